This design comes from an exercise in tuning for a short achievable clock period and few clock cycles on the open sky130 flow, not from production work.
Function was checked by simulation only, so behaviour that the tests miss may differ from the original.
The runs stand in the order in which they began. Some may have run side by side, so a run need not build on the results above it, and the first need not be the original design.
Not every run is shown, and edits may drop behaviour that the tests do not exercise.

==> design/flow/design.v <==
`timescale 1ns / 1ps
module CU(
    input [5:0] op,
    input [5:0] funct,
    input [4:0] rt_op,
	 input [1:0] ACmpB,
	 input [1:0] ACmp0,
	 output cal_r,
	 output cal_i,
	 output load,
	 output store,
	 output branch,
	 output j_addr,
	 output j_link,
	 output j_reg,
	 output md,
	 output mf,
	 output mt,
	 output [1:0] NPCOp,
	 output EXTOp,
	 output [1:0] ALUASel,
	 output [1:0] ALUBSel,
	 output [3:0] ALUOp,
	 output [3:0] HILOOp,
	 output [1:0] EYSel,
	 output [2:0] DMOp,
	 output DMWr,
	 output RFWr,
	 output [1:0] GRFA3Sel,
	 output [1:0] GRFWDSel
    );
	parameter special	= 6'b00_0000;
	parameter regimm	= 6'b00_0001;
	parameter ADD		= 6'b10_0000;	 
	parameter ADDU		= 6'b10_0001;	 
	parameter SUB		= 6'b10_0010;	 
	parameter SUBU		= 6'b10_0011;	 
	parameter AND		= 6'b10_0100;	 
	parameter OR		= 6'b10_0101;	 
	parameter XOR		= 6'b10_0110;	 
	parameter NOR		= 6'b10_0111;	 
	parameter SLT		= 6'b10_1010;	 
	parameter SLTU		= 6'b10_1011;	 
	parameter SLL		= 6'b00_0000;	 
	parameter SRL		= 6'b00_0010;	 
	parameter SRA		= 6'b00_0011;	 
	parameter SLLV		= 6'b00_0100;	 
	parameter SRLV		= 6'b00_0110;	 
	parameter SRAV		= 6'b00_0111;	 
	parameter ADDI		= 6'b00_1000;
	parameter ADDIU 	= 6'b00_1001;
	parameter SLTI		= 6'b00_1010;
	parameter SLTIU	= 6'b00_1011;
	parameter ANDI		= 6'b00_1100;
	parameter ORI		= 6'b00_1101;
	parameter XORI		= 6'b00_1110;
	parameter LUI		= 6'b00_1111;
	parameter MULT		= 6'b01_1000;	 
	parameter MULTU	= 6'b01_1001;	 
	parameter DIV		= 6'b01_1010;	 
	parameter DIVU		= 6'b01_1011;	 
	parameter MFHI		= 6'b01_0000;	 
	parameter MTHI		= 6'b01_0001;	 
	parameter MFLO		= 6'b01_0010;	 
	parameter MTLO		= 6'b01_0011;	 
	parameter LB		= 6'b10_0000;
	parameter LH		= 6'b10_0001;
	parameter LW		= 6'b10_0011;
	parameter LBU		= 6'b10_0100;
	parameter LHU		= 6'b10_0101;
	parameter SB		= 6'b10_1000;
	parameter SH		= 6'b10_1001;
	parameter SW		= 6'b10_1011;
	parameter BEQ		= 6'b00_0100;
	parameter BNE		= 6'b00_0101;
	parameter BLEZ 	= 6'b00_0110;
	parameter BGTZ 	= 6'b00_0111;	 
	parameter BGEZ 	= 5'b0_0001;	 
	parameter BLTZ 	= 5'b0_0000;	 
	parameter JAL		= 6'b00_0011;
	parameter J			= 6'b00_0010;
	parameter JR		= 6'b00_1000;	 
	parameter JALR 	= 6'b00_1001;   
	parameter BGEZAL	= 5'b1_0001;    
	assign addu		= (op == special) & (funct == ADDU);
	assign add		= (op == special) & (funct == ADD );
	assign subu		= (op == special) & (funct == SUBU);
	assign sub		= (op == special) & (funct == SUB );
	assign _and		= (op == special) & (funct == AND );
	assign _or		= (op == special) & (funct == OR  );
	assign _xor		= (op == special) & (funct == XOR );
	assign _nor		= (op == special) & (funct == NOR );
	assign slt		= (op == special) & (funct == SLT );
	assign sltu		= (op == special) & (funct == SLTU);
	assign sll		= (op == special) & (funct == SLL );
	assign srl		= (op == special) & (funct == SRL );
	assign sra		= (op == special) & (funct == SRA );
	assign sllv		= (op == special) & (funct == SLLV);
	assign srlv		= (op == special) & (funct == SRLV);
	assign srav		= (op == special) & (funct == SRAV);
	assign addi		= (op == ADDI);
	assign addiu	= (op == ADDIU);
	assign slti		= (op == SLTI);
	assign sltiu	= (op == SLTIU);
	assign andi		= (op == ANDI);
	assign ori		= (op == ORI);
	assign xori		= (op == XORI);
	assign lui		= (op == LUI);
	assign mult		= (op == special) & (funct == MULT );
	assign multu	= (op == special) & (funct == MULTU);
	assign div		= (op == special) & (funct == DIV  );
	assign divu		= (op == special) & (funct == DIVU );
	assign mfhi		= (op == special) & (funct == MFHI );
	assign mthi		= (op == special) & (funct == MTHI );
	assign mflo		= (op == special) & (funct == MFLO );
	assign mtlo		= (op == special) & (funct == MTLO );
	assign lw		= (op == LW	);
	assign lh		= (op == LH	);
	assign lhu		= (op == LHU);
	assign lb		= (op == LB	);
	assign lbu		= (op == LBU);
	assign sw		= (op == SW	);
	assign sh		= (op == SH	);
	assign sb		= (op == SB	);
	assign beq		= (op == BEQ);
	assign bne		= (op == BNE);
	assign bgtz 	= (op == BGTZ);
	assign blez		= (op == BLEZ);
	assign bgez		= (op == regimm)	& (rt_op == BGEZ);
	assign bltz		= (op == regimm)	& (rt_op == BLTZ);
	assign jal		= (op == JAL);
	assign j			= (op == J  );
	assign jr		= (op == special) & (funct == JR	 );
	assign jalr 	= (op == special) & (funct == JALR);
	assign bgezal	= (op == regimm)	& (rt_op == BGEZAL);
	assign cal_r  = add | addu | sub | subu | slt | sltu | _and | _or | _xor | _nor |
						 sll | sllv | srl | srlv | sra | srav ;
	assign cal_i  = addi | addiu | slti | sltiu | andi | ori | xori | lui ;
	assign md	  = mult | multu | div  | divu ;
	assign mt	  = mthi | mtlo ;
	assign mf	  = mfhi | mflo ;
	assign load   = lw | lh | lb | lhu | lbu ;
	assign store  = sw | sh | sb ;
	assign branch = beq | bne | bgtz | blez | bgez | bltz | bgezal ;
	assign j_addr = j | jal ;
	assign j_link = jal | jalr | bgezal ;
	assign j_reg  = jr | jalr ;
	assign NPCOp = ((beq && ACmpB == 2'b00)	| 
						 (bne && ACmpB != 2'b00)	|
						 (bgtz && ACmp0 == 2'b01)|
						 (blez && ACmp0 != 2'b01)|
						 (bltz && ACmp0 == 2'b10)|
						 (bgez && ACmp0 != 2'b10)|
						 (bgezal && ACmp0 != 2'b10)) ? 2'b01 :
						(j | jal)	? 2'b10	:
						(jr | jalr)	? 2'b11	:
						2'b00 ;
	assign EXTOp = (andi | ori | xori | lui) ? 1'b0 : 1'b1 ;
	assign ALUASel = ( sll  | srl  | sra  ) ? 2'b01 : 2'b00 ;
	assign ALUBSel = (cal_i | load | store) ? 2'b01   : 2'b00 ;
	assign ALUOp = (addu | add | addi | addiu) ? 4'b0000 :
						(subu | sub ) ? 4'b0001 :
						(slt  | slti) ? 4'b1010 :
						(sltu | sltiu)? 4'b1011:
						(_and | andi) ? 4'b0100 :
						(_or  | ori ) ? 4'b0010  :
						(_xor | xori) ? 4'b0101 :
						(_nor) ? 4'b0110 : 
						(sll  | sllv) ? 4'b0111 :
						(srl  | srlv) ? 4'b1000 :
						(sra  | srav) ? 4'b1001 :
						(lui)  ? 4'b0011 :
						4'b0000 ;  
	assign HILOOp = (mult ) ? 4'b0000  :
						 (multu) ? 4'b0001 :
						 (div  ) ? 4'b0010   :
						 (divu ) ? 4'b0011  :
						 (mfhi ) ? 4'b0100  :
						 (mthi ) ? 4'b0101  :
						 (mflo ) ? 4'b0110  :
						 (mtlo ) ? 4'b0111  :
							4'b1000;
	assign EYSel = (mf) ? 2'b00 : 2'b01 ;
	assign DMOp  = (lw | sw) ? 3'b000 :
						(lh | sh) ? 3'b001 :
						(lb | sb) ? 3'b010 :
						(lhu)     ? 3'b011:
						(lbu)     ? 3'b100:
						3'b000 ;
	assign DMWr  = store ;
	assign RFWr  = cal_r | cal_i | load | j_link | mf ;
	assign GRFA3Sel = (cal_r | jalr | mf) ? 2'b01 :
							(cal_i | load) ? 2'b00 :
							(bgezal && ACmp0 == 2'b10) ? 2'b11 :
							2'b10 ;
	assign GRFWDSel =	(load)   ? 2'b01  : 
							(j_link) ? 2'b10 :
							2'b00 ;
endmodule
`timescale 1ns / 1ps
module D_CMP(
    input signed [31:0] A,
    input signed [31:0] B,
    output [1:0] ACmpB,
    output [1:0] ACmp0
    );
	assign ACmpB = (A == B) ? 2'b00 : 
						(A > B ) ? 2'b01 :
						(A < B ) ? 2'b10 : -1;
	assign ACmp0 = (A == 0) ? 2'b00 : 
						(A > 0 ) ? 2'b01 :
						(A < 0 ) ? 2'b10 : -1;
endmodule
`timescale 1ns / 1ps
module D_EXT(
    input [15:0] I,
    input EXTOp,
    output [31:0] O
    );
	assign O = (EXTOp == 1'b0) ? {16'h0000,I} : {{16{I[15]}},I} ;
endmodule
`timescale 1ns / 1ps
module D_GRF(
    input [31:0] WPC,
    input Clk,
    input Rst,
    input RFWr,
    input [4:0] A1,
    input [4:0] A2,
    input [4:0] A3,
    input [31:0] WD,
    output [31:0] RD1,
    output [31:0] RD2
    );
	reg [31:0] grf[0:31];  
	integer i;
	wire [31:0] grf4 = grf[4];
	assign RD1 = (A3 == A1 && RFWr == 1 && A1 != 0) ? WD : grf[A1] ;  
	assign RD2 = (A3 == A2 && RFWr == 1 && A2 != 0) ? WD : grf[A2] ;  
	always @(posedge Clk) begin
		if(Rst == 1) begin
			for(i=0;i<32;i=i+1) grf[i] <= 0;
		end else if(RFWr == 1 && A3 != 0) begin
			grf[A3] <= WD;				
		end
	end
endmodule
`timescale 1ns / 1ps
module D_NPC(
    input [31:0] PC,
	 input [31:0] PC_F,
    input [25:0] IMM,
    input [31:0] RA,
    input [1:0] NPCOp,
    output [31:0] NPC
    );
	wire [31:0] PC_b,PC_j;
	assign PC_b = PC + 4 + {{14{IMM[15]}},IMM[15:0],2'b00};
	assign PC_j = {PC[31:28], IMM, 2'b00};
	assign NPC = (NPCOp == 2'b00)  ? PC_F + 4 :  
					 (NPCOp == 2'b01) ? PC_b :
					 (NPCOp == 2'b10 )  ? PC_j :
					 (NPCOp == 2'b11	)  ? RA 	 : 
						PC_F + 4 ;
endmodule
`timescale 1ns / 1ps
module D_REG(
    input Clk,
    input Rst,
    input We,
    input [31:0] IR_in,
    input [31:0] PC_in,
    output reg [31:0] IR_out,
    output reg [31:0] PC_out
    );
	always @(posedge Clk) begin
		if(Rst == 1) begin
			IR_out <= 0;
			PC_out <= 0;
		end else if(We == 1) begin
			IR_out <= IR_in;
			PC_out <= PC_in;
		end
	end
endmodule
`timescale 1ns / 1ps
module D_LEVEL(
    input Clk,
    input Rst,
	 input Reg_Rst,
    input We,  
	 input [31:0] IR_in,
	 input [31:0] PC_in,
	 input [31:0] WPC_in,
    input [31:0] WD_in,
    input [4:0] A3_in,
	 input RFWr_in,
    input [4:0] E_RFA3_in,
	 input [31:0] E_RFWD_in,
	 input E_RFWr_in,
	 input E_Forward_Ready_in,
	 input [4:0] M_RFA3_in,
	 input [31:0] M_RFWD_in,
	 input M_RFWr_in,
	 input M_Forward_Ready_in,
    output [31:0] IR_out,
    output [31:0] PC_out,
    output [31:0] RD1_out,
    output [31:0] RD2_out,
    output [31:0] EXT_out,
	 output [1:0]  ACmpB_out,
	 output [1:0]  ACmp0_out,
	 output [31:0] NPC_out
    );
	 D_REG D_REG (
    .Clk(Clk), 
    .Rst(Rst | Reg_Rst), 
    .We(We), 
    .IR_in(IR_in), 
    .PC_in(PC_in), 
    .IR_out(IR_out), 
    .PC_out(PC_out)
    );
	 wire [1:0] NPCOp;
	 wire EXTOp;
	 CU D_CU (
    .op(IR_out[31:26]), 
    .funct(IR_out[5:0]), 
    .rt_op(IR_out[20:16]), 
    .ACmpB(ACmpB_out), 
    .ACmp0(ACmp0_out), 
    .NPCOp(NPCOp), 
    .EXTOp(EXTOp)
    );
	 wire [31:0] RD1,RD2;
    D_GRF GRF (
    .WPC(WPC_in), 
    .Clk(Clk), 
    .Rst(Rst),  
    .A1(IR_out[25:21]), 
    .A2(IR_out[20:16]), 
    .A3(A3_in),   
    .WD(WD_in),   
	 .RFWr(RFWr_in),  
    .RD1(RD1), 
    .RD2(RD2)
    );
	assign RD1_out = (IR_out[25:21] == 0) ? 0 :
						  (IR_out[25:21] == E_RFA3_in && E_RFWr_in && E_Forward_Ready_in) ? E_RFWD_in :
						  (IR_out[25:21] == M_RFA3_in && M_RFWr_in && M_Forward_Ready_in) ? M_RFWD_in :
							 RD1 ;
	assign RD2_out = (IR_out[20:16] == 0) ? 0 :
						  (IR_out[20:16] == E_RFA3_in && E_RFWr_in && E_Forward_Ready_in) ? E_RFWD_in :
						  (IR_out[20:16] == M_RFA3_in && M_RFWr_in && M_Forward_Ready_in) ? M_RFWD_in :
							 RD2 ;
	 D_CMP CMP (
    .A(RD1_out), 
    .B(RD2_out), 
    .ACmpB(ACmpB_out), 
    .ACmp0(ACmp0_out)
    );
    D_EXT EXT (
    .I(IR_out[15:0]), 
    .EXTOp(EXTOp), 
    .O(EXT_out)
    );
    D_NPC NPC (
    .PC(PC_out), 
	 .PC_F(PC_in),
    .IMM(IR_out[25:0]), 
    .RA(RD1_out), 
    .NPCOp(NPCOp), 
    .NPC(NPC_out)
    );
endmodule
`timescale 1ns / 1ps
module E_ALU(
    input [31:0] A,
    input [31:0] B,
    input [3:0] ALUOp,
    output [31:0] Y
    );
	assign Y = (ALUOp == 4'b0000 ) ? A + B	:  
              (ALUOp == 4'b0001 ) ? A - B	:  
				  (ALUOp == 4'b0100 ) ? A & B 	:  
				  (ALUOp == 4'b0010  ) ? A | B	:  
              (ALUOp == 4'b0101 ) ? A ^ B 	:  
              (ALUOp == 4'b0110 ) ? ~(A|B)	:  
				  (ALUOp == 4'b0011 ) ? B << 16 :  
              (ALUOp == 4'b0111 ) ? B << A[4:0]	:  
              (ALUOp == 4'b1000 ) ? B >> A[4:0]	:  
              (ALUOp == 4'b1001 ) ? $signed($signed(B) >>> A[4:0]):  
              (ALUOp == 4'b1010 ) ? $signed(A) < $signed(B)  :  
              (ALUOp == 4'b1011) ? A < B 	:  
					-1;
endmodule
`timescale 1ns / 1ps
module E_HILO(
    input Clk,
    input Rst,
	 input [3:0] HILOOp,
    input [31:0] D1,
    input [31:0] D2,
	 output IsBusy,
    output [31:0] Out
    );
	reg [31:0] HI,LO;
	reg [31:0] HI_tmp, LO_tmp;
	integer Wait;
	wire Start;
	reg  Busy;
	assign Start = (HILOOp == 4'b0000) | (HILOOp == 4'b0001) |
						(HILOOp == 4'b0010 ) | (HILOOp == 4'b0011 ) ;
	assign IsBusy = Start | Busy ;
	assign Out = (HILOOp == 4'b0100) ? HI :
					 (HILOOp == 4'b0110) ? LO : 0;
	always @(posedge Clk) begin
		if(Rst == 1) begin
			HI <= 0;
			LO <= 0;
			Wait <= 0;
			Busy <= 0;
		end else begin
			if(Wait == 0) begin
				case(HILOOp)
				 4'b0000	: begin
										Busy <= 1;
										Wait <= 5;
										{HI_tmp,LO_tmp} <= $signed(D1) * $signed(D2);
								  end
				 4'b0001: begin
										Busy <= 1;
										Wait <= 5;
										{HI_tmp,LO_tmp} <= D1 * D2 ;
								  end
				 4'b0010	: begin
										Busy <= 1;
										Wait <= 10;
										LO_tmp <= $signed(D1) / $signed(D2);
										HI_tmp <= $signed(D1) % $signed(D2);
								  end
				 4'b0011	: begin
										Busy <= 1;
										Wait <= 10;
										LO_tmp <= D1 / D2 ;
										HI_tmp <= D1 % D2 ;
								  end
				 4'b0101	: begin
										HI <= D1 ;			 
								  end
				 4'b0111	: begin
										LO <= D1 ;
								  end
				 default		: ;
				endcase
			end else if(Wait == 1) begin
				Wait <= 0;
				Busy <= 0;
				HI <= HI_tmp;
				LO <= LO_tmp;
			end else Wait <= Wait - 1;
		end
	end
endmodule
`timescale 1ns / 1ps
module E_REG(
    input Clk,
    input Rst,
    input We,
    input [31:0] IR_in,
    input [31:0] PC_in,
    input [31:0] EXT_in,
    input [31:0] V1_in,
    input [31:0] V2_in,
	 input [1:0] ACmpB_in,
	 input [1:0] ACmp0_in,
    output reg [31:0] IR_out,
    output reg [31:0] PC_out,
    output reg [31:0] EXT_out,
    output reg [31:0] V1_out,
    output reg [31:0] V2_out,
	 output reg [1:0] ACmpB_out,
	 output reg [1:0] ACmp0_out 
    );
    always @(posedge Clk) begin
        if(Rst == 1) begin
            IR_out  <= 0;
            PC_out  <= 0;
            EXT_out <= 0;
            V1_out  <= 0;
            V2_out  <= 0;
				ACmpB_out <= 0;
				ACmp0_out <= 0;
        end else if(We == 1) begin
            IR_out  <= IR_in;
            PC_out  <= PC_in;
            EXT_out <= EXT_in;
            V1_out  <= V1_in;
            V2_out  <= V2_in;
				ACmpB_out <= ACmpB_in;
				ACmp0_out <= ACmp0_in;
        end
    end
endmodule
`timescale 1ns / 1ps
module E_LEVEL(
    input Clk,
    input Rst,
	 input Reg_Rst,
    input We,
    input [31:0] IR_in,
    input [31:0] PC_in,
    input [31:0] RD1_in,
    input [31:0] RD2_in,
    input [31:0] EXT_in,
	 input [1:0] ACmpB_in,
	 input [1:0] ACmp0_in,
    input [4:0] M_RFA3_in,
	 input [31:0] M_RFWD_in,
	 input M_RFWr_in,
	 input M_Forward_Ready_in,
	 input [4:0] W_RFA3_in,
	 input [31:0] W_RFWD_in,
	 input W_RFWr_in,
	 input W_Forward_Ready_in,
    output [31:0] IR_out,
    output [31:0] PC_out,
    output [31:0] Y_out,
    output [31:0] V2_out,
	 output [1:0] ACmpB_out,
	 output [1:0] ACmp0_out,
	 output [31:0] HILO_out,
	 output Busy_out,
	 output [4:0] E_RFA3_out,
	 output [31:0] E_RFWD_out,
	 output E_RFWr_out,
	 output E_Forward_Ready_out
    );
	wire [31:0] V1_out,V2_out0;
	wire [31:0] EXT_out;
	E_REG E_REG (
    .Clk(Clk), 
    .Rst(Rst | Reg_Rst), 
    .We(We), 
	 .IR_in(IR_in), 
    .PC_in(PC_in), 
    .EXT_in(EXT_in), 
    .V1_in(RD1_in), 
    .V2_in(RD2_in),
	 .ACmpB_in(ACmpB_in), 
    .ACmp0_in(ACmp0_in), 
    .IR_out(IR_out), 
    .PC_out(PC_out), 
    .EXT_out(EXT_out), 
    .V1_out(V1_out), 
    .V2_out(V2_out0),  
	 .ACmpB_out(ACmpB_out),
	 .ACmp0_out(ACmp0_out)
    );
	wire [3:0] ALUOp,HILOOp;
	wire [1:0] ALUASel,ALUBSel,EYSel;
	wire [1:0] GRFA3Sel,GRFWDSel;
	wire j_link; 
	CU E_CU (
    .op(IR_out[31:26]), 
    .funct(IR_out[5:0]), 
    .rt_op(IR_out[20:16]),  
	 .ACmpB(ACmpB_out), 
    .ACmp0(ACmp0_out), 
    .ALUOp(ALUOp),
	 .ALUASel(ALUASel),
    .ALUBSel(ALUBSel),
	 .HILOOp(HILOOp),
	 .EYSel(EYSel),
	 .RFWr(E_RFWr_out), 
    .GRFA3Sel(GRFA3Sel), 
    .GRFWDSel(GRFWDSel),
	 .j_link(j_link)
    );
	assign E_RFA3_out = (GRFA3Sel == 2'b00) ? IR_out[20:16] :
							  (GRFA3Sel == 2'b01) ? IR_out[15:11] :
						     (GRFA3Sel == 2'b10) ? 5'd31 :
							  (GRFA3Sel == 2'b11) ? 5'd0  :
							   IR_out[20:16];
	assign E_RFWD_out = (GRFWDSel == 2'b10) ? PC_out + 8 : 
								0 ;
	assign E_Forward_Ready_out = j_link ;
 	wire [31:0] ALU_A, ALU_B;
	wire [31:0] FWD_RS, FWD_RT;
	assign FWD_RS = (IR_out[25:21] == 0) ? 0 :
						 (IR_out[25:21] == M_RFA3_in && M_RFWr_in && M_Forward_Ready_in) ? M_RFWD_in :
						 (IR_out[25:21] == W_RFA3_in && W_RFWr_in && W_Forward_Ready_in) ? W_RFWD_in :
							V1_out ;
	assign FWD_RT = (IR_out[20:16] == 0) ? 0 :
						 (IR_out[20:16] == M_RFA3_in && M_RFWr_in && M_Forward_Ready_in) ? M_RFWD_in :
						 (IR_out[20:16] == W_RFA3_in && W_RFWr_in && W_Forward_Ready_in) ? W_RFWD_in :
							V2_out0 ;
	assign ALU_A = (ALUASel == 2'b00)  ? FWD_RS			:   
						(ALUASel == 2'b01)? IR_out[10:6] : 0 ;
	assign ALU_B = (ALUBSel == 2'b00)  ? FWD_RT 		:
						(ALUBSel == 2'b01)  ? EXT_out	 	: 0 ;
	assign V2_out = FWD_RT; 
	wire [31:0] ALU_out;
	E_ALU ALU (
    .A(ALU_A), 
    .B(ALU_B), 
    .ALUOp(ALUOp), 
    .Y(ALU_out)
    );
	E_HILO HILO (
    .Clk(Clk), 
    .Rst(Rst), 
    .HILOOp(HILOOp), 
    .D1(FWD_RS), 
    .D2(FWD_RT),
    .IsBusy(Busy_out), 
    .Out(HILO_out)
    );
	 assign Y_out = (EYSel == 2'b01) ? ALU_out  :
						 (EYSel == 2'b00)? HILO_out : 
						  ALU_out ;
endmodule
`timescale 1ns / 1ps
module IFU(
    input Clk,
    input Rst,
	 input We,
	 input [31:0] NPC,
    output [31:0] PC_out
    );
	reg [31:0] PC;
	integer i;
	assign PC_out = PC ;
	always @(posedge Clk) begin
		if(Rst == 1) begin
			PC <= 32'h0000_3000;
		end else if(We == 1) begin
			PC <= NPC;
		end
	end
endmodule
`timescale 1ns / 1ps
module M_BE(
    input [1:0] Addr,
    input [31:0] Write,
    input [2:0] DMOp,
	 input DMWr,
    output reg [3:0] ByteEn,
    output reg [31:0] DataWd
    );
	always @(*) begin
		DataWd <= Write;
		ByteEn <= 4'b0000;
		if(DMWr == 1) begin
			case(DMOp)
			 3'b000 : begin
							DataWd <= Write;
							ByteEn <= 4'b1111;
						end
			 3'b001 : begin
							if(Addr[1] == 1'b0) begin
								DataWd <= {16'h0,Write[15:0]};
								ByteEn <= 4'b0011;
							end else if(Addr[1] == 1'b1) begin
								DataWd <= {Write[15:0],16'h0};
								ByteEn <= 4'b1100;
							end
						end
			 3'b010 : begin
							if(Addr == 2'b00) begin
								DataWd <= {24'h0,Write[7:0]};
								ByteEn <= 4'b0001;
							end else if(Addr == 2'b01) begin
								DataWd <= {16'h0,Write[7:0],8'h0};
								ByteEn <= 4'b0010;
							end else if(Addr == 2'b10) begin
								DataWd <= {8'h0,Write[7:0],16'h0};
								ByteEn <= 4'b0100;
							end else if(Addr == 2'b11) begin
								DataWd <= {Write[7:0],24'h0};
								ByteEn <= 4'b1000;
							end
						end
			 default: ;
			endcase
		end else begin
			DataWd <= Write;
			ByteEn <= 4'b0000;
		end
	end
endmodule
`timescale 1ns / 1ps
module M_DEXT(
    input [1:0] Addr,
    input [31:0] Data,
    input [2:0] DMOp,
    output [31:0] Dout
    );
	assign Dout = (DMOp == 3'b000) ? Data :
					  (DMOp == 3'b001) ? {{16{Data[15+16*Addr[1]]}},Data[15+16*Addr[1] -: 16]} :
					  (DMOp == 3'b010) ? {{24{Data[7+8*Addr[1:0]]}},Data[7+8*Addr[1:0] -: 8 ]} :
					  (DMOp == 3'b011)? {16'd0,Data[15+16*Addr[1] -: 16]} :
					  (DMOp == 3'b100)? {24'd0,Data[7+8*Addr[1:0] -: 8 ]} : -1;
endmodule
`timescale 1ns / 1ps
module M_REG(
    input Clk,
    input Rst,
    input We,
    input [31:0] IR_in,
    input [31:0] PC_in,
    input [31:0] Y_in,
    input [31:0] V2_in,
	 input [31:0] HILO_in,
	 input [1:0] ACmpB_in,
	 input [1:0] ACmp0_in,
    output reg [31:0] IR_out,
    output reg [31:0] PC_out,
    output reg [31:0] Y_out,
    output reg [31:0] V2_out,
	 output reg [31:0] HILO_out,
	 output reg [1:0] ACmpB_out,
	 output reg [1:0] ACmp0_out
    );
	always @(posedge Clk) begin
		if(Rst == 1) begin
			IR_out <= 0;
			PC_out <= 0;
			Y_out  <= 0;
			V2_out <= 0;
			HILO_out <= 0;
			ACmpB_out <= 0;
			ACmp0_out <= 0;
		end else if(We == 1) begin
			IR_out <= IR_in;
			PC_out <= PC_in;
			Y_out  <= Y_in ;
			V2_out <= V2_in;
			HILO_out <= HILO_in;
			ACmpB_out <= ACmpB_in;
			ACmp0_out <= ACmp0_in;
		end
	end
endmodule
`timescale 1ns / 1ps
module M_LEVEL(
    input Clk,
    input Rst,
	 input Reg_Rst,
    input We,
    input [31:0] IR_in,
    input [31:0] PC_in,
    input [31:0] Y_in,
    input [31:0] V2_in,
	 input [31:0] HILO_in,
	 input [1:0] ACmpB_in,
	 input [1:0] ACmp0_in,
	 input [4:0] W_RFA3_in,
	 input [31:0] W_RFWD_in,
	 input W_RFWr_in,
	 input W_Forward_Ready_in,
    output [31:0] IR_out,
    output [31:0] PC_out,
    output [31:0] Y_out,
    output [31:0] RD_out,
	 output [31:0] HILO_out,
	 output [1:0] ACmpB_out,
	 output [1:0] ACmp0_out,
	 output [4:0] M_RFA3_out,
	 output [31:0] M_RFWD_out,
	 output M_RFWr_out,
	 output M_Forward_Ready_out,
	 output [31:0] m_data_addr,
	 output [3:0]  m_data_byteen,
	 output [31:0] m_data_wdata,
	 output [31:0] m_inst_addr,
	 input  [31:0] m_data_rdata
    );
	wire [31:0] V2_out;
	M_REG M_REG (
    .Clk(Clk), 
    .Rst(Rst | Reg_Rst), 
    .We(We), 
    .IR_in(IR_in), 
    .PC_in(PC_in), 
    .Y_in(Y_in), 
    .V2_in(V2_in), 
	 .HILO_in(HILO_in),
	 .ACmpB_in(ACmpB_in),
	 .ACmp0_in(ACmp0_in),
    .IR_out(IR_out), 
    .PC_out(PC_out), 
    .Y_out(Y_out), 
    .V2_out(V2_out),
	 .HILO_out(HILO_out),
	 .ACmpB_out(ACmpB_out),
	 .ACmp0_out(ACmp0_out)
    );
	wire [2:0] DMOp;
	wire DMWr;
	wire [1:0] GRFA3Sel,GRFWDSel; 
	wire cal_r, cal_i, j_link; 
	CU M_CU (
    .op(IR_out[31:26]), 
    .funct(IR_out[5:0]), 
    .rt_op(IR_out[20:16]),
	 .ACmpB(ACmpB_out),
	 .ACmp0(ACmp0_out),
    .DMOp(DMOp), 
    .DMWr(DMWr),
	 .RFWr(M_RFWr_out), 
    .GRFA3Sel(GRFA3Sel), 
    .GRFWDSel(GRFWDSel),
	 .cal_r(cal_r),
	 .cal_i(cal_i),
	 .j_link(j_link),
	 .mf(mf)
    );
	assign M_RFA3_out = (GRFA3Sel == 2'b00) ? IR_out[20:16] :
							  (GRFA3Sel == 2'b01) ? IR_out[15:11] :
						     (GRFA3Sel == 2'b10) ? 5'd31 : 
						     (GRFA3Sel == 2'b11) ? 5'd0  : 
							   IR_out[20:16];
	assign M_RFWD_out = (GRFWDSel == 2'b00) ? Y_out :
							  (GRFWDSel == 2'b10) ? PC_out + 8 : 
								0 ;
	assign M_Forward_Ready_out = cal_r | cal_i | j_link | mf ;
	wire [31:0] FWD_RT;
	assign FWD_RT = (IR_out[20:16] == 0) ? 0 :
						 (IR_out[20:16] == W_RFA3_in && W_RFWr_in && W_Forward_Ready_in) ? W_RFWD_in :
						  V2_out ;
	M_BE BE (
	 .Addr(Y_out[1:0]),
	 .Write(FWD_RT),
	 .DMOp(DMOp),
	 .DMWr(DMWr),
	 .ByteEn(m_data_byteen),
	 .DataWd(m_data_wdata)
	 );
	assign m_data_addr = Y_out;
	assign m_inst_addr = PC_out;
	M_DEXT DEXT (
    .Addr(Y_out[1:0]), 
    .Data(m_data_rdata), 
    .DMOp(DMOp), 
    .Dout(RD_out)
    );
endmodule
`timescale 1ns / 1ps
module W_REG(
    input Clk,
    input Rst,
    input We,
    input [31:0] IR_in,
    input [31:0] PC_in,
    input [31:0] DR_in,
    input [31:0] Y_in,
	 input [31:0] HILO_in,
	 input [1:0] ACmpB_in,
	 input [1:0] ACmp0_in,
    output reg [31:0] IR_out,
    output reg [31:0] PC_out,
    output reg [31:0] DR_out,
    output reg [31:0] Y_out,
	 output reg [31:0] HILO_out,
	 output reg [1:0] ACmpB_out,
	 output reg [1:0] ACmp0_out
    );
	always @(posedge Clk) begin
		if(Rst == 1) begin
			IR_out <= 0;
			PC_out <= 0;
			DR_out <= 0;
			Y_out  <= 0;
			HILO_out <= 0;
			ACmpB_out <= 0;
			ACmp0_out <= 0;
		end else if(We == 1) begin
			IR_out <= IR_in;
			PC_out <= PC_in;
			DR_out <= DR_in;
			Y_out  <= Y_in ;
			HILO_out <= HILO_in;
			ACmpB_out <= ACmpB_in;
			ACmp0_out <= ACmp0_in;
		end
	end
endmodule
`timescale 1ns / 1ps
module W_LEVEL(
    input Clk,
    input Rst,
	 input Reg_Rst,
    input We,
    input [31:0] IR_in,
    input [31:0] PC_in,
    input [31:0] DR_in,
    input [31:0] Y_in,
	 input [31:0] HILO_in,
	 input [1:0] ACmpB_in,
	 input [1:0] ACmp0_in,
    output [4:0] A3_out,
	 output [31:0] WD_out,
	 output RFWr_out,	 
	 output [31:0] IR_out,
	 output [31:0] PC_out,
	 output [31:0] HILO_out,
	 output [1:0] ACmpB_out,
	 output [1:0] ACmp0_out,
	 output [4:0] W_RFA3_out,
	 output [31:0] W_RFWD_out,
	 output W_RFWr_out,
	 output W_Forward_Ready_out
    );
	wire [31:0] DR_out, Y_out;
	W_REG W_REG (
    .Clk(Clk), 
    .Rst(Rst | Reg_Rst), 
    .We(We), 
    .IR_in(IR_in), 
    .PC_in(PC_in), 
    .DR_in(DR_in), 
    .Y_in(Y_in), 
	 .HILO_in(HILO_in),
	 .ACmpB_in(ACmpB_in),
	 .ACmp0_in(ACmp0_in),
    .IR_out(IR_out), 
    .PC_out(PC_out), 
    .DR_out(DR_out), 
    .Y_out(Y_out),
	 .HILO_out(HILO_out),
	 .ACmpB_out(ACmpB_out),
	 .ACmp0_out(ACmp0_out)
    );
	wire [1:0] GRFA3Sel,GRFWDSel; 
	CU W_CU (
    .op(IR_out[31:26]), 
    .funct(IR_out[5:0]), 
    .rt_op(IR_out[20:16]), 
	 .ACmpB(ACmpB_out),
	 .ACmp0(ACmp0_out),
    .RFWr(W_RFWr_out), 
    .GRFA3Sel(GRFA3Sel), 
    .GRFWDSel(GRFWDSel),
	 .cal_r(cal_r), 
    .cal_i(cal_i), 
	 .load(load),
	 .j_link(j_link),
	 .mf(mf)
    );
	assign W_RFA3_out = (GRFA3Sel == 2'b00) ? IR_out[20:16] :
							  (GRFA3Sel == 2'b01) ? IR_out[15:11] :
						     (GRFA3Sel == 2'b10) ? 5'd31 : 
						     (GRFA3Sel == 2'b11) ? 5'd0  : 
							   IR_out[20:16];
	assign W_RFWD_out = (GRFWDSel == 2'b00) ? Y_out :
							  (GRFWDSel == 2'b01 ) ? DR_out:
							  (GRFWDSel == 2'b10) ? PC_out + 8 : 
								Y_out;
	assign W_Forward_Ready_out = cal_r | cal_i | load | j_link | mf ;
	assign A3_out = W_RFA3_out;
	assign WD_out = W_RFWD_out;
	assign RFWr_out = W_RFWr_out;
endmodule
`timescale 1ns / 1ps
module SU(
    input [31:0] D_instr,
    input [31:0] E_instr,
    input [31:0] M_instr,
	 input [1:0] E_ACmpB,
	 input [1:0] M_ACmpB,
	 input [1:0] E_ACmp0,
	 input [1:0] M_ACmp0,
	 input E_Busy,
    output stall
    );
	wire [1:0] Tuse_RS, Tuse_RT;
	wire [1:0] Tnew_E, Tnew_M;
	wire stall_rs_e, stall_rs_m, stall_rs;
	wire stall_rt_e, stall_rt_m, stall_rt;
	assign stall_rs_e = (Tuse_RS < Tnew_E) && D_instr[25:21] && (D_instr[25:21] == E_RFA3) && E_RFWr;
	assign stall_rs_m = (Tuse_RS < Tnew_M) && D_instr[25:21] && (D_instr[25:21] == M_RFA3) && M_RFWr;
	assign stall_rs = stall_rs_e | stall_rs_m ;
	assign stall_rt_e = (Tuse_RT < Tnew_E) && D_instr[20:16] && (D_instr[20:16] == E_RFA3) && E_RFWr;
	assign stall_rt_m = (Tuse_RT < Tnew_M) && D_instr[20:16] && (D_instr[20:16] == M_RFA3) && M_RFWr;
	assign stall_rt = stall_rt_e | stall_rt_m ;
	assign stall_hilo = E_Busy && (D_md | D_mf | D_mt) ;
	assign stall = stall_rs | stall_rt | stall_hilo ;
	wire D_cal_r, D_cal_i, D_load, D_store, D_branch, D_j_reg, D_md, D_mf, D_mt;
	CU D_instr_judge (
    .op(D_instr[31:26]), 
    .funct(D_instr[5:0]), 
    .rt_op(D_instr[20:16]), 
    .cal_r(D_cal_r), 
    .cal_i(D_cal_i), 
    .load(D_load), 
    .store(D_store), 
    .branch(D_branch), 
    .j_reg(D_j_reg),
	 .md(D_md),
	 .mf(D_mf),
	 .mt(D_mt)
    );
	assign Tuse_RS = (D_cal_r | D_cal_i | D_load | D_store | D_md | D_mt) ? 2'd1:
						  (D_branch | D_j_reg) ? 2'd0 : 2'd3 ;
	assign Tuse_RT = (D_store) ? 2'd2 :
						  (D_cal_r | D_md) ? 2'd1 :
						  (D_branch)? 2'd0 : 2'd3 ;
	wire E_cal_r, E_cal_i, E_load, E_mf;
	wire E_RFWr;
	wire [1:0] E_GRFA3Sel;
	wire [4:0] E_RFA3;
	CU E_instr_judge (
    .op(E_instr[31:26]), 
    .funct(E_instr[5:0]), 
    .rt_op(E_instr[20:16]), 
	 .ACmpB(E_ACmpB),
	 .ACmp0(E_ACmp0),
    .cal_r(E_cal_r), 
    .cal_i(E_cal_i), 
    .load(E_load), 
	 .mf(E_mf),
    .RFWr(E_RFWr), 
    .GRFA3Sel(E_GRFA3Sel)
    );
	assign E_RFA3 = (E_GRFA3Sel == 2'b00) ? E_instr[20:16] :
						 (E_GRFA3Sel == 2'b01) ? E_instr[15:11] :
						 (E_GRFA3Sel == 2'b10) ? 5'd31 : 
						 (E_GRFA3Sel == 2'b11) ? 5'd0  : 
						   E_instr[20:16];
	assign Tnew_E = (E_load) ? 2'd2 :
						 (E_cal_r | E_cal_i | E_mf) ? 2'd1 :
							2'd0;
	wire M_load;
	wire M_RFWr;
	wire [1:0] M_GRFA3Sel;
	wire [4:0] M_RFA3;
	CU M_instr_judge (
    .op(M_instr[31:26]), 
    .funct(M_instr[5:0]), 
    .rt_op(M_instr[20:16]), 
	 .ACmpB(M_ACmpB),	 
	 .ACmp0(M_ACmp0),	 
    .load(M_load),  
    .RFWr(M_RFWr), 
    .GRFA3Sel(M_GRFA3Sel)
    );
	assign M_RFA3 = (M_GRFA3Sel == 2'b00) ? M_instr[20:16] :
						 (M_GRFA3Sel == 2'b01) ? M_instr[15:11] :
						 (M_GRFA3Sel == 2'b10) ? 5'd31 : 
						 (M_GRFA3Sel == 2'b11) ? 5'd0  : 
						   M_instr[20:16];
	assign Tnew_M = M_load ? 2'd1 : 2'd0 ;
endmodule
`timescale 1ns / 1ps
module mips(
    input clk,
    input reset,
	 output [31:0] i_inst_addr,
	 input  [31:0] i_inst_rdata,
	 output [31:0] m_data_addr,
	 output [3:0]  m_data_byteen,
	 output [31:0] m_data_wdata,
	 output [31:0] m_inst_addr,
	 input  [31:0] m_data_rdata,
	 output w_grf_we,
	 output [4:0]  w_grf_addr,
	 output [31:0] w_grf_wdata,
	 output [31:0] w_inst_addr
    );
	wire stall;
	wire PC_en = !stall;
	wire D_reg_en = !stall, E_reg_en = 1, M_reg_en = 1, W_reg_en = 1;
	wire D_reg_rst = 0, E_reg_rst = stall, M_reg_rst = 0, W_reg_rst = 0;
	wire [4:0]  E2x_RFA3, M2x_RFA3, W2x_RFA3;
	wire [31:0] E2x_RFWD, M2x_RFWD, W2x_RFWD;
	wire 			E2x_RFWr, M2x_RFWr, W2x_RFWr;
	wire 			E2x_Ready, M2x_Ready, W2x_Ready;
	wire [1:0] D_ACmpB, E_ACmpB, M_ACmpB;  
	wire [1:0] D_ACmp0, E_ACmp0, M_ACmp0;  
	wire E_Busy;
	wire [31:0] NPC;
	wire [31:0] F_pc   , D_pc   , E_pc   , M_pc   , W_pc   ;
	wire [31:0] F_instr, D_instr, E_instr, M_instr, W_instr;
	IFU F_IFU (
    .Clk(clk), 
    .Rst(reset), 
	 .We(PC_en),
    .NPC(NPC), 
    .PC_out(F_pc)
    );
	assign i_inst_addr = F_pc;
	assign F_instr = i_inst_rdata;
	 SU SU (
    .D_instr(D_instr), 
    .E_instr(E_instr), 
    .M_instr(M_instr),
	 .E_ACmpB(E_ACmpB),
	 .M_ACmpB(M_ACmpB),
	 .E_ACmp0(E_ACmp0),
	 .M_ACmp0(M_ACmp0),
	 .E_Busy(E_Busy),
    .stall(stall)
    );
	wire [31:0] W_WD;
	wire [4:0] W_A3;
	wire W_RFWr;
	wire [31:0] D_RD1, D_RD2, D_EXT;
	D_LEVEL D (
    .Clk(clk), 
    .Rst(reset), 
	 .Reg_Rst(D_reg_rst),
    .We(D_reg_en), 
    .IR_in(F_instr), 
    .PC_in(F_pc),
	 .WPC_in(W_pc),
    .A3_in(W_A3),
    .WD_in(W_WD),
    .RFWr_in(W_RFWr), 
    .E_RFA3_in(E2x_RFA3), 
    .E_RFWD_in(E2x_RFWD), 
    .E_RFWr_in(E2x_RFWr), 
    .E_Forward_Ready_in(E2x_Ready), 
    .M_RFA3_in(M2x_RFA3), 
    .M_RFWD_in(M2x_RFWD), 
    .M_RFWr_in(M2x_RFWr), 
    .M_Forward_Ready_in(M2x_Ready), 
	 .IR_out(D_instr), 
    .PC_out(D_pc), 
    .RD1_out(D_RD1), 
    .RD2_out(D_RD2), 
    .EXT_out(D_EXT), 
    .NPC_out(NPC),
	 .ACmpB_out(D_ACmpB),
	 .ACmp0_out(D_ACmp0)
    );
	wire [31:0] E_Y, E_V2, E_HILO;
	E_LEVEL E (
    .Clk(clk), 
    .Rst(reset), 
	 .Reg_Rst(E_reg_rst),
    .We(E_reg_en), 
    .IR_in(D_instr), 
    .PC_in(D_pc), 
    .RD1_in(D_RD1), 
    .RD2_in(D_RD2), 
    .EXT_in(D_EXT), 
	 .ACmpB_in(D_ACmpB),
	 .ACmp0_in(D_ACmp0),
    .M_RFA3_in(M2x_RFA3), 
    .M_RFWD_in(M2x_RFWD), 
    .M_RFWr_in(M2x_RFWr), 
    .M_Forward_Ready_in(M2x_Ready), 
    .W_RFA3_in(W2x_RFA3), 
    .W_RFWD_in(W2x_RFWD), 
    .W_RFWr_in(W2x_RFWr), 
    .W_Forward_Ready_in(W2x_Ready),
	 .IR_out(E_instr), 
    .PC_out(E_pc), 
    .Y_out(E_Y), 
    .V2_out(E_V2), 
	 .HILO_out(E_HILO),
	 .ACmpB_out(E_ACmpB),
	 .ACmp0_out(E_ACmp0),
	 .Busy_out(E_Busy),
    .E_RFA3_out(E2x_RFA3), 
    .E_RFWD_out(E2x_RFWD), 
    .E_RFWr_out(E2x_RFWr), 
    .E_Forward_Ready_out(E2x_Ready)
    );
	wire [31:0] M_Y, M_RD, M_HILO;
	M_LEVEL M (
    .Clk(clk), 
    .Rst(reset), 
	 .Reg_Rst(M_reg_rst),
    .We(M_reg_en), 
    .IR_in(E_instr), 
    .PC_in(E_pc), 
    .Y_in(E_Y), 
    .V2_in(E_V2),
	 .HILO_in(E_HILO),
	 .ACmpB_in(E_ACmpB),
	 .ACmp0_in(E_ACmp0),	 
	 .W_RFA3_in(W2x_RFA3), 
    .W_RFWD_in(W2x_RFWD), 
    .W_RFWr_in(W2x_RFWr), 
    .W_Forward_Ready_in(W2x_Ready), 
	 .IR_out(M_instr), 
    .PC_out(M_pc), 
    .Y_out(M_Y), 
    .RD_out(M_RD), 
	 .HILO_out(M_HILO),
	 .ACmpB_out(M_ACmpB),
	 .ACmp0_out(M_ACmp0),
    .M_RFWD_out(M2x_RFWD), 
    .M_RFA3_out(M2x_RFA3), 
    .M_RFWr_out(M2x_RFWr), 
    .M_Forward_Ready_out(M2x_Ready),
	 .m_data_addr(m_data_addr),  
    .m_data_wdata(m_data_wdata),
    .m_data_byteen(m_data_byteen),
    .m_inst_addr(m_inst_addr),
	 .m_data_rdata(m_data_rdata) 
    );
	W_LEVEL W (
    .Clk(clk), 
    .Rst(reset), 
	 .Reg_Rst(W_reg_rst),
    .We(W_reg_en), 
    .IR_in(M_instr), 
    .PC_in(M_pc), 
    .DR_in(M_RD), 
    .Y_in(M_Y), 
	 .HILO_in(M_HILO),
	 .ACmpB_in(M_ACmpB),
	 .ACmp0_in(M_ACmp0),
	 .IR_out(W_instr),
	 .PC_out(W_pc),
	 .A3_out(W_A3), 
	 .WD_out(W_WD), 
    .RFWr_out(W_RFWr), 
	 .W_RFWD_out(W2x_RFWD), 
    .W_RFA3_out(W2x_RFA3), 
    .W_RFWr_out(W2x_RFWr), 
    .W_Forward_Ready_out(W2x_Ready)
    );
	assign w_grf_we = W_RFWr;
	assign w_grf_addr = W_A3;
	assign w_grf_wdata = W_WD;
	assign w_inst_addr = W_pc;
endmodule
==> design/flow/run.sh <==
#!/bin/bash
# synth_recipe.tcl (not shown) runs the flow's synth.tcl, then flattens the netlist and writes it again
# the make line also repeats each setting of config.mk as NAME=value (left out here)
make -C /OpenROAD-flow-scripts/flow DESIGN_CONFIG=/design/flow/config.mk WORK_HOME=/design/flow/orfs CLKGATE_MAP_FILE= SYNTH_SCRIPT=/design/flow/synth_recipe.tcl finish
==> design/flow/config.mk <==
export PLATFORM = sky130hd
export DESIGN_NAME = mips
export DESIGN_NICKNAME = mips
export VERILOG_FILES = /design/flow/design.v
export SDC_FILE = /design/flow/constraint.sdc
export NUM_CORES = 4
export LEC_CHECK = 0
export CAP_MARGIN = 20
export CORE_MARGIN = 2
export CORE_UTILIZATION = 40
export SLEW_MARGIN = 20
==> design/flow/constraint.sdc <==
create_clock -name core_clock -period 110.0 [get_ports {clk}]
set_input_delay 22.0000 -clock core_clock [delete_from_list [all_inputs] [get_ports {clk}]]
set_output_delay 22.0000 -clock core_clock [all_outputs]
set_load 0.01 [all_outputs]
==> results of run 1 <==
[registers in the layout, summed over array words and instances, names as in the netlist, 32 cells and up, named ones only]
name,count
F_IFU.PC,32
E.HILO.LO_tmp,32
M.M_REG.PC_out,32
E.E_REG.IR_out,32
E.E_REG.V1_out,32
W.W_REG.DR_out,32
E.HILO.HI_tmp,32
D.D_REG.IR_out,32
E.HILO.Wait,32
M.M_REG.V2_out,32
E.E_REG.PC_out,32
E.E_REG.V2_out,32
W.W_REG.Y_out,32
M.M_REG.Y_out,32
E.HILO.HI,32
E.HILO.LO,32
W.W_REG.PC_out,32
D.GRF.grf,1024
D.D_REG.PC_out,32
[worst max path at each step]
stage               slack (ps)  depth (start not counted)                from           endpoint
global placement         -2700                        464  W.W_REG.IR_out[27]  E.HILO.HI_tmp[25]
floorplan                 3580                        522  W.W_REG.IR_out[29]  E.HILO.LO_tmp[26]
CTS                        250                        467  W.W_REG.IR_out[29]  E.HILO.HI_tmp[25]
detailed placement       -1050                        467  W.W_REG.IR_out[27]  E.HILO.HI_tmp[25]
[per-layer routing]
metal  up-vias  GRT usage, %  share of wire (%)
li1      84920             -                  -
met1     98396         50.61                 38
met2     12287         59.03                 43
met3      2877         8.934                 11
met4        30         24.72                7.9
met5         -             0              0.020
[per-stage QoR]
step / instance area [um^2] / worst slack [ps] / hold slack (ps) / instances
floorplan: 203500 / 3582 / 423.9 / 23279
global placement: 228200 / -2698 / 451.0 / 31206
detailed placement: 228300 / -1047 / 452.9 / 31212
CTS: 234400 / 251.2 / 446.3 / 31543
global route: 236200 / -191.7 / 475.0 / 31627
finish: 236300 / 6534 / 458.4 / 31681
[placed cells by master (no fill, tap or decap), types with 647 or more instances in the layout]
cell type / count
nor2_1: 3087
buf_4: 2313
nand2_1: 2275
inv_1: 2005
ha_1: 1617
fa_1: 1476
a21oi_1: 1176
edfxtp_1: 1088
o21ai_0: 954
nor3_1: 683
mux4_2: 647
[what timing repair did]
item                                    in CTS  in global routing
endpoints found under the setup margin      33                 64
gates cloned                                 1                  4
buffers inserted                             1                 75
gates resized for setup                      8                264
pin swaps                                    2                 43
[cells by family after synthesis]
logic type | count (synthesis) | synth area share, %
xor+xnor | 964 | 4.158
mux | 1114 | 9.564
compound gates | 4884 | 15.85
fa+ha+maj | 3094 | 24.48
buf+inv | 3389 | 6.349
simple gates | 8140 | 17.89
flops | 1662 | 21.71
other cells | 1 | 0.001843
[area by class of cell]
type,instances,area (um^2)
fill,48900,269500
sequential,1662,44200
antenna,58,145.1
timing repair buffer,2628,20740
inverter,2065,7790
clock buffer,242,5210
tap,6706,8391
clock inverter,87,842.1
multi-input combinational,18233,149000
==> flow_metrics.env, run 1 <==
export IMPL_status="timing/DRC/antenna clean"
export IMPL_finalSetupViolCount=0
export IMPL_synth_edf_count=1088
export IMPL_core_um2=505800
export IMPL_vias_per_cell=6.266
export IMPL_gp_congestion=1.079
export IMPL_cts_sinks=1662
export IMPL_clock_latency_ps=1010
export IMPL_layout_min_cycle_time_ps=103470
export IMPL_fp_row_count=261
export IMPL_areaGrowthSynthToFinish_pct=16.16
export IMPL_final_hold_viol_count=0
export IMPL_final_util_pct=46.72
export IMPL_crit_slowest_cell="a21boi_0"
export IMPL_yosys_register_bits=1662
export IMPL_drive_gt1_share_pct=16.75
export IMPL_critPathBufInv=56
export IMPL_worst_setup_path_start_kind="flip-flop"
export IMPL_grt_pass1_vias=191224
export IMPL_initial_core_util_pct=40.22
export IMPL_grt_max_degree=113
export IMPL_fmax_mhz=9.665
export IMPL_grt_overflow=0
export IMPL_vias=198510
export IMPL_worstPathMaxFanout=31
export IMPL_rrSetupSlack_ps=6530
export IMPL_whs_path_depth=1
export IMPL_tns_ps=0
export IMPL_r2r_cells=505
export IMPL_cpMostUsedCell="o21a_1"
export IMPL_skew_ps=143.8
export IMPL_numCtsBuffers=187
export IMPL_yosys_warnings=66
export IMPL_synth_area_top_cells="edfxtp_1 (16%), fa_1 (15%), ha_1 (9.9%)"
export IMPL_synth_cell_types=133
export IMPL_cts_root_buf="clkbuf_16"
export IMPL_portBuffers=267
export IMPL_relSlewSlack_pct=6.026
export IMPL_dr_pass1_iters=7
export IMPL_avgSynthCellArea_um2=8.750
export IMPL_synthTopCellsByCount="nor2_1 (3,110), nand2_1 (2,351), inv_1 (2,039)"
export IMPL_clock_path_buffers=4
export IMPL_r2r_start="W.W_REG.IR_out[29]"
export IMPL_slowest_delay_ps=950
export IMPL_htreeDepth=4
export IMPL_die_w_um=717.1
export IMPL_synthArstFlopShare_pct=0
export IMPL_crit_required_ps=110640
export IMPL_chipHeight_um=717.1
export IMPL_finalWirelength_mm=1033
export IMPL_ant_nets=0
export IMPL_hp_start="D.D_REG.PC_out[31]"
export IMPL_slew_viol_final=0
export IMPL_ioPinCount=268
export IMPL_cts_tree="built"
export IMPL_cts_hold_buffers_added=0
export IMPL_drv_cap=0
export IMPL_path_depth=505
export IMPL_antenna_found_initial=83
export IMPL_detailed_place_hpwl_mm=788.1
export IMPL_yosysTopAreaCell="edfxtp_1"
export IMPL_yosysMostFrequentCell="nor2_1"
export IMPL_endpoint_kind="flip-flop"
export IMPL_crit_path_start="W.W_REG.IR_out[29]"
export IMPL_synthFlopType="edfxtp_1"
export IMPL_ys_seq_area_share_pct=21.71
export IMPL_netlist_area_um2=203400
export IMPL_die_area_um2=514300
export IMPL_grt_pass1_wl_mm=1439
export IMPL_final_nets=27937
export IMPL_path_delay_family="compound AO/OA/AOI/OAI gates"
export IMPL_synth_top_cell_area_share_pct=16.06
export IMPL_critical_path_class="reg -> reg"
export IMPL_drt_first_iter_violations=25717
export IMPL_post_route_period_util_pct=94.06
export IMPL_crit_path_end="E.HILO.HI_tmp[30]"
export IMPL_r2r_end="E.HILO.HI_tmp[30]"
export IMPL_tightestPinTransition_ps=1400
export IMPL_hold_path_class="reg -> reg"
export IMPL_grt_usage_pct=39.10
export IMPL_worstPathArrival_ps=104110
export IMPL_worstHoldEndpoint="E.E_REG.PC_out[31]"
export IMPL_routedWlPerCell_um=32.62
export IMPL_drc=0
export IMPL_clkTransAtPathRegs_ps=70
export IMPL_syn_inst=23248
Testbench counts, summed over its fixed seeds: cycles 80,929.
Power of run 1 is not shown: the default activity estimate is doubtful for this run.
==> run 2, diff against run 1 <==
==> design/flow/design.v (replaced) <==
`timescale 1ns / 1ps
module mips(
    input clk,
    input reset,
    output [31:0] i_inst_addr,
    input  [31:0] i_inst_rdata,
    output [31:0] m_data_addr,
    output [3:0]  m_data_byteen,
    output [31:0] m_data_wdata,
    output [31:0] m_inst_addr,
    input  [31:0] m_data_rdata,
    output w_grf_we,
    output [4:0]  w_grf_addr,
    output [31:0] w_grf_wdata,
    output [31:0] w_inst_addr
    );
    reg  [31:0] pc;                  
    reg  [31:0] f_ir;                
    reg  [31:0] d_hold, d_pc;        
    reg         d_sel_hold, d_nop;
    wire [31:0] d_ir = d_nop ? 32'd0 : d_sel_hold ? d_hold : f_ir;
    reg  [31:0] x_pc, x_a, x_b;      
    reg  [4:0]  x_dst;
    reg         x_add, x_sub, x_and, x_or, x_xor, x_nor, x_slt, x_sltu;
    reg         x_sll, x_srl, x_sra, x_mfhi, x_mflo;
    reg         x_mul, x_div, x_sgn, x_mthi, x_mtlo;
    reg         x_ld, x_ldb, x_ldh, x_ldu;
    reg         x_fa, x_fb;
    reg  [31:0] x_addr, x_wdata;
    reg  [3:0]  x_be;
    reg  [31:0] w_pc, w_res, w_raw;  
    reg  [4:0]  w_dst;
    reg         w_ld, w_ldb, w_ldh, w_ldu;
    reg  [1:0]  w_al;
    reg         o_we;                
    reg  [4:0]  o_dst;
    reg  [31:0] o_val, o_pc;
    reg  [31:0] hi, lo;              
    reg         hi_n, lo_n;          
    wire [31:0] hi_rd = hi_n ? -hi : hi;
    wire [31:0] lo_rd = lo_n ? -lo : lo;
    reg         rst;
    always @(posedge clk) rst <= reset;
    assign i_inst_addr   = pc;
    assign m_data_addr   = x_addr;
    assign m_data_byteen = x_be;
    assign m_data_wdata  = x_wdata;
    assign m_inst_addr   = x_pc;
    assign w_grf_we      = o_we;
    assign w_grf_addr    = o_dst;
    assign w_grf_wdata   = o_val;
    assign w_inst_addr   = o_pc;
    wire [7:0]  l_byte = w_al[1] ? (w_al[0] ? w_raw[31:24] : w_raw[23:16])
                                 : (w_al[0] ? w_raw[15:8]  : w_raw[7:0]);
    wire [15:0] l_half = w_al[1] ? w_raw[31:16] : w_raw[15:0];
    wire [31:0] w_ldv  = w_ldb ? {{24{~w_ldu & l_byte[7]}}, l_byte} :
                         w_ldh ? {{16{~w_ldu & l_half[15]}}, l_half} : w_raw;
    wire [31:0] w_val  = w_ld ? w_ldv : w_res;
    reg  [31:1] rv;
    wire [31:0] rf [0:31];
    assign rf[0] = 32'd0;
    genvar gi;
    generate
        for (gi = 1; gi < 32; gi = gi + 1) begin : g_rf
            reg [31:0] q;
            always @(posedge clk)
                if (w_dst == gi) q <= w_val;
            assign rf[gi] = rv[gi] ? q : 32'd0;
        end
    endgenerate
    always @(posedge clk) begin
        if (rst) rv <= 31'd0;
        else if (w_dst != 5'd0) rv[w_dst] <= 1'b1;
    end
    wire [5:0]  op = d_ir[31:26];
    wire [5:0]  fn = d_ir[5:0];
    wire [4:0]  rs = d_ir[25:21];
    wire [4:0]  rt = d_ir[20:16];
    wire [4:0]  rd = d_ir[15:11];
    wire [4:0]  sh = d_ir[10:6];
    wire [15:0] imm = d_ir[15:0];
    wire sp     = (op == 6'h00);
    wire ri     = (op == 6'h01);
    wire f_add  = sp & (fn == 6'h20 | fn == 6'h21);
    wire f_sub  = sp & (fn == 6'h22 | fn == 6'h23);
    wire f_and  = sp & (fn == 6'h24);
    wire f_or   = sp & (fn == 6'h25);
    wire f_xor  = sp & (fn == 6'h26);
    wire f_nor  = sp & (fn == 6'h27);
    wire f_slt  = sp & (fn == 6'h2a);
    wire f_sltu = sp & (fn == 6'h2b);
    wire f_sll  = sp & (fn == 6'h00);
    wire f_srl  = sp & (fn == 6'h02);
    wire f_sra  = sp & (fn == 6'h03);
    wire f_sllv = sp & (fn == 6'h04);
    wire f_srlv = sp & (fn == 6'h06);
    wire f_srav = sp & (fn == 6'h07);
    wire f_jr   = sp & (fn == 6'h08);
    wire f_jalr = sp & (fn == 6'h09);
    wire f_mfhi = sp & (fn == 6'h10);
    wire f_mthi = sp & (fn == 6'h11);
    wire f_mflo = sp & (fn == 6'h12);
    wire f_mtlo = sp & (fn == 6'h13);
    wire f_mult = sp & (fn == 6'h18);
    wire f_multu= sp & (fn == 6'h19);
    wire f_div  = sp & (fn == 6'h1a);
    wire f_divu = sp & (fn == 6'h1b);
    wire i_addi = (op == 6'h08) | (op == 6'h09);
    wire i_slti = (op == 6'h0a);
    wire i_sltiu= (op == 6'h0b);
    wire i_andi = (op == 6'h0c);
    wire i_ori  = (op == 6'h0d);
    wire i_xori = (op == 6'h0e);
    wire i_lui  = (op == 6'h0f);
    wire i_lb   = (op == 6'h20);
    wire i_lh   = (op == 6'h21);
    wire i_lw   = (op == 6'h23);
    wire i_lbu  = (op == 6'h24);
    wire i_lhu  = (op == 6'h25);
    wire i_sb   = (op == 6'h28);
    wire i_sh   = (op == 6'h29);
    wire i_sw   = (op == 6'h2b);
    wire i_beq  = (op == 6'h04);
    wire i_bne  = (op == 6'h05);
    wire i_blez = (op == 6'h06);
    wire i_bgtz = (op == 6'h07);
    wire i_bltz = ri & (rt == 5'd0);
    wire i_bgez = ri & (rt == 5'd1);
    wire i_bgezal = ri & (rt == 5'd17);
    wire i_j    = (op == 6'h02);
    wire i_jal  = (op == 6'h03);
    wire c_shi  = f_sll | f_srl | f_sra;
    wire c_calr = f_add | f_sub | f_and | f_or | f_xor | f_nor | f_slt | f_sltu |
                  c_shi | f_sllv | f_srlv | f_srav;
    wire c_cali = i_addi | i_slti | i_sltiu | i_andi | i_ori | i_xori | i_lui;
    wire c_load = i_lb | i_lh | i_lw | i_lbu | i_lhu;
    wire c_store= i_sb | i_sh | i_sw;
    wire c_md   = f_mult | f_multu | f_div | f_divu;
    wire c_mf   = f_mfhi | f_mflo;
    wire c_mt   = f_mthi | f_mtlo;
    wire c_hilo = c_md | c_mf | c_mt;
    wire c_link = i_jal | f_jalr | i_bgezal;
    wire use_rs_d = i_beq | i_bne | i_blez | i_bgtz | i_bltz | i_bgez | i_bgezal |
                    f_jr | f_jalr | c_load | c_store;
    wire use_rt_d = i_beq | i_bne | c_store;
    wire use_rs_x = (c_calr & ~c_shi) | (c_cali & ~i_lui) | c_md | c_mt;
    wire use_rt_x = c_calr | c_md;
    wire [31:0] x_res;
    wire x_hit_rs = (x_dst == rs) & (rs != 5'd0);
    wire x_hit_rt = (x_dst == rt) & (rt != 5'd0);
    wire w_hit_rs = (w_dst == rs) & (rs != 5'd0);
    wire w_hit_rt = (w_dst == rt) & (rt != 5'd0);
    wire [31:0] rsv = x_hit_rs ? x_res : w_hit_rs ? w_val : rf[rs];
    wire [31:0] rtv = x_hit_rt ? x_res : w_hit_rt ? w_val : rf[rt];
    reg        dv_busy, dv_qn, dv_rn;
    reg  [2:0] dv_cnt;
    reg  [31:0] dv_r, dv_q, dv_d;
    reg  [33:0] dv_d3;
    wire st_load = x_ld & ((use_rs_d & x_hit_rs) | (use_rt_d & x_hit_rt));
    wire st_hilo = c_hilo & (x_div | (dv_busy & (dv_cnt != 3'd1)));
    wire stall   = st_load | st_hilo;
    wire rs_eq  = (rsv == rtv);
    wire rs_neg = rsv[31];
    wire rs_z   = (rsv == 32'd0);
    wire taken  = (i_beq & rs_eq) | (i_bne & ~rs_eq) |
                  (i_blez & (rs_neg | rs_z)) | (i_bgtz & ~(rs_neg | rs_z)) |
                  (i_bltz & rs_neg) | ((i_bgez | i_bgezal) & ~rs_neg);
    wire [31:0] t_br = d_pc + 32'd4 + {{14{imm[15]}}, imm, 2'b00};
    wire [31:0] t_j  = {d_pc[31:28], d_ir[25:0], 2'b00};
    wire [31:0] npc  = taken ? t_br :
                       (i_j | i_jal) ? t_j :
                       (f_jr | f_jalr) ? rsv : pc + 32'd4;
    wire [4:0] dst = (c_calr | f_jalr | c_mf) ? rd :
                     (c_cali | c_load) ? rt :
                     (i_jal | (i_bgezal & ~rs_neg)) ? 5'd31 : 5'd0;
    wire [31:0] maddr = rsv + {{16{imm[15]}}, imm};
    wire [3:0]  be = i_sw ? 4'b1111 :
                     i_sh ? (maddr[1] ? 4'b1100 : 4'b0011) :
                     i_sb ? (4'b0001 << maddr[1:0]) : 4'b0000;
    wire [31:0] wdata = i_sw ? rtv : i_sh ? {2{rtv[15:0]}} : {4{rtv[7:0]}};
    wire [31:0] ext = (i_andi | i_ori | i_xori) ? {16'd0, imm} :
                      i_lui ? {imm, 16'd0} : {{16{imm[15]}}, imm};
    wire [31:0] opa = c_shi ? {27'd0, sh} : c_link ? d_pc : i_lui ? 32'd0 : rsv;
    wire [31:0] opb = c_link ? 32'd8 : c_cali ? ext : rtv;
    always @(posedge clk) begin
        f_ir   <= i_inst_rdata;
        d_hold <= d_ir;
        if (rst) begin
            pc         <= 32'h0000_3000;
            d_nop      <= 1'b1;
            d_sel_hold <= 1'b0;
        end else begin
            d_sel_hold <= stall;
            if (!stall) begin
                pc    <= npc;
                d_nop <= 1'b0;
            end
        end
        if (!stall) d_pc <= pc;
    end
    wire bub = rst | stall;
    always @(posedge clk) begin
        x_pc    <= d_pc;
        x_a     <= opa;
        x_b     <= opb;
        x_addr  <= maddr;
        x_wdata <= wdata;
        x_ldb   <= i_lb | i_lbu;
        x_ldh   <= i_lh | i_lhu;
        x_ldu   <= i_lbu | i_lhu;
        x_sgn   <= f_mult | f_div;
        x_fa    <= use_rs_x & x_ld & x_hit_rs;
        x_fb    <= use_rt_x & x_ld & x_hit_rt;
        x_add   <= f_add | i_addi | c_link | i_lui;
        x_sub   <= f_sub;
        x_and   <= f_and | i_andi;
        x_or    <= f_or | i_ori;
        x_xor   <= f_xor | i_xori;
        x_nor   <= f_nor;
        x_slt   <= f_slt | i_slti;
        x_sltu  <= f_sltu | i_sltiu;
        x_sll   <= f_sll | f_sllv;
        x_srl   <= f_srl | f_srlv;
        x_sra   <= f_sra | f_srav;
        x_mfhi  <= f_mfhi;
        x_mflo  <= f_mflo;
        if (bub | reset) x_be <= 4'd0;
        else             x_be <= be;
        if (bub) begin
            x_dst  <= 5'd0;
            x_ld   <= 1'b0;
            x_mul  <= 1'b0;
            x_div  <= 1'b0;
            x_mthi <= 1'b0;
            x_mtlo <= 1'b0;
        end else begin
            x_dst  <= dst;
            x_ld   <= c_load;
            x_mul  <= f_mult | f_multu;
            x_div  <= f_div | f_divu;
            x_mthi <= f_mthi;
            x_mtlo <= f_mtlo;
        end
    end
    wire [31:0] a = x_fa ? w_ldv : x_a;
    wire [31:0] b = x_fb ? w_ldv : x_b;
    wire [4:0]  sa = a[4:0];
    wire [31:0] r_sum = a + b;
    wire [31:0] r_dif = a - b;
    wire        r_slt = $signed(a) < $signed(b);
    wire        r_sltu = a < b;
    wire [31:0] r_sll = b << sa;
    wire [31:0] r_srl = b >> sa;
    wire [31:0] r_sra = $signed(b) >>> sa;
    assign x_res = ({32{x_add}}  & r_sum) |
                   ({32{x_sub}}  & r_dif) |
                   ({32{x_and}}  & (a & b)) |
                   ({32{x_or}}   & (a | b)) |
                   ({32{x_xor}}  & (a ^ b)) |
                   ({32{x_nor}}  & ~(a | b)) |
                   ({32{x_slt}}  & {31'd0, r_slt}) |
                   ({32{x_sltu}} & {31'd0, r_sltu}) |
                   ({32{x_sll}}  & r_sll) |
                   ({32{x_srl}}  & r_srl) |
                   ({32{x_sra}}  & r_sra) |
                   ({32{x_mfhi}} & hi_rd) |
                   ({32{x_mflo}} & lo_rd);
    wire [65:0] prod = $signed({x_sgn & a[31], a}) * $signed({x_sgn & b[31], b});
    wire        dsa = x_sgn & a[31];
    wire        dsb = x_sgn & b[31];
    wire [31:0] ua  = dsa ? -a : a;
    wire [31:0] ub  = dsb ? -b : b;
    wire [3:0]  lt;                   
    genvar gc;
    generate
        for (gc = 0; gc < 4; gc = gc + 1) begin : g_lt
            assign lt[gc] = (ua >> (8 * gc)) < ub;
        end
    endgenerate
    reg  [31:0] s_r, s_q;
    reg  [33:0] s_t;
    reg  [34:0] s_1, s_2, s_3;
    integer k;
    always @(*) begin
        s_r = dv_r;
        s_q = dv_q;
        for (k = 0; k < 4; k = k + 1) begin
            s_t = {s_r, s_q[31:30]};
            s_q = {s_q[29:0], 2'b00};
            s_1 = {1'b0, s_t} - {3'b000, dv_d};
            s_2 = {1'b0, s_t} - {2'b00, dv_d, 1'b0};
            s_3 = {1'b0, s_t} - {1'b0, dv_d3};
            if (!s_3[34]) begin
                s_r = s_3[31:0];
                s_q[1:0] = 2'd3;
            end else if (!s_2[34]) begin
                s_r = s_2[31:0];
                s_q[1:0] = 2'd2;
            end else if (!s_1[34]) begin
                s_r = s_1[31:0];
                s_q[1:0] = 2'd1;
            end else begin
                s_r = s_t[31:0];
            end
        end
    end
    always @(posedge clk) begin
        if (rst) begin
            hi      <= 32'd0;
            lo      <= 32'd0;
            hi_n    <= 1'b0;
            lo_n    <= 1'b0;
            dv_busy <= 1'b0;
            dv_cnt  <= 3'd0;
        end else if (dv_busy) begin
            dv_cnt <= dv_cnt - 3'd1;
            dv_r   <= s_r;
            dv_q   <= s_q;
            if (dv_cnt == 3'd1) begin
                dv_busy <= 1'b0;
                hi   <= s_r;
                lo   <= s_q;
                hi_n <= dv_rn;
                lo_n <= dv_qn;
            end
        end else if (x_mul) begin
            hi   <= prod[63:32];
            lo   <= prod[31:0];
            hi_n <= 1'b0;
            lo_n <= 1'b0;
        end else if (x_div) begin
            dv_d  <= ub;
            dv_d3 <= {2'b00, ub} + {1'b0, ub, 1'b0};
            dv_qn <= dsa ^ dsb;
            dv_rn <= dsa;
            if (lt[0]) begin
                hi   <= a;
                lo   <= 32'd0;
                hi_n <= 1'b0;
                lo_n <= 1'b0;
            end else begin
                dv_busy <= 1'b1;
                casez (lt[3:1])
                    3'b??1:  begin dv_cnt <= 3'd1; dv_r <= ua >> 8;  dv_q <= ua << 24; end
                    3'b?10:  begin dv_cnt <= 3'd2; dv_r <= ua >> 16; dv_q <= ua << 16; end
                    3'b100:  begin dv_cnt <= 3'd3; dv_r <= ua >> 24; dv_q <= ua << 8;  end
                    default: begin dv_cnt <= 3'd4; dv_r <= 32'd0;    dv_q <= ua;       end
                endcase
            end
        end else begin
            if (x_mthi) begin
                hi   <= a;
                hi_n <= 1'b0;
            end
            if (x_mtlo) begin
                lo   <= a;
                lo_n <= 1'b0;
            end
        end
    end
    always @(posedge clk) begin
        w_pc  <= x_pc;
        w_res <= x_res;
        w_raw <= m_data_rdata;
        w_ld  <= x_ld;
        w_ldb <= x_ldb;
        w_ldh <= x_ldh;
        w_ldu <= x_ldu;
        w_al  <= x_addr[1:0];
        w_dst <= rst ? 5'd0 : x_dst;
        o_we  <= ~reset & ~rst & (w_dst != 5'd0);
        o_dst <= w_dst;
        o_val <= w_val;
        o_pc  <= w_pc;
    end
endmodule
==> design/flow/flow/run.sh (new file) <==
#!/bin/bash
# Layout: the standard ORFS flow (standard synthesis unchanged), with
# repair_timing driven by a setup margin.  The clock period and the SDC are
# the design's; the margin only makes the resizer work on the paths that
# set the achieved period (the ports' fixed delays leave ~85 ns of slack at
# the 110 ns clock, so without a margin nothing is repaired).
set -uo pipefail
export SETUP_SLACK_MARGIN=87
bash standard.sh > standard_flow.log 2>&1
status=$?
exit $status
==> design/flow/standard.sh (new file) <==
#!/bin/bash
# synth_recipe.tcl (not shown) runs the flow's synth.tcl, then flattens the netlist and writes it again
# the make line also repeats each setting of config.mk as NAME=value (left out here)
make -C /OpenROAD-flow-scripts/flow DESIGN_CONFIG=/design/flow/config.mk WORK_HOME=/design/flow/orfs CLKGATE_MAP_FILE= SYNTH_SCRIPT=/design/flow/synth_recipe.tcl "${@:-finish}"
--- a/design/flow/config.mk
+++ b/design/flow/config.mk
@@ -7,5 +7,6 @@
 export LEC_CHECK = 0
 export CAP_MARGIN = 20
 export CORE_MARGIN = 2
-export CORE_UTILIZATION = 40
+export CORE_UTILIZATION = 35
+export PLACE_DENSITY = 0.45
 export SLEW_MARGIN = 20
removed: design/flow/run.sh
==> flow_metrics.env, run 2 <==
export IMPL_status="timing/DRC/antenna clean"
export IMPL_ys_seq_area_share_pct=29.98
export IMPL_htreeDepth=4
export IMPL_drc=0
export IMPL_syn_inst=17082
export IMPL_core_um2=437800
export IMPL_ant_nets=0
export IMPL_postPlaceCellArea_um2=166800
export IMPL_endpoint_kind="output pin"
export IMPL_stdcell_count=23356
export IMPL_chipHeight_um=666.7
export IMPL_critPathBufInv=1
export IMPL_worst_setup_path_start_kind="flip-flop"
export IMPL_r2r_end="dv_r[5]"
export IMPL_dpl_cell_count=22811
export IMPL_tns_ps=0
export IMPL_cts_sinks=1725
export IMPL_clock_latency_ps=1060
export IMPL_vias=153465
export IMPL_routed_top_layer="met5"
export IMPL_final_nets=19441
export IMPL_post_route_period_util_pct=21.35
export IMPL_r2r_cells=66
export IMPL_worstPathArrival_ps=1490
export IMPL_synth_cell_types=119
export IMPL_synth_fa_ha_area_share_pct=22.40
export IMPL_worstHoldEndpoint="w_ldh"
export IMPL_drt_first_iter_violations=22385
export IMPL_slew_viol_final=0
export IMPL_cts_hold_buffers_added=0
export IMPL_synthMuxAreaShare_pct=2.187
export IMPL_final_hold_viol_count=0
export IMPL_synthTopCellsByCount="nand2_1 (1,972), inv_1 (1,391), nor2_1 (1,249)"
export IMPL_path_depth=1
export IMPL_yosys_warnings=1
export IMPL_drive_gt1_share_pct=11.47
export IMPL_rrSetupSlack_ps=89410
export IMPL_dr_wl_met2_mm=392.7
export IMPL_largest_register_ffs=992
export IMPL_avgSynthCellArea_um2=9.000
export IMPL_path_delay_family="flip-flops"
export IMPL_grt_overflow=0
export IMPL_areaGrowthSynthToFinish_pct=13.43
export IMPL_vias_per_cell=6.571
export IMPL_synth_area_top_cells="edfxtp_1 (23%), fa_1 (15%), ha_1 (7.5%)"
export IMPL_path_cells="buf_2"
export IMPL_grt_pass1_vias=144419
export IMPL_slowest_delay_ps=310
export IMPL_crit_required_ps=88000
export IMPL_fp_row_count=243
export IMPL_clock_path_buffers=4
export IMPL_cts_root_buf="clkbuf_16"
export IMPL_gp_congestion=1.069
export IMPL_synth_edf_count=1155
export IMPL_fmax_mhz=42.57
export IMPL_routedWlPerCell_um=40.14
export IMPL_dr_pass1_iters=7
export IMPL_grt_usage_pct=40.94
export IMPL_synthArstFlopShare_pct=0
export IMPL_ioPinCount=268
export IMPL_yosys_register_bits=1725
export IMPL_whs_path_depth=0
export IMPL_finalWirelength_mm=937.5
export IMPL_hp_start="x_ldh"
export IMPL_yosysMostFrequentCell="nand2_1"
export IMPL_fin_area_um2=174400
export IMPL_yosysTopAreaCell="edfxtp_1"
export IMPL_skew_ps=184.4
export IMPL_final_util_pct=39.83
export IMPL_clkTransAtPathRegs_ps=60
export IMPL_synthFlopType="edfxtp_1"
export IMPL_synth_compound_area_share_pct=17.93
export IMPL_portBuffers=267
export IMPL_cts_tree="built"
export IMPL_r2r_start="dv_q[30]"
export IMPL_largest_register="g_rf.q"
export IMPL_synthSimpleGateAreaFrac_pct=17.65
export IMPL_final_cell_mix="nand2_1 (1,967), inv_1 (1,384), nor2_1 (1,178)"
export IMPL_rsz0062_at_grt="yes"
export IMPL_tightestPinTransition_ps=1359
export IMPL_netlist_area_um2=153700
export IMPL_layout_min_cycle_time_ps=23490
export IMPL_synth_xor_area_share_pct=3.675
export IMPL_wl_met1_mm=343.6
export IMPL_grt_max_degree=79
export IMPL_numCtsBuffers=206
export IMPL_final_common_cell="nand2_1"
export IMPL_worstPathMaxFanout=1
export IMPL_antenna_found_initial=139
export IMPL_finalSetupViolCount=0
export IMPL_detailed_place_hpwl_mm=679.0
export IMPL_synth_top_cell_area_share_pct=22.56
export IMPL_die_area_um2=444500
export IMPL_relSlewSlack_pct=9.403
export IMPL_reg_largest_list="g_rf.q (992), dv_d3 (33)"
export IMPL_die_w_um=666.7
export IMPL_drv_cap=0
export IMPL_hold_path_class="reg -> reg"
export IMPL_initial_core_util_pct=35.11
export IMPL_grt_pass1_wl_mm=1256
export IMPL_met3_length_mm=105.1
export IMPL_crit_slowest_cell="dfxtp_1"
export IMPL_critical_path_class="reg -> out"
export IMPL_synth_top_family_by_area="adder cells"
-- run 2: cells by family after synthesis --
group,after synthesis
and+or+nand+nor,5839
AOI/OAI and AO/OA,4021
buffers and inverters,2476
adders and majority gates,2067
DFF,1725
xor gates and xnor gates,645
muxes,309
-- run 2: metrics by stage --
stage	worst slack, ps	hold WS (ps)
finish	86510	328.4
global route	86520	338.0
CTS	86520	328.3
detailed placement	86560	312.1
global placement	86580	312.9
floorplan	87420	309.6
-- run 2: layout make-up --
type	instances	area, um^2
well taps	5757	7203
fillers	44437	263400
inverters	1440	5408
clock buffers	276	5821
multi-input cells	12881	99660
flip-flops and latches	1725	46380
diodes	123	307.8
clock inverters	100	1039
repair buffers	1054	8562
-- run 2: how the worst max path moves through the flow --
stage	from	endpoint
final	o_val[8]	w_grf_wdata[8]
after global routing	o_val[8]	w_grf_wdata[8]
after CTS	o_val[8]	w_grf_wdata[8]
after detailed placement	reset	x_be[3]
after global placement	reset	x_be[2]
after floorplan	reset	x_be[3]
-- run 2: routing by layer --
layer  GRT usage (%)  vias up
met5          0.1628        -
met4           32.64       60
met1           48.90    76212
met3           12.97     3806
met2           60.67    11474
li1                -    61913
-- run 2: timing repair --
action                                  in CTS  in global routing
hold endpoints to repair                     0                  0
resized for setup                         1078                 73
endpoints found under the setup margin     202                202
cloned                                       0                  0
buffers inserted                            33                  8
Testbench counts for the RTL of run 2, summed over its fixed seeds: cycles 74,090.
Power of run 2 is not shown: the default activity estimate is doubtful for this run.

-- static timing again, ports no longer ideal --
No port has a modelled driver above. Below, the same layouts with a new extraction and two added sets of constraints.
Step 1 sets driving cells, clkbuf_16 on the clock port and buf_2 on the other inputs (assumed; they add their load-dependent delay and slew).
Step 2 times the ports against the registers' clock, not the clock port: input delays grow and output delays shrink by t, the midpoint of the rising clock arrivals with the driver on.
a / b / c = ideal / step 1 / step 2; a / b = the first two.
| run | t (ns) | setup slack, ns | worst hold slack (ns) | worst setup path after step 2 | latest minus earliest clock arrival (ns) |
|---|---|---|---|---|---|
| run 1 | 1.040 | 6.534 / 6.534 / 6.534 | 0.458 / 0.458 / 0.458 | register to register | 0.145 / 0.145 |
| run 2 | 1.084 | 86.512 / 86.399 / 86.445 | 0.328 / 0.328 / 0.328 | input to register | 0.194 / 0.194 |
After both steps setup and hold are still met in every run listed. The setup slack of run 2, which loses most, moves by -0.113 ns with the drivers and by -0.067 ns with both steps.
